This is an optimization exercise on Yosys and OpenROAD, whose aim is small area, not a production implementation. In this exercise RTL edits were held to simulation tests only and were not proved equivalent to the original. Runs are listed by start time; runs that overlapped did not see each other's results, and the first one shown may already differ from the original design. Some runs may be left out. An edit can pass the tests and still lose a function that they never use. No driver is modelled on the clock port, so clocking that relies on it looks cheaper here than on a real chip.

==> flow/design.v <==
module debounce #(parameter DURATION = 1000000)(
input clk,
input rst_bar,
input a,
output qbar,
output term);
reg a_delay;
reg a_nedg;
reg qbar_temp;
reg term_temp;
integer count;
always @(posedge clk) begin  
if (!rst_bar || a == 1'b0) begin 
	a_delay <= 1'b0;	 
end
else if (a == 1'b1) begin	 
	a_delay <= 1'b1;	 
end
end
always @(a,a_delay) begin  
if ({a,a_delay} == 2'b01) begin 
	a_nedg = 1'b1;		 
end
else begin
	a_nedg = 1'b0;		 
end
end
always @(posedge clk) begin	 
if (!rst_bar) begin		 
	count <= 0;		 
end
else if (a_nedg == 1'b1) begin	 
	count <= 1;		 
end				 
else if (count >= 1 && count < DURATION) begin 
	count <= count + 1;
end
else if (count == DURATION) begin 
	count <= 0;
end
end
always @(posedge clk) begin  
if (!rst_bar) begin		 
	qbar_temp <= 1'b1;	 
	term_temp <= 1'b0;	 
end
else if (count == 0) begin	 
	term_temp <= 1'b0;	 
	if (a == 1'b1)		 
		qbar_temp <= 1'b1; 
end				 
else if ((count >= 1 && count < 500000) || (count > 500000 && count < DURATION)) begin 
	qbar_temp <= 1'b0;					 
	term_temp <= 1'b0;
end
else if (count == 500000 && a == 1'b0) begin 
	term_temp <= 1'b1;	 
end
end
assign qbar = qbar_temp;
assign term = term_temp;
endmodule 
module key_encoder(
input [3:0] row_in,
input [3:0] col_in,
output kp_bar,
output [3:0] key_code);
reg [3:0] key_code_temp;
reg kp_bar_temp;
integer i, j;
always @(row_in,col_in) begin
kp_bar_temp = 1'b1;		 
key_code_temp = 4'b0000;	 
for (i=0;i<4;i=i+1)begin 	     
	if (row_in[i] == 1'b0) begin 
		for(j=0;j<4;j=j+1) begin  
			if (col_in == 4'b1111) begin 
				kp_bar_temp = 1'b1; 
			end
			else if (col_in[j] == 1'b0) begin 
				key_code_temp = (i * 4) + j; 
				kp_bar_temp = 1'b0;	    
			end
		end
	end
end
end
assign key_code = key_code_temp;
assign kp_bar = kp_bar_temp;
endmodule
module row_buffer(
input [3:0] row_in,
output [3:0] row_driver);
integer i;
reg [3:0] row_driver_temp;
always @(row_in) begin
for (i=0;i<4;i=i+1) begin	 
	if (row_in[i] == 1'b1) begin 
		row_driver_temp[i] <= 1'b1; 
	end
	else begin		 
		row_driver_temp[i] <= 1'b0;
	end
end
end
assign row_driver = row_driver_temp;
endmodule 
module row_scanner(
input rst_bar,
input clk,
input en1,
input en2,
output [3:0]qout);
reg [3:0] qout_temp;
integer STATE;
always @(posedge clk) begin	 
if(!rst_bar) begin		 
	STATE <= 0;
end
else if (en1 && en2) begin	 
if (STATE < 3) begin		 
	STATE <= STATE + 1;
end
else begin			 
	STATE <= 0;
end
end
end
always @(*) begin		 
case (STATE) 			 
	0 : qout_temp = 4'b1110; 
	1 : qout_temp = 4'b1101; 
	2 : qout_temp = 4'b1011; 
	3 : qout_temp = 4'b0111; 
	default : qout_temp = 4'b1110; 
endcase
end
assign qout = qout_temp;
endmodule 
module scan_rate #(parameter prescaler = 8)(
input clk,
input reset_bar,
output q);
integer count;
reg qtemp;
always @(posedge clk) begin
if(!reset_bar) begin	 
	count <= prescaler - 1; 
	qtemp <= 1'b0;	 
end
else
if (count == 0) begin	 
	qtemp <= 1'b1;	
	count <= prescaler - 1; 
end
else begin	 
	qtemp <= 1'b0; 
	count <= count - 1; 
end
end
assign q = qtemp;
endmodule 
module spi_buffer(
input clk,
input rst_bar,
input [3:0] key_code,
input term,
input transfer_done,
output [7:0] d,
output busy,
output [1:0] status_ctr);
reg [3:0] d_temp [0:1];
reg read_ptr;
reg write_ptr;
reg [1:0] status_ctr_temp;
reg busy_temp;
always @(posedge clk) begin  
if (!rst_bar) begin
	read_ptr <= 1'b0;
end
else begin
	if (transfer_done) begin
		read_ptr <= ~read_ptr;
	end
end
end
always @(posedge clk) begin  
if (!rst_bar) begin
	write_ptr <= 1'b0;
end
else
	if (term && status_ctr < 2) begin
		d_temp[write_ptr] <= key_code;
		write_ptr <= ~write_ptr;
	end
end
always @(posedge clk) begin  
if (!rst_bar) begin
	busy_temp <= 1'b0;
	status_ctr_temp <= 0;
end
else begin
	if (term) begin
		if (status_ctr_temp < 2) begin
			status_ctr_temp <= status_ctr_temp + 1;
			if (status_ctr_temp == 1) begin
				if (transfer_done) begin
					busy_temp <= 1'b0;
					status_ctr_temp <= 1;
				end
				else begin
					busy_temp <= 1'b1;
				end
			end
			else begin
				busy_temp <= 1'b0;
			end
		end
	end
	else if (transfer_done) begin
		busy_temp <= 1'b0;
		if (status_ctr_temp > 0) begin
			status_ctr_temp <= status_ctr_temp - 1;
		end
	end
end
end
assign status_ctr = status_ctr_temp;
assign d = {4'b0000,d_temp[read_ptr]};
assign busy = busy_temp;
endmodule 
module spi_synchronizer(
input clk,
input rst_bar,
input ss_bar,
input sck,
output ssbar_synced_ne,
output ssbar_synced_pe,
output sck_synced,
output rst);
reg rst_temp;
reg ssbar_nedg;
reg ssbar_pedg;
reg sck_nedg;
reg ssbar_synced_ne_temp;
reg ssbar_synced_temp;
reg ssbar_synced_pe_temp;
reg sck_synced_temp;
integer count;
always @(posedge clk) begin
rst_temp <= ~rst_bar;
end
always @(posedge clk) begin
ssbar_synced_ne_temp <= 1'b0;	 
if (ssbar_nedg == 1'b1 && ss_bar == 1'b0) begin 
	ssbar_synced_ne_temp <= 1'b1;	 
	ssbar_nedg <= ss_bar;		 
end					 
else if (ssbar_nedg != ss_bar) begin 
	ssbar_nedg <= ss_bar;	 
end
end
always @(posedge clk) begin	
ssbar_synced_pe_temp <= 1'b0;	 
if (ssbar_pedg == 1'b0 && ss_bar == 1'b1) begin 
	ssbar_synced_pe_temp <= 1'b1;	 
	ssbar_pedg <= ss_bar;		 
end					 
else if (ssbar_pedg != ss_bar) begin 
	ssbar_pedg <= ss_bar;		 
end
end
always @(posedge clk) begin
sck_synced_temp <= 1'b0;	 
if (sck_nedg == 1'b1 && sck == 1'b0) begin 
	sck_synced_temp <= 1'b1; 
	sck_nedg <= sck;	 
end				 
else if (sck_nedg != sck) begin	 
	sck_nedg <= sck;	 
end
end
assign rst = rst_temp;
assign ssbar_synced_ne = ssbar_synced_ne_temp;
assign ssbar_synced_pe = ssbar_synced_pe_temp;
assign sck_synced = sck_synced_temp;
endmodule 
module spi_transfer(
input clk,
input rst,
input [7:0] key_code,
input ssbar_synced_ne,
input ssbar_synced_pe,
input sck_synced,
input [1:0] status_ctr,
output dav,
output transfer_done,
output miso);
reg dav_temp;
reg miso_temp;
reg transfer_done_temp;
integer count;
reg [1:0] STATE;
always @(posedge clk) begin
if (rst) begin			 
	miso_temp <= 1'b0;	 
	count <= 8;
end
else begin	 
if (ssbar_synced_pe) begin 
	miso_temp <= 1'b0; 
	count <= 8;	
end		 
else if (ssbar_synced_ne || sck_synced) begin 
	if (count > 0) begin	 
		miso_temp <= key_code[count-1]; 
		count <= count - 1;	     
	end
	else begin	 
		miso_temp <= 1'b0; 
	end		 
end
end
end
always @(posedge clk) begin
if (rst) begin
	transfer_done_temp <= 1'b0;
end
else begin
	if (count == 0 && sck_synced == 1'b1) begin
		transfer_done_temp <= 1'b1;
	end
	else begin
		transfer_done_temp <= 1'b0;
	end
end
end
always @(posedge clk) begin
if (rst) begin	 
	dav_temp <= 1'b0; 
	STATE <= 2'b00;
end
else begin 
case (STATE)
	2'b00 : begin 
		if (status_ctr > 0) begin 
			dav_temp <= 1'b1; 
			STATE <= 2'b01;
		end
		else begin 
			dav_temp <= 1'b0;
		end
	end
	2'b01 : begin 
		if (ssbar_synced_ne) begin 
			dav_temp <= 1'b0;
		end 
		else if (ssbar_synced_pe) begin 
			STATE <= 2'b00;  
		end		 
	end
endcase
end
end
assign miso = miso_temp;
assign dav = dav_temp;
assign transfer_done = transfer_done_temp;
endmodule 
module spi_interface(
input clk,
input rst_bar,
input ss_bar,
input sck,
input [3:0] key_code,
input term,
output miso,
output dav,
output busy
 );
wire [7:0] d;
wire [1:0] status_ctr;
wire transfer_done;
wire rst;
wire ssbar_synced_ne;
wire ssbar_synced_pe;
wire sck_synced;
spi_buffer buffer(
.clk(clk),
.rst_bar(rst_bar),
.term(term),
.transfer_done(transfer_done),
.key_code(key_code),
.busy(busy),
.d(d),
.status_ctr(status_ctr));
spi_synchronizer synchronizer(
.clk(clk),
.rst_bar(rst_bar),
.ss_bar(ss_bar),
.sck(sck),
.ssbar_synced_ne(ssbar_synced_ne),
.ssbar_synced_pe(ssbar_synced_pe),
.sck_synced(sck_synced),
.rst(rst));
spi_transfer transfer(
.clk(clk),
.rst(rst),
.key_code(d),
.ssbar_synced_pe(ssbar_synced_pe),
.ssbar_synced_ne(ssbar_synced_ne),
.sck_synced(sck_synced),
.status_ctr(status_ctr),
.dav(dav),
.transfer_done(transfer_done),
.miso(miso));
endmodule
module keysafe(
input clk,
input rst_bar,
input [3:0] col_in,
input sck,
input ss_bar,
output [3:0] row_out,
output dav,
output busy,
output miso);
wire [3:0] qout_row_scanner_out;
wire [3:0] key_code_key_encoder_out;
wire kp_bar_key_encoder_out;
wire qbar_debounce_out;
wire term_debounce_out;
wire q_scan_rate_out;
key_encoder key_encoder(
.col_in(col_in),
.row_in(qout_row_scanner_out),
.key_code(key_code_key_encoder_out),
.kp_bar(kp_bar_key_encoder_out));
debounce #(.DURATION(1000000)) debounce(
.a(kp_bar_key_encoder_out),
.clk(clk),
.rst_bar(rst_bar),
.qbar(qbar_debounce_out),
.term(term_debounce_out));
scan_rate #(.prescaler(8)) scan_rate(
.clk(clk),
.reset_bar(rst_bar),
.q(q_scan_rate_out));
row_scanner row_scanner(
.clk(clk),
.rst_bar(rst_bar),
.en1(qbar_debounce_out),
.en2(q_scan_rate_out),
.qout(qout_row_scanner_out));
row_buffer row_buffer(
.row_in(qout_row_scanner_out),
.row_driver(row_out));
spi_interface spi(
.clk(clk),
.rst_bar(rst_bar),
.ss_bar(ss_bar),
.sck(sck),
.key_code(key_code_key_encoder_out),
.term(term_debounce_out),
.dav(dav),
.busy(busy),
.miso(miso)
 );
endmodule 
==> flow/run.sh <==
#!/bin/bash
# synth_recipe.tcl (not shown) runs the flow's synth.tcl, then flattens the netlist and writes it again
# the make line also repeats each setting of config.mk as NAME=value (left out here)
make -C /OpenROAD-flow-scripts/flow DESIGN_CONFIG=/design/flow/config.mk WORK_HOME=/design/flow/orfs CLKGATE_MAP_FILE= SYNTH_SCRIPT=/design/flow/synth_recipe.tcl finish
==> flow/config.mk <==
export PLATFORM = sky130hd
export DESIGN_NAME = keysafe
export DESIGN_NICKNAME = keysafe
export VERILOG_FILES = /design/flow/design.v
export SDC_FILE = /design/flow/constraint.sdc
export NUM_CORES = 4
export LEC_CHECK = 0
export CAP_MARGIN = 20
export CORE_MARGIN = 2
export CORE_UTILIZATION = 40
export SLEW_MARGIN = 20
==> flow/constraint.sdc <==
create_clock -name core_clock -period 20.0 [get_ports {clk}]
set_input_delay 4.0000 -clock core_clock [delete_from_list [all_inputs] [get_ports {clk}]]
set_output_delay 4.0000 -clock core_clock [all_outputs]
set_load 0.01 [all_outputs]
==> results of run 1 <==
synthesized netlist by cell type (5+ instances only):
cell,count,area (sq um)
nand2_1,35,131
inv_1,26,97.6
o31ai_1,21,158
dfxtp_1,146,2920
nor2_1,95,357
nand3_1,41,205
a21oi_1,42,210
o21ai_0,15,75.1
or4_1,34,255
nor3_1,20,100
or2_1,5,31.3
nor4_1,23,144
and3_1,23,144
nand4_1,28,175
o211ai_1,6,45.0
o41ai_1,6,52.6
or2_2,5,31.3
and4_1,5,43.8
xnor2_1,15,131
nand2b_1,6,37.5
a311oi_1,7,61.3
or3_1,38,238
xor2_1,41,359
clkbuf_1,32,120
edfxtp_1,11,330
a31oi_1,10,62.6
o21ai_1,6,30.0
ha_1,15,188
nand3b_1,5,37.5
final timing paths:
path	endpoint	slack (ns)	cells past startpoint
worst max-delay path	row_out[1]	13.34	5
worst min-delay path	scan_rate.count[13]	0.47	2
worst max register to register	scan_rate.count[3]	16.95	6
worst min register to register	scan_rate.count[13]	0.47	2
per-stage QoR:
step	area (sq um)	setup slack (ns)	cells	hold slack (ns)
after floorplan	7440	14.59	827	0.437
after detailed placement	7820	13.82	1041	0.458
after global routing	8410	13.09	1073	0.478
after CTS	8410	13.35	1073	0.466
after global placement	7800	13.81	1041	0.447
final	8410	13.34	1073	0.466
sequential cells by signal, summed over array words and instances, names as in the netlist, 2 cells and up, named ones only:
name and count:
scan_rate.count 32, spi.buffer.status_ctr_temp 2, debounce.count 32, row_scanner.STATE 32, spi.buffer.d_temp 8, spi.transfer.count 32
cells by family (layout without fill, tap and decap cells):
logic type               Yosys count  count (layout)  share of synthesized area, %
AO/OA/AOI/OAI                    147             147                          13.9
XOR/XNOR                          56              56                          6.59
adder cells (fa/ha/maj)           15              15                          2.52
buffers and inverters             62              79                          3.28
flip-flops                       157             157                          43.7
multiplexers                       6               6                          1.14
AND/OR/NAND/NOR                  384             384                          28.9
cells in the final DEF, fill, tap and decap left out, types with 15 or more instances in the layout:
cell type	n
nor3_1	20
a21oi_1	42
nor2_1	95
or4_1	34
xor2_1	41
inv_1	26
dfxtp_1	146
o21ai_0	15
o31ai_1	20
nand3_1	41
clkbuf_16	17
or3_1	38
nand4_1	28
nor4_1	21
xnor2_1	15
nand2_1	35
ha_1	15
and3_1	23
layer usage:
metal | part of all wire [%] | wire length, microns
met4 | 1.0 | 158
met1 | 50 | 7760
met3 | 3.0 | 458
met2 | 46 | 7100
met5 | 0 | 0
final cells by class:
type / instances / area share, %
flip-flops and latches: 157 / 38.7
repair buffers: 21 / 2.29
inverters: 26 / 1.16
multi-input cells: 608 / 47.5
well taps: 229 / 3.41
clock inverters: 14 / 1.89
clock buffers: 18 / 5.10
critical path, delay by kind of cell, from the launching register on:
family | cells | cell delay [ns]
DFF | 1 | 0.36
buffers and inverters | 1 | 0.49
and+or+nand+nor | 4 | 1.40
==> flow_metrics.tcl, run 1 <==
set metrics [dict create \
    multi_input_comb_area_sq_mm 0.00399 \
    worstPathRequired_ns 16.00 \
    report.final.setup_viol 0 \
    cp_cell_sequence "nor4_1 -> nand4_1 -> nor3_1 -> nand3_1 -> clkdlybuf4s50_1" \
    use_met2_pct 26.2 \
    regToRegStartpoint "scan_rate.count[14]" \
    regArea_sq_mm 0.00325 \
    start_util_pct 41.1 \
    ant_nets 0 \
    outcome "timing/DRC/antenna clean" \
    syn_inst 827 \
    crit_start "row_scanner.STATE[3]" \
    finClkSkew_ns 0.0111 \
    critical_path_class "reg -> out" \
    fin_crit_ns 6.66 \
    first_global_vias 5594 \
    crit_path_end_kind "output port" \
    hold_start "scan_rate.count[13]" \
    layout.nets 854 \
    pin_count 15 \
    gp_congestion 0.805 \
    slowest_delay_ns 0.49 \
    cts_resized 0 \
    tightest_slew_ns 0.854 \
    synth.net_count 850 \
    hpwl_mm 10.5 \
    yosysSeqAreaShare_pct 43.7 \
    htreeDepth 4 \
    drtIter0Drc 366 \
    worstSkewPairLatency_ns 0.43 \
    syn_area_per_cell_sq_um 9.00 \
    start_kind "flop" \
    max_freq_mhz 150 \
    clock-root-buffer "clkbuf_16" \
    tns_ns 0 \
    clk_pin_slew_ns 0.06 \
    die_width_microns 140 \
    post_cts_buffers 0 \
    holdBufCountCts 0 \
    synth_warnings 8 \
    rsz0062_at_grt "no" \
    area_growth_pct 13.0 \
    period_share_pct 33.3 \
    grtUsageMet1_pct 21.2 \
    drive_gt1_share_pct 7.58 \
    cts_sinks 157 \
    ys_ff_latch 157 \
    finish.utilization_pct 46.5 \
    port_buffers 14 \
    clockBufferDepth 2 \
    fillers 1705 \
    synth_cell_type_count 67 \
    worst_path_max_delay_cell "clkdlybuf4s50_1" \
    cts_made_buffers 17 \
    core.rowCount 49 \
    synth_edf_count 11 \
    cts_tree "done" \
    drc 0 \
    dieArea_sq_mm 0.0197 \
    grt_antenna_before_repair 0 \
    worst-path-max-fanout 6 \
    hold_path.class "reg -> reg" \
    busiest_layer "met2" \
    routed_wl_mm 15.5 \
    synth_area_sq_mm 0.00744 \
    drt_first_pass_iters 5 \
    vias 6108 \
    yosys_most_used_dff "dfxtp_1" \
    gr-usage-met3_pct 4.03 \
    hold_viol 0 \
    grt_max_degree 32 \
    timing.max_cap.violations 0 \
    grt-ovfl-total 0 \
    drt-vias-per-instance 5.69 \
    slew_headroom_pct 42.6 \
    grt_pass1_wl_mm 26.4 \
    die_height_microns 140 \
    worstPathArrival_ns 2.67 \
    maxSlewViolCount 0 \
    wl_per_cell_microns 14.4 \
    async_reset_ff_share_pct 0 \
    track_usage_pct 16.1 \
    core_sq_mm 0.0181 \
    num_antenna_cells 0 \
]
Power of run 1 is not shown: the default activity estimate is doubtful for this run.
==> inputs of run 2 (changes only) <==
==> flow/design.v (replaced) <==
module keysafe(
input clk,
input rst_bar,
input [3:0] col_in,
input sck,
input ss_bar,
output [3:0] row_out,
output dav,
output busy,
output miso);
reg [1:0] row;
reg [2:0] pre;       
reg rst_d;           
assign row_out = ~(4'b0001 << row);
wire a = &col_in;
wire [1:0] col = {~col_in[3] | ~col_in[2], ~col_in[3] | (col_in[2] & ~col_in[1])};
wire [3:0] code = {a ? 2'b00 : row, col};
reg a_d;
reg [18:0] x;
reg [0:0] ph;
reg term;
reg qbar;
wire a_nedg = ~a & a_d;
wire idle = (x == 19'd0);
wire at_e = (x == 19'd342406);
wire fb = x[18] ^ x[0] ^ x[1] ^ x[4];
always @(posedge clk) begin
	a_d <= rst_bar & a;
	term <= rst_bar & at_e & (ph == 1'd0) & ~a;
	qbar <= ~rst_bar | (idle & (a | qbar));
	if (a_nedg)
		ph <= 1'd0;
	else if (at_e)
		ph <= ph + 1'd1;
	if (!rst_bar)
		x <= 19'd0;
	else if (a_nedg)
		x <= 19'd1;
	else if (at_e)
		x <= (ph == 1'd1) ? 19'd0 : 19'd1;
	else
		x <= {x[17:0], fb};
end
wire step_row = qbar & (pre == 3'd0) & ~rst_d;
always @(posedge clk) begin
	rst_d <= ~rst_bar;
	if (!rst_bar) begin
		pre <= 3'd0;
		row <= 2'd0;
	end else begin
		pre <= pre + 3'd1;
		if (step_row)
			row <= row + 2'd1;
	end
end
reg [3:0] d0, d1;
reg rp, wp;
reg [1:0] cnt;       
wire td;             
wire wr = term & ~cnt[1];
assign busy = cnt[1];
always @(posedge clk) begin
	if (wr & ~wp) d0 <= code;
	if (wr & wp) d1 <= code;
	if (!rst_bar) begin
		rp <= 1'b0;
		wp <= 1'b0;
		cnt <= 2'd0;
	end else begin
		if (td) rp <= ~rp;
		if (wr) wp <= ~wp;
		if (term) begin
			if (!cnt[1]) cnt <= (cnt[0] & td) ? 2'd1 : cnt + 2'd1;
		end else if (td && cnt != 2'd0)
			cnt <= cnt - 2'd1;
	end
end
localparam IDLE = 4'h8, DAV = 4'h9, DONE = 4'hf;
reg [3:0] s;
reg ss1, sk1, sk2;
reg miso_r;
wire sck_ne = sk2 & ~sk1;
wire [3:0] rd = rp ? d1 : d0;
assign dav = (s == DAV);
assign td = (s == DONE);
assign miso = miso_r;
always @(posedge clk) begin
	ss1 <= ss_bar;
	sk1 <= sck;
	sk2 <= sk1;
	if (rst_d) begin
		miso_r <= 1'b0;
		s <= IDLE;
	end else begin
		if (sck_ne)
			miso_r <= (s[3:2] == 2'b00) & (s[1:0] != 2'b00) & rd[s[1:0] - 2'd1] |
			          (s == 4'd4) & rd[3];
		case (s)
		IDLE: if (cnt != 2'd0) s <= DAV;
		DAV: if (!ss1) s <= 4'd7;
		default: if (ss1) s <= IDLE;
			else if (sck_ne) s <= s - 4'd1;
			else if (s == DONE) s <= 4'd0;
		endcase
	end
end
endmodule
==> run 2 against run 1 <==
Die area decreased by 71%. Core utilization grew 0.18 points. Critical path depth down 2. Sequential cell count down 108. Clock-buffer cell count shrank 12. Highest routed layer unchanged. Non-clock buffer count is 7 lower. Worst hold slack worse by 0.095 ns.
==> flow_metrics.tcl, run 2 <==
set metrics [dict create \
    outcome "timing/DRC/antenna clean" \
    synth_edf_count 8 \
    regToRegStartpoint "s[0]" \
    clk_pin_slew_ns 0.09 \
    cts_tree "done" \
    die_width_microns 76.1 \
    synth_top_area_share_pct 39.5 \
    worstSkewPairLatency_ns 0.30 \
    timing.max_cap.violations 0 \
    ys_ff_latch 49 \
    track_usage_pct 12.9 \
    worst_path_max_delay_cell "clkdlybuf4s50_1" \
    min_to "sk2" \
    final_cell_mix "dfxtp_1 (41), and2_1 (23), nor2_1 (15)" \
    report.final.setup_viol 0 \
    cts_resized 0 \
    ant_nets 0 \
    crit_path_end_kind "output port" \
    final_common_cell "dfxtp_1" \
    drc 0 \
    area_growth_pct 14.0 \
    largest_register "x" \
    max_freq_mhz 166 \
    crit_family "simple AND/OR/NAND/NOR gates" \
    synth_most_common_cell "dfxtp_1" \
    r2r_cells 6 \
    hold_viol 0 \
    drtIter0Drc 50 \
    tightest_slew_ns 0.553 \
    die_height_microns 76.1 \
    clockBufferDepth 2 \
    vias 1398 \
    gp_congestion 0.802 \
    cts_made_buffers 5 \
    finClkSkew_ns 0.00391 \
    yosysSeqAreaShare_pct 51.1 \
    regArea_sq_mm 0.00106 \
    start_util_pct 41.0 \
    whs_path_depth 0 \
    worstPathRequired_ns 16.00 \
    finish.utilization_pct 46.7 \
    pin_count 15 \
    period_share_pct 30.0 \
    clock-root-buffer "clkbuf_8" \
    drive_gt1_share_pct 6.42 \
    synth_warnings 1 \
    cts_sinks 49 \
    largest_reg_flops 19 \
    synth_top_cell_by_area "dfxtp_1" \
    cp_cell_sequence "nor2b_1 -> and2_1 -> clkdlybuf4s50_1" \
    syn_area_per_cell_sq_um 10.3 \
    drt-vias-per-instance 4.85 \
    synth_common_cells "dfxtp_1 (41), and2_1 (23), nor2_1 (15)" \
    drt_first_pass_iters 4 \
    hpwl_mm 2.49 \
    multi_input_comb_area_sq_um 912 \
    slowest_delay_ns 0.53 \
    r2r_setup_slack_ns 17.84 \
    core.rowCount 26 \
    grt_max_degree 19 \
    synth_cell_type_count 44 \
    cp.buffers_inverters 1 \
    tns_ns 0 \
    yosys_most_used_dff "dfxtp_1" \
    async_reset_ff_share_pct 0 \
    worstPathArrival_ns 2.01 \
    dieArea_sq_mm 0.00579 \
    slew_headroom_pct 62.6 \
    hold_start "sk1" \
    rsz0062_at_grt "no" \
    synth.net_count 220 \
    start_kind "flop" \
    r2r-end "s[0]" \
    fin_crit_ns 6.01 \
    maxSlewViolCount 0 \
    worst-path-max-fanout 9 \
    holdBufCountCts 0 \
    core_sq_mm 0.00507 \
    grt-ovfl-total 0 \
    wl_per_cell_microns 12.0 \
    post_cts_buffers 0 \
    place_ws_ns 14.35 \
    routed_wl_mm 3.46 \
    layout.nets 235 \
    first_global_vias 1347 \
    timing.final.ws_setup_ns 13.99 \
    num_antenna_cells 0 \
    port_buffers 14 \
    hold_path.class "reg -> reg" \
    synth_area_sq_mm 0.00208 \
    htreeDepth 2 \
    synth.area.top_cells "dfxtp_1 (39%), edfxtp_1 (12%), and2_1 (6.9%)" \
    holdWs_ns 0.372 \
    syn_inst 202 \
    critical_path_class "reg -> out" \
    grt_antenna_before_repair 0 \
    fillers 500 \
    grt_pass1_wl_mm 6.07 \
]
==> run 2: final cells by class <==
type / instances / area share [%]
clock buffers: 6 / 3.96
flip-flops and latches: 49 / 44.8
repair buffers: 14 / 5.92
well taps: 70 / 3.70
multi-input cells: 132 / 38.5
clock inverters: 2 / 0.740
inverters: 15 / 2.38
==> run 2: layer usage <==
layer  GRT usage (%)  vias up  wire length, microns
met5               0        -                     0
met2            20.7       12                  1580
li1                -      733                     -
met3            3.08        4                    93
met1            16.5      649                  1730
met4            6.18        0                    46
==> run 2: worst max path at each step <==
stage / to / from / depth (start not counted)
after floorplan: dav / s[0] / 2
after global placement: dav / s[3] / 3
after detailed placement: dav / s[3] / 3
after CTS: dav / s[3] / 3
after global routing: dav / s[3] / 3
final: dav / s[3] / 3
==> run 2: metrics by stage <==
stage,cell area (sq um),std cells
3_3_place_gp,2260,280
3_5_place_dp,2260,280
5_1_grt,2370,288
4_1_cts,2370,288
2_1_floorplan,2080,202
6_report,2370,288
==> run 2: logic make-up (layout without fill, tap and decap cells) <==
kind of cell | count (synthesis) | after routing | synth area share, %
multiplexers | 5 | 5 | 3.01
XOR/XNOR | 7 | 7 | 2.95
AND/OR/NAND/NOR | 78 | 78 | 20.8
AO/OA/AOI/OAI | 32 | 32 | 11.1
flip-flops | 49 | 49 | 51.1
adder cells (fa/ha/maj) | 10 | 10 | 6.02
buffers and inverters | 21 | 37 | 5.06
Power of run 2 is not shown: the default activity estimate is doubtful for this run.
==> inputs of run 3 (changes only) <==
==> flow/design.v (replaced) <==
module keysafe(
input clk,
input rst_bar,
input [3:0] col_in,
input sck,
input ss_bar,
output [3:0] row_out,
output dav,
output busy,
output miso);
reg [1:0] row;
reg [2:0] pre;       
reg rst_d;           
assign row_out = {~(row[1] & row[0]), ~(row[1] & ~row[0]), ~(~row[1] & row[0]), ~(~row[1] & ~row[0])};
wire a = &col_in;
wire [1:0] col = {~col_in[3] | ~col_in[2], ~col_in[3] | (col_in[2] & ~col_in[1])};
wire [3:0] code = {row[1] & ~a, row[0] & ~a, col};
localparam [18:0] POL = 19'd174762;
localparam [18:0] S1 = 19'd32768;
reg a_d;
reg [18:0] y;
reg ph;
reg term;
reg qbar;
wire [18:0] x = y ^ POL;
wire a_nedg = ~a & a_d;
wire zlow = ~|(x & 19'd522231);
wire idle = zlow & ~(x[3] | x[11]);
wire at_e = zlow & x[3] & x[11];
wire fb = x[18] ^ x[2] ^ x[9] ^ x[11];
wire clr = ~rst_bar | (at_e & ph & ~a_nedg);
wire load = a_nedg | (at_e & ~ph);
wire [18:0] x_next = clr ? 19'd0 : load ? S1 : {x[17:0], fb};
always @(posedge clk) begin
	a_d <= rst_bar & a;
	term <= rst_bar & at_e & ~ph & ~a;
	qbar <= ~rst_bar | (idle & (a | qbar));
	ph <= ~a_nedg & (ph | at_e);
	y <= x_next ^ POL;
end
wire step_row = qbar & ~(pre[2] | pre[1] | pre[0]) & ~rst_d;
always @(posedge clk) begin
	rst_d <= ~rst_bar;
	pre[0] <= rst_bar & ~pre[0];
	pre[1] <= rst_bar & (pre[1] ^ pre[0]);
	pre[2] <= rst_bar & (pre[2] ^ (pre[1] & pre[0]));
	row[0] <= rst_bar & (row[0] ^ step_row);
	row[1] <= rst_bar & (row[1] ^ (row[0] & step_row));
end
reg [3:0] d0, d1;
reg rp, wp;
reg c_b, c_o;
wire td;
wire wr = term & ~c_b;
assign busy = c_b;
always @(posedge clk) begin
	if (wr & ~wp) d0 <= code;
	if (wr & wp) d1 <= code;
	rp <= rst_bar & (rp ^ td);
	wp <= rst_bar & (wp ^ wr);
	c_b <= rst_bar & ((c_b & (term | ~td)) | (c_o & term & ~td));
	c_o <= rst_bar & ((~c_b & ~c_o & term) | (c_o & ~(term ^ td)) | (c_b & ~term & td));
end
reg [3:0] s;
reg ss1, sk1, sk2;
reg miso_r;
wire sck_ne = sk2 & ~sk1;
wire [3:0] rd = rp ? d1 : d0;
wire xfer = ~s[3];
wire s_idle = s[3] & ~s[1] & s[0];
wire s_dav = s[3] & ~s[0];
wire s_done = s[3] & s[1];
assign dav = s_dav;
assign td = s_done;
assign miso = miso_r;
wire dec = (s_idle & (c_b | c_o)) | (s_dav & ~ss1) | (xfer & sck_ne);
wire [3:0] s_dec = {s[3] ^ ~(s[2] | s[1] | s[0]), s[2] ^ ~(s[1] | s[0]), s[1] ^ ~s[0], ~s[0]};
wire bit_sel = ~s[3] & ~s[2] & (s[1] | s[0]) & rd[{s[1], s[0]} - 2'd1] | (s == 4'd4) & rd[3];
always @(posedge clk) begin
	ss1 <= ss_bar;
	sk1 <= sck;
	sk2 <= sk1;
	if (rst_d) begin
		miso_r <= 1'b0;
		s <= 4'd9;
	end else begin
		if (sck_ne) miso_r <= bit_sel;
		if (xfer & ss1) s <= 4'd9;
		else if (s_done) s <= 4'd0;
		else if (dec) s <= s_dec;
	end
end
endmodule
==> run 3 against run 2 <==
Global-route usage up 0.98 points. Core utilization rose by 1.9 points. Die area down 11%. Register-to-register slack better by 0.36 ns. Largest cell class unchanged. Critical path type unchanged.
==> flow_metrics.tcl, run 3 <==
set metrics [dict create \
    cts_tree "done" \
    hold_path.class "reg -> reg" \
    grt_pass1_wl_mm 5.43 \
    final_cell_mix "dfxtp_1 (41), nor2_1 (21), clkdlybuf4s50_1 (14)" \
    synth_warnings 1 \
    yosys_most_used_dff "dfxtp_1" \
    grt-ovfl-total 0 \
    drive_gt1_share_pct 9.19 \
    htreeDepth 2 \
    synth_top_area_share_pct 44.7 \
    drtIter0Drc 49 \
    synth_edf_count 8 \
    ys_ff_latch 49 \
    regToRegStartpoint "s[0]" \
    r2r_cells 6 \
    drt_first_pass_iters 4 \
    die_height_microns 71.8 \
    tightest_slew_ns 0.568 \
    crit_path_end_kind "output port" \
    gp_congestion 0.921 \
    routed_wl_mm 3.16 \
    worst-path-max-fanout 6 \
    grt_antenna_before_repair 0 \
    cts_made_buffers 5 \
    clk_pin_slew_ns 0.08 \
    slew_headroom_pct 62.0 \
    synth.net_count 179 \
    report.final.setup_viol 0 \
    layout.nets 198 \
    syn_inst 165 \
    drc 0 \
    worstPathArrival_ns 1.46 \
    finClkSkew_ns 0.00415 \
    worstPathRequired_ns 16.00 \
    core.rowCount 24 \
    r2r-end "miso_r" \
    clock-root-buffer "clkbuf_8" \
    clockBufferDepth 2 \
    num_antenna_cells 0 \
    syn_area_per_cell_sq_um 11.1 \
    final_common_cell "dfxtp_1" \
    synth_top_cell_by_area "dfxtp_1" \
    cts_sinks 49 \
    whs_path_depth 0 \
    largest_register "y" \
    async_reset_ff_share_pct 0 \
    holdBufCountCts 0 \
    rsz0062_at_grt "no" \
    fin_crit_ns 5.46 \
    max_freq_mhz 183 \
    synth_cell_type_count 37 \
    hold_viol 0 \
    area_growth_pct 15.9 \
    critical_path_class "reg -> out" \
    synth_area_sq_mm 0.00184 \
    start_kind "flop" \
    hpwl_mm 2.38 \
    die_width_microns 71.8 \
    r2r_setup_slack_ns 18.20 \
    grt_max_degree 16 \
    track_usage_pct 13.9 \
    period_share_pct 27.3 \
    synth.area.top_cells "dfxtp_1 (45%), edfxtp_1 (13%), nor2_1 (4.3%)" \
    wl_per_cell_microns 13.3 \
    port_buffers 14 \
    synth_most_common_cell "dfxtp_1" \
    timing.max_cap.violations 0 \
    pin_count 15 \
    maxSlewViolCount 0 \
    tns_ns 0 \
    post_cts_buffers 0 \
    first_global_vias 1186 \
    largest_reg_flops 19 \
    synth_common_cells "dfxtp_1 (41), nor2_1 (21), inv_1 (10), nand3_1 (10)" \
    worstSkewPairLatency_ns 0.30 \
    drt-vias-per-instance 5.07 \
    cts_resized 0 \
    outcome "timing/DRC/antenna clean" \
    hold_start "sk1" \
    min_to "sk2" \
    ant_nets 0 \
    dieArea_sq_mm 0.00515 \
    core_sq_mm 0.00438 \
    vias 1201 \
    start_util_pct 41.9 \
    yosysSeqAreaShare_pct 57.7 \
]
## run 3: cell families (layout without fill, tap and decap cells)
logic type	after synthesis	after routing	synth area share, %
AOI/OAI and AO/OA	19	19	7.49
muxes	6	6	5.17
buffers and inverters	13	33	2.72
adders and majority gates	6	6	4.08
and+or+nand+nor	65	65	19.5
DFF	49	49	57.7
xor gates and xnor gates	7	7	3.34
## run 3: how the worst max path moves through the flow
stage,startpoint,to,cells past startpoint
finish,s[3],dav,3
global route,s[3],dav,3
CTS,s[3],dav,3
detailed placement,col_in[3],y[10],5
global placement,col_in[2],y[0],5
floorplan,col_in[2],y[0],5
## run 3: final cells by class
cell class	instances	area [sq um]
timing repair buffer	14	140
sequential	49	1060
fill	392	2250
tap	52	65.1
inverter	11	41.3
clock buffer	6	82.6
clock inverter	2	13.8
multi-input combinational	103	727
## run 3: routing by layer
layer	wire [microns]	track usage [%]
met3	109	5.49
met5	0	0
met1	1380	15.4
met4	38	5.03
met2	1630	24.2
## run 3: metrics by stage
stage	instances	hold WS (ns)	area [sq um]	worst slack, ns	util (%)
3_3_place_gp	229	0.366	2030	14.46	46.4
3_5_place_dp	229	0.377	2030	14.39	46.4
4_1_cts	237	0.382	2130	14.53	48.6
2_1_floorplan	165	0.359	1840	15.20	-
6_report	237	0.381	2130	14.54	48.6
5_1_grt	237	0.393	2130	14.44	48.6
## run 3: worst max-delay path, stage by stage, from the launching register on
cell and delay, ns:
dfxtp_1 0.45, inv_1 0.09, nor2_1 0.09, clkdlybuf4s50_1 0.53
Power of run 3 is not shown: the default activity estimate is doubtful for this run.
==> inputs of run 4 (changes only) <==
--- a/flow/config.mk
+++ b/flow/config.mk
@@ -9,3 +9,6 @@
 export CORE_MARGIN = 2
 export CORE_UTILIZATION = 40
+export CTS_BUF_LIST = sky130_fd_sc_hd__clkbuf_8
+export CTS_CLUSTER_DIAMETER = 100
+export CTS_CLUSTER_SIZE = 50
 export SLEW_MARGIN = 20
==> run 4 against run 3 <==
Fmax did not move. Worst hold slack did not move. Core utilization did not move. Critical path type unchanged.
==> flow_metrics.tcl, run 4 <==
set metrics [dict create \
    outcome "timing/DRC/antenna clean" \
    post_cts_buffers 0 \
    finClkSkew_ns 0.00415 \
    cts_tree "done" \
    r2r_cells 6 \
    synth_top_area_share_pct 44.7 \
    first_global_vias 1186 \
    clk_pin_slew_ns 0.08 \
    layout.nets 198 \
    crit_path_end_kind "output port" \
    worstPathRequired_ns 16.00 \
    grt-ovfl-total 0 \
    multi_input_comb_area_sq_um 727 \
    wl_per_cell_microns 13.3 \
    crit_start "s[3]" \
    grt_antenna_before_repair 0 \
    maxSlewViolCount 0 \
    period_share_pct 27.3 \
    drtIter0Drc 49 \
    slowest_delay_ns 0.53 \
    critical_path_class "reg -> out" \
    worst_path_max_delay_cell "clkdlybuf4s50_1" \
    fillers 392 \
    regToRegStartpoint "s[0]" \
    clockBufferDepth 2 \
    timing.max_cap.violations 0 \
    largest_reg_flops 19 \
    tightest_slew_ns 0.568 \
    tns_ns 0 \
    worstPathArrival_ns 1.46 \
    core.rowCount 24 \
    cts_made_buffers 5 \
    core_sq_mm 0.00438 \
    synth_warnings 1 \
    synth.area.top_cells "dfxtp_1 (45%), edfxtp_1 (13%), nor2_1 (4.3%)" \
    report.final.setup_viol 0 \
    worstSkewPairLatency_ns 0.30 \
    vias 1201 \
    holdBufCountCts 0 \
    rsz0062_at_grt "no" \
    start_util_pct 41.9 \
    ys_ff_latch 49 \
    synth_area_sq_mm 0.00184 \
    slew_headroom_pct 62.0 \
    routed_wl_mm 3.16 \
    drive_gt1_share_pct 9.19 \
    yosysSeqAreaShare_pct 57.7 \
    cts_resized 0 \
    synth_cell_type_count 37 \
    final_common_cell "dfxtp_1" \
    max_freq_mhz 183 \
    cts_sinks 49 \
    synth_edf_count 8 \
    async_reset_ff_share_pct 0 \
    synth_most_common_cell "dfxtp_1" \
    track_usage_pct 13.9 \
    port_buffers 14 \
    dieArea_sq_mm 0.00515 \
    place_ws_ns 14.39 \
    drc 0 \
    gp_congestion 0.921 \
    die_height_microns 71.8 \
    synth.net_count 179 \
    finish.utilization_pct 48.6 \
    clock-root-buffer "clkbuf_8" \
    r2r_setup_slack_ns 18.20 \
    syn_area_per_cell_sq_um 11.1 \
    pin_count 15 \
    cp_cell_sequence "inv_1 -> nor2_1 -> clkdlybuf4s50_1" \
    synth_top_cell_by_area "dfxtp_1" \
    worst-path-max-fanout 6 \
    timing.final.ws_setup_ns 14.54 \
    drt_first_pass_iters 4 \
    area_growth_pct 15.9 \
    num_antenna_cells 0 \
    regArea_sq_mm 0.00106 \
    start_kind "flop" \
    yosys_most_used_dff "dfxtp_1" \
    drt-vias-per-instance 5.07 \
    setup.worst_path.end "dav" \
    syn_inst 165 \
    fin_crit_ns 5.46 \
    grt_pass1_wl_mm 5.43 \
    grt_max_degree 16 \
    synth_common_cells "dfxtp_1 (41), nor2_1 (21), inv_1 (10), nand3_1 (10)" \
    hold_path.class "reg -> reg" \
    r2r-end "miso_r" \
    die_width_microns 71.8 \
    largest_register "y" \
    final_cell_mix "dfxtp_1 (41), nor2_1 (21), clkdlybuf4s50_1 (14)" \
    hold_viol 0 \
    htreeDepth 2 \
    hold_start "sk1" \
    hpwl_mm 2.38 \
    ant_nets 0 \
]
==> run 4: cell counts in the layout (fill, tap and decap cells not counted) <==
No cell type changed its count.
==> run 4: cell type report <==
type,count,area share (%)
Clock buffer,6,3.88
Clock inverter,2,0.646
Inverter,11,1.94
Multi-Input combinational cell,103,34.1
Sequential cell,49,49.8
Tap cell,52,3.05
Timing Repair Buffer,14,6.58
==> run 4: worst min-delay path by stage <==
stage	slack [ns]	depth (start not counted)	end
after floorplan	0.36	0	sk2
after global routing	0.39	0	sk2
after detailed placement	0.38	0	sk2
after CTS	0.38	0	sk2
after global placement	0.37	0	sk2
final	0.38	0	sk2
==> run 4: kinds of logic (layout without fill, tap and decap cells) <==
logic type | after synthesis | count (layout) | synth area share (%)
and+or+nand+nor | 65 | 65 | 19.5
buffers and inverters | 13 | 33 | 2.72
muxes | 6 | 6 | 5.17
xor gates and xnor gates | 7 | 7 | 3.34
DFF | 49 | 49 | 57.7
adders and majority gates | 6 | 6 | 4.08
AOI/OAI and AO/OA | 19 | 19 | 7.49
==> run 4: worst max-delay path: cells and delay by family, from the launching register on <==
family	cells	cell delay [ns]
buf+inv	2	0.62
flops	1	0.45
simple gates	1	0.09
==> run 4: per-layer routing <==
metal	share of wire [%]	up-vias	GRT usage, %	wire length (microns)
li1	-	616	-	-
met1	44	570	15.4	1380
met2	52	10	24.2	1630
met3	3.5	5	5.49	109
met4	1.2	0	5.03	38
met5	0	-	0	0
==> run 4: through the flow <==
step,cells,area (sq um),hold WS (ns)
2_1_floorplan,165,1840,0.359
3_3_place_gp,229,2030,0.366
3_5_place_dp,229,2030,0.377
4_1_cts,237,2130,0.382
5_1_grt,237,2130,0.393
6_report,237,2130,0.381
Power of run 4 is not shown: the default activity estimate is doubtful for this run.
==> inputs of run 5 (changes only) <==
==> flow/flow/run.sh (new file) <==
#!/bin/bash
# Standard ORFS layout (standard.sh, standard synthesis unchanged), with
# the smallest buffer on the ports and a clock tree with fewer, larger clusters.
set -euo pipefail
export BUFFER_PORTS_ARGS="-buffer_cell sky130_fd_sc_hd__buf_1"
export CTS_ARGS="-sink_clustering_enable -repair_clock_nets -buf_list sky130_fd_sc_hd__clkbuf_8 -sink_clustering_size 50 -sink_clustering_max_diameter 200 -dont_use_dummy_load"
bash standard.sh > standard_flow.log 2>&1
==> flow/standard.sh (new file) <==
#!/bin/bash
# synth_recipe.tcl (not shown) runs the flow's synth.tcl, then flattens the netlist and writes it again
# the make line also repeats each setting of config.mk as NAME=value (left out here)
make -C /OpenROAD-flow-scripts/flow DESIGN_CONFIG=/design/flow/config.mk WORK_HOME=/design/flow/orfs CLKGATE_MAP_FILE= SYNTH_SCRIPT=/design/flow/synth_recipe.tcl "${@:-finish}"
--- a/flow/config.mk
+++ b/flow/config.mk
@@ -9,6 +9,3 @@
 export CORE_MARGIN = 2
 export CORE_UTILIZATION = 40
-export CTS_BUF_LIST = sky130_fd_sc_hd__clkbuf_8
-export CTS_CLUSTER_DIAMETER = 100
-export CTS_CLUSTER_SIZE = 50
 export SLEW_MARGIN = 20
removed: flow/run.sh
==> run 5 against run 4 <==
Synthesized area stayed put. Critical path depth fell by 1. Setup slack better by 0.36 ns. Sequential share of layout area up 2.8 points. Worst hold slack lost 0.0020 ns. First-iteration DRC count fell by 24%. Fmax rose by 7.0%. Highest routed layer unchanged. Critical path type unchanged. Critical endpoint is now row_out[0]. Still clean.
==> flow_metrics.tcl, run 5 <==
set metrics [dict create \
    synth_most_common_cell "dfxtp_1" \
    outcome "timing/DRC/antenna clean" \
    hold_viol 0 \
    worstSetupPathDepth 2 \
    async_reset_ff_share_pct 0 \
    worst_path_max_delay_cell "dfxtp_1" \
    largest_reg_flops 19 \
    htreeDepth 2 \
    die_width_microns 71.8 \
    grt_pass1_wl_mm 5.49 \
    grt-ovfl-total 0 \
    cts_tree "done" \
    synth_top_cell_by_area "dfxtp_1" \
    drt-vias-per-instance 5.24 \
    worstSkewPairLatency_ns 0.29 \
    syn_inst 165 \
    fin_crit_ns 5.10 \
    start_util_pct 41.9 \
    final_cell_mix "dfxtp_1 (41), nor2_1 (21), buf_1 (14)" \
    min_to "sk2" \
    ant_nets 0 \
    finClkSkew_ns 0.0145 \
    synth_top_area_share_pct 44.7 \
    worst-path-max-fanout 6 \
    cts_resized 0 \
    synth_warnings 1 \
    slowest_delay_ns 0.37 \
    whs_path_depth 0 \
    post_cts_buffers 0 \
    crit_path_end_kind "output port" \
    largest_register "y" \
    clk_pin_slew_ns 0.08 \
    holdBufCountCts 0 \
    multi_input_comb_area_sq_um 727 \
    synth_common_cells "dfxtp_1 (41), nor2_1 (21), inv_1 (10), nand3_1 (10)" \
    synth_area_sq_mm 0.00184 \
    r2r-end "miso_r" \
    first_global_vias 1286 \
    hold_path.class "reg -> reg" \
    max_freq_mhz 196 \
    synth.area.top_cells "dfxtp_1 (45%), edfxtp_1 (13%), nor2_1 (4.3%)" \
    gp_congestion 0.889 \
    ys_ff_latch 49 \
    tns_ns 0 \
    port_buffers 14 \
    area_growth_pct 9.67 \
    critical_path_class "reg -> out" \
    r2r_setup_slack_ns 18.24 \
    yosys_most_used_dff "dfxtp_1" \
    fillers 420 \
    grt_antenna_before_repair 0 \
    hold_start "sk1" \
    core_sq_mm 0.00438 \
    vias 1227 \
    routed_wl_mm 3.17 \
    rsz0062_at_grt "no" \
    report.final.setup_viol 0 \
    drtIter0Drc 37 \
    die_height_microns 71.8 \
    track_usage_pct 14.0 \
    regToRegStartpoint "s[0]" \
    crit_family "flip-flops" \
    clockBufferDepth 2 \
    drc 0 \
    drive_gt1_share_pct 7.69 \
    yosysSeqAreaShare_pct 57.7 \
    tightest_slew_ns 0.660 \
    grt_max_degree 16 \
    slew_headroom_pct 56.0 \
    cts_made_buffers 5 \
    hpwl_mm 2.40 \
    timing.max_cap.violations 0 \
    cts_sinks 49 \
    dieArea_sq_mm 0.00515 \
    start_kind "flop" \
    pin_count 15 \
    synth_edf_count 8 \
    r2r_cells 6 \
    final_common_cell "dfxtp_1" \
    period_share_pct 25.5 \
    num_antenna_cells 0 \
    synth.net_count 179 \
    layout.nets 198 \
    syn_area_per_cell_sq_um 11.1 \
    drt_first_pass_iters 4 \
    regArea_sq_mm 0.00106 \
    maxSlewViolCount 0 \
    clock-root-buffer "clkbuf_8" \
    core.rowCount 24 \
    synth_cell_type_count 37 \
    worstPathRequired_ns 16.00 \
    cp.buffers_inverters 1 \
    wl_per_cell_microns 13.6 \
    worstPathArrival_ns 1.10 \
    cp_cell_sequence "or2_2 -> buf_1" \
]
==> run 5: cell counts after synthesis <==
No cell type changed its count.
==> run 5: cells by family after synthesis <==
| kind of cell | after synthesis | synth area share [%] |
|---|---|---|
| buffers and inverters | 13 | 2.72 |
| xor gates and xnor gates | 7 | 3.34 |
| and+or+nand+nor | 65 | 19.5 |
| muxes | 6 | 5.17 |
| AOI/OAI and AO/OA | 19 | 7.49 |
| DFF | 49 | 57.7 |
| adders and majority gates | 6 | 4.08 |
==> run 5: how the worst max path moves through the flow <==
| stage | slack [ns] | start | endpoint |
|---|---|---|---|
| 2_1_floorplan | 15.20 | col_in[2] | y[0] |
| 3_3_place_gp | 14.78 | col_in[2] | y[4] |
| 3_5_place_dp | 14.73 | col_in[2] | y[0] |
| 4_1_cts | 14.87 | row[0] | row_out[0] |
| 5_1_grt | 14.83 | row[0] | row_out[0] |
| 6_report | 14.90 | row[0] | row_out[0] |
==> run 5: metrics by stage <==
| stage | std cells | worst slack (ns) | hold slack (ns) | util [%] | area (sq um) |
|---|---|---|---|---|---|
| floorplan | 165 | 15.20 | 0.359 | - | 1840 |
| global placement | 229 | 14.78 | 0.365 | 44.4 | 1950 |
| detailed placement | 229 | 14.73 | 0.370 | 44.4 | 1950 |
| CTS | 234 | 14.87 | 0.382 | 46.0 | 2020 |
| global route | 234 | 14.83 | 0.387 | 46.0 | 2020 |
| finish | 234 | 14.90 | 0.379 | 46.0 | 2020 |
==> run 5: final cells by class <==
type / instances / area share, %
timing repair buffer: 14 / 2.61
multi-input combinational: 103 / 36.1
inverter: 11 / 2.05
sequential: 49 / 52.6
tap: 52 / 3.23
clock buffer: 5 / 3.41
==> run 5: worst register-to-register path, stage by stage, from the launching register on <==
cell	delay (ns)
dfxtp_1	0.44
inv_1	0.11
ha_1	0.35
mux4_1	0.28
mux2_2	0.27
nand3_1	0.12
a31oi_1	0.09
==> run 5: layer usage <==
metal | vias up | GRT usage, % | wire length, microns
met4 | 0 | 8.81 | 142
li1 | 608 | - | -
met1 | 575 | 14.3 | 1300
met2 | 30 | 24.6 | 1610
met5 | - | 0 | 0
met3 | 14 | 4.64 | 113
Power of run 5 is not shown: the default activity estimate is doubtful for this run.
==> inputs of run 6 (changes only) <==
==> flow/flow/run.sh (replaced) <==
#!/bin/bash
# Standard ORFS layout (standard.sh, standard synthesis unchanged), with
# the smallest buffer on the ports, a clock tree with fewer, larger clusters and
# every combinational cell at the smallest drive of its family before floorplan.
set -euo pipefail
export BUFFER_PORTS_ARGS="-buffer_cell sky130_fd_sc_hd__buf_1"
export CTS_ARGS="-sink_clustering_enable -repair_clock_nets -buf_list sky130_fd_sc_hd__clkbuf_8 -sink_clustering_size 50 -sink_clustering_max_diameter 200 -dont_use_dummy_load"
export PRE_FLOORPLAN_TCL="$PWD/flow/downsize.tcl"
bash standard.sh > standard_flow.log 2>&1
==> flow/flow/downsize.tcl (new file) <==
# Give every combinational cell the smallest drive strength of its family
# (same function, same pins); the 20 ns clock leaves ample slack.
proc my_downsize {} {
  set db [ord::get_db]
  set dont_use {}
  if {[info exists ::env(DONT_USE_CELLS)]} { set dont_use $::env(DONT_USE_CELLS) }
  set fam [dict create]
  foreach lib [$db getLibs] {
    foreach m [$lib getMasters] {
      set n [$m getName]
      if {[lsearch -exact $dont_use $n] >= 0} continue
      if {![regexp {^(sky130_fd_sc_hd__[a-z0-9]+)_([0-9]+)$} $n -> base drv]} continue
      dict lappend fam $base $m
    }
  }
  set cnt 0
  foreach inst [[ord::get_db_block] getInsts] {
    set m [$inst getMaster]
    set n [$m getName]
    if {![regexp {^(sky130_fd_sc_hd__[a-z0-9]+)_([0-9]+)$} $n -> base drv]} continue
    if {[regexp {df|dl|sdf|edf|tap|fill|decap|clkbuf|clkinv|conb|diode} $base]} continue
    if {![dict exists $fam $base]} continue
    set best $m
    foreach c [dict get $fam $base] {
      if {[$c getWidth] < [$best getWidth]} { set best $c }
    }
    if {$best ne $m} {
      $inst swapMaster $best
      incr cnt
    }
  }
  puts "my_downsize: swapped $cnt instances"
}
my_downsize
==> run 6 against run 5 <==
Still clean on timing, DRC and antenna. First-iteration DRC count grew 130%. Fmax is 0.14% higher. Via count is 0.57% lower. Cell area is 2.1% lower. Sequential cell count unchanged. Register-to-register slack worse by 0.03 ns. Clock-buffer cell count is the same. Cell count rose by 0.43%.
==> flow_metrics.tcl, run 6 <==
set metrics [dict create \
    min_to "sk2" \
    hold_path.class "reg -> reg" \
    cts_resized 0 \
    tightest_slew_ns 0.613 \
    r2r_cells 6 \
    cp.buffers_inverters 1 \
    post_cts_buffers 0 \
    whs_path_depth 0 \
    cp_cell_sequence "or2_2 -> buf_1" \
    max_freq_mhz 196 \
    clk_pin_slew_ns 0.08 \
    outcome "timing/DRC/antenna clean" \
    layout.nets 199 \
    largest_register "y" \
    wl_per_cell_microns 14.0 \
    first_global_vias 1272 \
    track_usage_pct 14.8 \
    final_common_cell "dfxtp_1" \
    port_buffers 14 \
    hold_viol 0 \
    grt_antenna_before_repair 0 \
    clock-root-buffer "clkbuf_8" \
    slowest_delay_ns 0.37 \
    cts_tree "done" \
    fillers 403 \
    start_util_pct 41.3 \
    worst_path_max_delay_cell "dfxtp_1" \
    hold_start "sk1" \
    synth_warnings 1 \
    crit_family "flip-flops" \
    multi_input_comb_area_sq_um 677 \
    regArea_sq_mm 0.00106 \
    worstPathArrival_ns 1.09 \
    core_sq_mm 0.00432 \
    final_cell_mix "dfxtp_1 (41), nor2_1 (21), buf_1 (14)" \
    start_kind "flop" \
    r2r_setup_slack_ns 18.21 \
    routed_wl_mm 3.30 \
    syn_inst 165 \
    slew_headroom_pct 59.0 \
    placed_cells 230 \
    core.rowCount 24 \
    die_width_microns 70.8 \
    dieArea_sq_mm 0.00502 \
    hpwl_mm 2.53 \
    drt_first_pass_iters 4 \
    pin_count 15 \
    clockBufferDepth 2 \
    cts_sinks 49 \
    timing.max_cap.violations 0 \
    drive_gt1_share_pct 7.10 \
    ant_nets 0 \
    tns_ns 0 \
    num_antenna_cells 0 \
    r2r-end "miso_r" \
    maxSlewViolCount 0 \
    largest_reg_flops 19 \
    crit_start "row[0]" \
    worstSkewPairLatency_ns 0.29 \
    gp_congestion 0.879 \
    vias 1220 \
    drc 0 \
    drt-vias-per-instance 5.19 \
    htreeDepth 2 \
    regToRegStartpoint "s[0]" \
    grt_max_degree 16 \
    instances_no_fill 235 \
    report.final.setup_viol 0 \
    critical_path_class "reg -> out" \
    finClkSkew_ns 0.0134 \
    worst-path-max-fanout 6 \
    synth.net_count 179 \
    drtIter0Drc 84 \
    period_share_pct 25.5 \
    cts_made_buffers 5 \
    fin_crit_ns 5.09 \
    grt-ovfl-total 0 \
    crit_path_end_kind "output port" \
    worstPathRequired_ns 16.00 \
    holdBufCountCts 0 \
    grt_pass1_wl_mm 5.87 \
    rsz0062_at_grt "no" \
    die_height_microns 70.8 \
]
==> run 6: layout make-up <==
class	count	share of cell area, %
clock buffer	5	3.49
inverter	11	2.09
multi-input combinational	103	34.3
sequential	49	53.8
tap	52	3.30
timing repair buffer	15	3.04
==> run 6: metal layers <==
metal  vias to the layer above  GRT usage (%)  wire [microns]
li1                        610              -               -
met1                       586           16.3            1350
met2                        16           26.9            1790
met3                         8           5.13             111
met4                         0           4.40              55
met5                         -              0               0
==> run 6: how the worst max path moves through the flow <==
stage                  to  cells after the start
3_3_place_gp         y[0]                      6
3_5_place_dp         y[8]                      6
5_1_grt               dav                      3
2_1_floorplan        y[0]                      5
4_1_cts        row_out[0]                      2
6_report       row_out[0]                      2
==> run 6: metrics by stage <==
step / util, % / area, sq um / setup WS, ns / hold WS [ns]
2_1_floorplan: - / 1790 / 14.79 / 0.347
3_3_place_gp: 44.0 / 1900 / 14.77 / 0.357
3_5_place_dp: 44.0 / 1900 / 14.73 / 0.360
4_1_cts: 45.6 / 1970 / 14.89 / 0.370
5_1_grt: 45.6 / 1970 / 14.81 / 0.387
6_report: 45.6 / 1970 / 14.91 / 0.368
Power of run 6 is not shown: the default activity estimate is doubtful for this run.
==> inputs of run 7 (changes only) <==
--- a/flow/design.v
+++ b/flow/design.v
@@ -59,6 +59,6 @@
 	rp <= rst_bar & (rp ^ td);
 	wp <= rst_bar & (wp ^ wr);
-	c_b <= rst_bar & ((c_b & (term | ~td)) | (c_o & term & ~td));
-	c_o <= rst_bar & ((~c_b & ~c_o & term) | (c_o & ~(term ^ td)) | (c_b & ~term & td));
+	c_b <= rst_bar & ((c_b & ~td) | (c_o & term & ~td) | (c_b & term));
+	c_o <= rst_bar & ((c_o & ~td) | term | c_b);
 end
 reg [3:0] s;
@@ -66,15 +66,14 @@
 reg miso_r;
 wire sck_ne = sk2 & ~sk1;
+wire nz = c_o;
 wire [3:0] rd = rp ? d1 : d0;
-wire xfer = ~s[3];
-wire s_idle = s[3] & ~s[1] & s[0];
-wire s_dav = s[3] & ~s[0];
-wire s_done = s[3] & s[1];
-assign dav = s_dav;
-assign td = s_done;
+wire [3:0] f;
+assign f[0] = (s[0] & ~ss1 & ~sck_ne) | (~s[0] & sck_ne) | (~s[1] & s[3] & sck_ne);
+assign f[1] = (~s[2] & ss1) | (s[3] & sck_ne) | (s[1] & ~s[2] & ~sck_ne) | (s[0] & s[1] & ~s[2]) | (s[1] & ss1 & ~nz);
+assign f[2] = (ss1) | (s[0] & ~s[1] & s[3] & sck_ne);
+assign f[3] = (s[3] & ~sck_ne) | (ss1) | (~s[0] & ~s[1] & sck_ne) | (s[0] & s[3]);
+assign dav = (~s[1] & s[2]);
+assign td = (s[0] & s[2]);
 assign miso = miso_r;
-wire dec = (s_idle & (c_b | c_o)) | (s_dav & ~ss1) | (xfer & sck_ne);
-wire [3:0] s_dec = {s[3] ^ ~(s[2] | s[1] | s[0]), s[2] ^ ~(s[1] | s[0]), s[1] ^ ~s[0], ~s[0]};
-wire bit_sel = ~s[3] & ~s[2] & (s[1] | s[0]) & rd[{s[1], s[0]} - 2'd1] | (s == 4'd4) & rd[3];
 always @(posedge clk) begin
 	ss1 <= ss_bar;
@@ -83,10 +82,8 @@
 	if (rst_d) begin
 		miso_r <= 1'b0;
-		s <= 4'd9;
+		s <= 4'd14;
 	end else begin
-		if (sck_ne) miso_r <= bit_sel;
-		if (xfer & ss1) s <= 4'd9;
-		else if (s_done) s <= 4'd0;
-		else if (dec) s <= s_dec;
+		if (sck_ne) miso_r <= ~s[3] & ~s[2] & rd[s[1:0]];
+		s <= f;
 	end
 end
==> flow/flow/run.sh (replaced) <==
#!/bin/bash
# Standard ORFS layout (standard.sh) with these changes:
# - after the standard synthesis (unchanged), its gates between the flip-flops
#   are re-mapped for area by ABC (flow/remap.sh); flip-flops stay as they are,
# - the smallest buffer on the ports,
# - every combinational cell at the smallest drive of its family (before floorplan),
# - a flat clock tree: the clock port drives 3 or more clock buffers (the fewest
#   whose estimated clock slew is within 105 ps), one per equal-size k-means
#   cluster of flip-flops (before CTS, which then skips the clock nets).
set -euo pipefail
export BUFFER_PORTS_ARGS="-buffer_cell sky130_fd_sc_hd__buf_1"
export PRE_FLOORPLAN_TCL="$PWD/flow/downsize.tcl"
export PRE_CTS_TCL="$PWD/flow/clock.tcl"
export CTS_ARGS="-sink_clustering_enable -repair_clock_nets -dont_use_dummy_load"
bash standard.sh synth > standard_synth.log 2>&1
RES=orfs/results/$FLOW_PLATFORM/keysafe/base
cp $RES/1_2_yosys.v standard_1_2_yosys.v
bash flow/remap.sh standard_1_2_yosys.v remapped.v > remap.log 2>&1
sleep 1
cp remapped.v $RES/1_2_yosys.v
bash standard.sh > standard_flow.log 2>&1
==> flow/flow/clkbuf.tcl (new file) <==
# Clock distribution for a small design: the clock port drives a few clock
# buffers directly, each feeding one cluster of nearby flip-flops (k-means with
# equal-size clusters on the placed positions).  my_clock_auto tries 3, 4,
# ... buffers and keeps the first whose worst flip-flop clock slew, estimated
# from the placement, is within the target.  CTS then skips these nets.
proc my_clk_slew {} {
  set w 0.0
  foreach p [get_pins -hierarchical */CLK] {
    foreach pr {slew_max_rise slew_max_fall} {
      set s [get_property $p $pr]
      if {$s > $w} { set w $s }
    }
  }
  return $w
}

proc my_clock_tree {nbuf bufname} {
  set block [ord::get_db_block]
  set db [ord::get_db]
  set clk [[$block findBTerm clk] getNet]
  set master [$db findMaster $bufname]
  set sinks {}
  foreach it [$clk getITerms] {
    set bb [[$it getInst] getBBox]
    lappend sinks [list $it [expr {([$bb xMin]+[$bb xMax])/2.0}] [expr {([$bb yMin]+[$bb yMax])/2.0}]]
  }
  set n [llength $sinks]
  set cap [expr {($n + $nbuf - 1) / $nbuf}]
  set sorted [lsort -real -index 1 $sinks]
  set cent {}
  for {set k 0} {$k < $nbuf} {incr k} {
    set s [lindex $sorted [expr {int(($k + 0.5) * $n / $nbuf)}]]
    lappend cent [list [lindex $s 1] [lindex $s 2]]
  }
  for {set iter 0} {$iter < 40} {incr iter} {
    # capacity-limited assignment: closest (sink, cluster) pairs first
    set pairs {}
    set i 0
    foreach s $sinks {
      for {set k 0} {$k < $nbuf} {incr k} {
        lassign [lindex $cent $k] cx cy
        lappend pairs [list [expr {abs([lindex $s 1]-$cx) + abs([lindex $s 2]-$cy)}] $i $k]
      }
      incr i
    }
    set assign [lrepeat $n -1]
    set sc [lrepeat $nbuf 0]
    foreach pr [lsort -real -index 0 $pairs] {
      lassign $pr d i k
      if {[lindex $assign $i] >= 0 || [lindex $sc $k] >= $cap} continue
      lset assign $i $k
      lset sc $k [expr {[lindex $sc $k] + 1}]
    }
    set sx [lrepeat $nbuf 0.0]; set sy [lrepeat $nbuf 0.0]
    foreach s $sinks a $assign {
      lset sx $a [expr {[lindex $sx $a] + [lindex $s 1]}]
      lset sy $a [expr {[lindex $sy $a] + [lindex $s 2]}]
    }
    set cent {}
    for {set k 0} {$k < $nbuf} {incr k} {
      lappend cent [list [expr {[lindex $sx $k]/max(1,[lindex $sc $k])}] [expr {[lindex $sy $k]/max(1,[lindex $sc $k])}]]
    }
  }
  set bufs {}
  for {set k 0} {$k < $nbuf} {incr k} {
    set buf [odb::dbInst_create $block $master "clkbuf_bench_$k"]
    set net [odb::dbNet_create $block "clk_bench_$k"]
    $net setSigType CLOCK
    lassign [lindex $cent $k] cx cy
    $buf setLocation [expr {int($cx)}] [expr {int($cy)}]
    $buf setPlacementStatus PLACED
    [$buf findITerm A] connect $clk
    [$buf findITerm X] connect $net
    set nets($k) $net
    lappend bufs $buf
  }
  foreach s $sinks a $assign {
    set it [lindex $s 0]
    $it disconnect
    $it connect $nets($a)
  }
  puts "my_clock_tree: $n sinks, $nbuf buffers $bufname, sizes $sc"
  return $bufs
}

# Undo my_clock_tree: sinks back on the clock port's net.
proc my_clock_undo {bufs} {
  set block [ord::get_db_block]
  set clk [[$block findBTerm clk] getNet]
  foreach buf $bufs {
    set net [[$buf findITerm X] getNet]
    foreach it [$net getITerms] {
      if {[$it getInst] eq $buf} continue
      $it disconnect
      $it connect $clk
    }
    odb::dbInst_destroy $buf
    odb::dbNet_destroy $net
  }
}

proc my_clock_auto {bufname target maxbuf} {
  set_propagated_clock [all_clocks]
  for {set nb 3} {$nb <= $maxbuf} {incr nb} {
    set bufs [my_clock_tree $nb $bufname]
    estimate_parasitics -placement
    set w [my_clk_slew]
    puts "my_clock_auto: $nb buffers, worst clock slew [format %.4f $w] ns (target $target)"
    if {$w <= $target || $nb == $maxbuf} break
    my_clock_undo $bufs
  }
  set skip {}
  foreach b $bufs { lappend skip [[[$b findITerm X] getNet] getName] }
  lappend skip [[[[ord::get_db_block] findBTerm clk] getNet] getName]
  set_cts_config -skip_nets $skip
}
==> flow/flow/clock.tcl (new file) <==
source [file join [file dirname [info script]] clkbuf.tcl]
my_clock_auto sky130_fd_sc_hd__clkbuf_8 0.105 6
==> flow/flow/mkmodels.py (new file) <==
#!/usr/bin/env python3
"""Write Verilog models (assign statements) of the combinational cells of a
liberty file, so that Yosys can re-map a mapped netlist's logic."""
import re, sys
lib = open(sys.argv[1]).read()
out = open(sys.argv[2], 'w')
for chunk in re.split(r'\n\s*cell \(', lib)[1:]:
    name = chunk.split('"')[1]
    if re.search(r'\b(ff|latch|statetable)\s*\(', chunk): continue
    pins = []
    for m in re.finditer(r'\bpin \("(\w+)"\)\s*\{', chunk):
        body = chunk[m.end():m.end() + 4000]
        d = re.search(r'direction\s*:\s*"?(\w+)"?', body)
        f = re.search(r'\bfunction\s*:\s*"([^"]*)"', body[:body.find('timing') if 'timing' in body else 4000])
        pins.append((m.group(1), d.group(1) if d else None, f.group(1) if f else None))
    outs = [p for p in pins if p[1] == 'output']
    ins = [p for p in pins if p[1] == 'input']
    if not outs or any(p[2] is None for p in outs): continue
    ports = ", ".join(p[0] for p in ins + outs)
    out.write(f"module {name}({ports});\n")
    for p in ins: out.write(f"  input {p[0]};\n")
    for p in outs:
        fn = p[2].replace('!', '~')
        fn = re.sub(r'\)\s*\(', ')&(', fn)
        out.write(f"  output {p[0]};\n  assign {p[0]} = {fn};\n")
    out.write("endmodule\n")
==> flow/flow/remap.sh (new file) <==
#!/bin/bash
# remap.sh IN.v OUT.v -- re-map the combinational logic of the standard
# synthesis netlist for area. Every flip-flop instance is kept as it is (same
# name, same cell); only the gates between them are re-optimised by ABC.
# Several ABC scripts are run and the smallest result is kept.
set -euo pipefail
IN=$1; OUT=$2
F=$(dirname $(readlink -f $0))
LIB=$FLOW_HOME/platforms/sky130hd/lib/sky130_fd_sc_hd__tt_025C_1v80.lib
YOSYS=${YOSYS_EXE:-$FLOW_HOME/../tools/install/yosys/bin/yosys}
python3 $F/mkmodels.py $LIB remap_models.v
DU=""
for c in $(grep -A40 "DONT_USE_CELLS +=" $FLOW_HOME/platforms/sky130hd/config.mk | grep -oE "sky130_fd_sc_hd__\w+"); do DU="$DU -dont_use $c"; done
best=""; bestA=""
for scr in $F/remap*.abc; do
  k=$(basename $scr .abc)
  cat > $k.ys <<EOY
read_liberty -lib $LIB
read_verilog -overwrite remap_models.v
read_verilog $IN
hierarchy -top $FLOW_TOP
flatten
delete t:\$scopeinfo
techmap
opt -purge
abc -liberty $LIB $DU -script $scr
opt_clean -purge
hilomap -singleton -hicell sky130_fd_sc_hd__conb_1 HI -locell sky130_fd_sc_hd__conb_1 LO
rename -enumerate -pattern _r%_
write_verilog -noattr -noexpr -nohex -nodec $k.v
stat -liberty $LIB
EOY
  if $YOSYS -l ${k}_yosys.log $k.ys > /dev/null 2>&1; then
    A=$(grep "Chip area" ${k}_yosys.log | tail -1 | awk '{print $NF}')
    echo "$k: $A"
    if [ -z "$bestA" ] || python3 -c "import sys; sys.exit(0 if $A < $bestA else 1)"; then best=$k; bestA=$A; fi
  fi
done
echo "kept $best ($bestA)"
cp $best.v $OUT
==> flow/flow/remap1.abc (new file) <==
strash
&get -n
&st
&dch
&nf -R 1000
&put
==> flow/flow/remap2.abc (new file) <==
strash
&get -n
&st
&dch -f
&nf -p -R 1000
&put
==> flow/flow/remap3.abc (new file) <==
strash
balance
rewrite
refactor
balance
rewrite
rewrite -z
balance
refactor -z
rewrite -z
balance
&get -n
&st
&dch -f
&nf -R 1000
&put
==> flow/flow/remap4.abc (new file) <==
strash
dch -f
amap
--- a/flow/config.mk
+++ b/flow/config.mk
@@ -7,5 +7,5 @@
 export LEC_CHECK = 0
 export CAP_MARGIN = 20
-export CORE_MARGIN = 2
-export CORE_UTILIZATION = 40
+export CORE_AREA = 2.3 2.72 63.7 62.56
+export DIE_AREA = 0 0 66 66
 export SLEW_MARGIN = 20
==> run 7 against run 6 <==
Sequential cell count is the same. Die area decreased by 13%. Global-route usage shrank 1.1 points. Cell count down 6.8%. Sequential share of layout area is 5.7 points higher. Critical path type is now in -> reg. Largest cell class unchanged.
==> flow_metrics.tcl, run 7 <==
set metrics [dict create \
    track_usage_pct 13.7 \
    post_cts_buffers 0 \
    worstSkewPairLatency_ns 0.16 \
    grt_pass1_wl_mm 4.77 \
    drt_first_pass_iters 4 \
    hold_viol 0 \
    tns_ns 0 \
    largest_register "y" \
    start_kind "input port" \
    drtIter0Drc 68 \
    slowest_delay_ns 0.57 \
    die_height_microns 66 \
    holdWs_ns 0.361 \
    syn_area_per_cell_sq_um 10.6 \
    maxSlewViolCount 0 \
    rsz0062_at_grt "no" \
    finish.utilization_pct 48.7 \
    tightest_slew_ns 0.609 \
    holdBufCountCts 0 \
    clk_pin_slew_ns 0.09 \
    cts_resized 0 \
    worst-path-max-fanout 10 \
    area_growth_pct 9.44 \
    fillers 342 \
    worstPathArrival_ns 5.70 \
    max_freq_mhz 178 \
    drive_gt1_share_pct 2.92 \
    final_common_cell "dfxtp_1" \
    grt-ovfl-total 0 \
    vias 1098 \
    hpwl_mm 2.07 \
    cp.buffers_inverters 2 \
    largest_reg_flops 19 \
    routed_wl_mm 2.74 \
    timing.max_cap.violations 0 \
    ant_nets 0 \
    start_util_pct 44.5 \
    layout.nets 181 \
    pin_count 15 \
    finClkSkew_ns 0.00894 \
    synth.net_count 162 \
    slew_headroom_pct 59.4 \
    grt_antenna_before_repair 0 \
    final_cell_mix "dfxtp_1 (41), nor2_1 (26), nand2_1 (18)" \
    hold_path.class "reg -> reg" \
    syn_inst 154 \
    worst_path_max_delay_cell "a21oi_1" \
    drt-vias-per-instance 5.01 \
    fin_crit_ns 5.61 \
    drc 0 \
    crit_path_end_kind "flop" \
    dieArea_sq_mm 0.00436 \
    report.final.setup_viol 0 \
    port_buffers 14 \
    die_width_microns 66 \
    synth_warnings 1 \
    critical_path_class "in -> reg" \
    wl_per_cell_microns 12.5 \
    crit_family "buffers and inverters" \
    period_share_pct 28.1 \
    core.rowCount 22 \
    synth_area_sq_mm 0.00163 \
    outcome "timing/DRC/antenna clean" \
    grt_max_degree 18 \
    first_global_vias 1038 \
    num_antenna_cells 0 \
    core_sq_mm 0.00366 \
    gp_congestion 0.821 \
    cp_cell_sequence "buf_1 -> clkinv_1 -> a21oi_1 -> nand2b_1 -> nor2_1" \
    worstPathRequired_ns 20.08 \
]
-- run 7: layout make-up --
type,instances,area [sq um],share of cell area [%]
plain buffers,3,41.3,2.31
multi-input cells,101,554,31.1
repair buffers,14,52.6,2.95
inverters,4,15.0,0.842
well taps,48,60.1,3.37
flip-flops and latches,49,1060,59.5
-- run 7: worst paths after layout --
path	from	slack, ns	end	depth (start not counted)
worst max-delay path	rst_bar	14.39	y[12]	5
worst min-delay path	sk1	0.36	sk2	0
worst max register to register	y[16]	18.23	y[12]	5
worst min register to register	sk1	0.36	sk2	0
-- run 7: per-layer routing --
metal  part of all wire (%)  up-vias  global-route usage (%)
met5                      0        -                       0
met3                    1.9        4                    1.02
met4                    1.3        0                    1.53
met1                     48      518                    18.9
met2                     49        6                    24.2
li1                       -      570                       -
-- run 7: metrics by stage --
| step | worst slack [ns] | std cells | instance area, sq um |
|---|---|---|---|
| floorplan | 14.89 | 154 | 1630 |
| finish | 14.39 | 219 | 1780 |
| detailed placement | 14.20 | 216 | 1740 |
| global route | 14.13 | 219 | 1780 |
| CTS | 14.36 | 219 | 1780 |
| global placement | 14.39 | 216 | 1740 |
Power of run 7 is not shown: the default activity estimate is doubtful for this run.
==> inputs of run 8 (changes only) <==
--- a/flow/flow/run.sh
+++ b/flow/flow/run.sh
@@ -2,5 +2,6 @@
 # Standard ORFS layout (standard.sh) with these changes:
 # - after the standard synthesis (unchanged), its gates between the flip-flops
-#   are re-mapped for area by ABC (flow/remap.sh); flip-flops stay as they are,
+#   are re-mapped for area by ABC (flow/remap.sh: several scripts over a few
+#   rounds, smallest result kept); flip-flops stay as they are,
 # - the smallest buffer on the ports,
 # - every combinational cell at the smallest drive of its family (before floorplan),
==> flow/flow/clock.tcl (replaced) <==
source [file join [file dirname [info script]] clkbuf.tcl]
my_clock_auto sky130_fd_sc_hd__clkbuf_8 0.105 4
==> flow/flow/remap.sh (replaced) <==
#!/bin/bash
# remap.sh IN.v OUT.v -- re-map the combinational logic of the standard
# synthesis netlist for area. Every flip-flop instance is kept as it is (same
# name, same cell); only the gates between them are re-optimised by ABC.
# Each round runs every ABC script in flow/remap_*.abc on the best netlist so
# far (the first round on the standard netlist); the smallest result is kept.
set -euo pipefail
IN=$1; OUT=$2
ROUNDS=${REMAP_ROUNDS:-4}
F=$(dirname $(readlink -f $0))
LIB=$FLOW_HOME/platforms/sky130hd/lib/sky130_fd_sc_hd__tt_025C_1v80.lib
YOSYS=${YOSYS_EXE:-$FLOW_HOME/../tools/install/yosys/bin/yosys}
python3 $F/mkmodels.py $LIB remap_models.v
DU=""
for c in $(grep -A40 "DONT_USE_CELLS +=" $FLOW_HOME/platforms/sky130hd/config.mk | grep -oE "sky130_fd_sc_hd__\w+"); do DU="$DU -dont_use $c"; done
mkdir -p remap
cur=$IN; best=""; bestA=""
for r in $(seq 1 $ROUNDS); do
  rbest=""; rbestA=""
  for scr in $F/remap_*.abc; do
    k=r${r}_$(basename $scr .abc)
    cat > remap/$k.ys <<EOY
read_liberty -lib $LIB
read_verilog -overwrite remap_models.v
read_verilog $cur
hierarchy -top $FLOW_TOP
flatten
delete t:\$scopeinfo
techmap
opt -purge
abc -liberty $LIB $DU -script $scr
opt_clean -purge
hilomap -singleton -hicell sky130_fd_sc_hd__conb_1 HI -locell sky130_fd_sc_hd__conb_1 LO
rename -enumerate -pattern _r%_
write_verilog -noattr -noexpr -nohex -nodec remap/$k.v
stat -liberty $LIB
EOY
    if $YOSYS -l remap/${k}_yosys.log remap/$k.ys > /dev/null 2>&1; then
      A=$(grep "Chip area" remap/${k}_yosys.log | tail -1 | awk '{print $NF}')
      echo "$k: $A"
      if [ -z "$rbestA" ] || python3 -c "import sys; sys.exit(0 if $A < $rbestA else 1)"; then rbest=remap/$k.v; rbestA=$A; fi
    fi
  done
  echo "round $r best: $rbest ($rbestA)"
  if [ -z "$bestA" ] || python3 -c "import sys; sys.exit(0 if $rbestA < $bestA else 1)"; then best=$rbest; bestA=$rbestA; fi
  cur=$rbest
done
echo "kept $best ($bestA)"
cp $best $OUT
==> flow/flow/remap_a5.abc (new file) <==
strash
balance
rewrite
refactor
balance
rewrite
rewrite -z
balance
refactor -z
rewrite -z
balance
&get -n
&st
&dch -f
&nf -R 1000
&put
==> flow/flow/remap_a6.abc (new file) <==
strash
dc2
&get -n
&st
&dch -f
&nf -a -R 1000
&put
==> flow/flow/remap_a7.abc (new file) <==
strash
balance
rewrite
refactor
balance
rewrite
rewrite -z
balance
refactor -z
rewrite -z
balance
strash
balance
rewrite
refactor
balance
rewrite
rewrite -z
balance
refactor -z
rewrite -z
balance
&get -n
&st
&dch -f
&nf -R 1000
&put
==> flow/flow/remap_area1.abc (new file) <==
strash
dch
map -a
topo
dnsize
==> flow/flow/remap_area2.abc (new file) <==
strash
&get -n
&st
&dch
&nf -R 1000
&put
==> flow/flow/remap_b1.abc (new file) <==
strash
&get -n
&st
&dch -f
&nf -R 1000
&put
strash
&get -n
&st
&dch -f
&nf -R 1000
&put
==> flow/flow/remap_b2.abc (new file) <==
strash
&get -n
&st
&if -K 6 -a
&mfs
&st
&dch -f
&nf -R 1000
&put
==> flow/flow/remap_b3.abc (new file) <==
strash
&get -n
&st
&dch -f
&nf -p -R 1000
&put
removed: flow/flow/remap1.abc
removed: flow/flow/remap2.abc
removed: flow/flow/remap3.abc
removed: flow/flow/remap4.abc
==> run 8 against run 7 <==
Via count down 0.73%. Cell area down 0.56%. Still clean on timing, DRC and antenna. Critical path depth stayed put.
==> flow_metrics.tcl, run 8 <==
set metrics [dict create \
    start_util_pct 44.3 \
    r2r_cells 6 \
    largest_reg_flops 19 \
    r2r-end "y[0]" \
    regToRegStartpoint "y[16]" \
    grt_pass1_wl_mm 4.60 \
    hold_path.class "reg -> reg" \
    holdBufCountCts 0 \
    num_antenna_cells 0 \
    pin_count 15 \
    drive_gt1_share_pct 2.94 \
    report.final.setup_viol 0 \
    first_global_vias 1060 \
    worstPathArrival_ns 5.70 \
    routed_wl_mm 2.64 \
    tightest_slew_ns 0.637 \
    hold_start "sk1" \
    period_share_pct 28.0 \
    ant_nets 0 \
    largest_register "y" \
    critical_path_class "in -> reg" \
    grt-ovfl-total 0 \
    synth_warnings 1 \
    hpwl_mm 2.04 \
    port_buffers 14 \
    synth_area_sq_mm 0.00162 \
    tns_ns 0 \
    vias 1090 \
    cp_cell_sequence "buf_1 -> clkinv_1 -> a21oi_1 -> nand2_1 -> nor2_1" \
    cts_resized 0 \
    hold_viol 0 \
    drt_first_pass_iters 4 \
    whs_path_depth 0 \
    die_width_microns 66 \
    crit_path_end_kind "flop" \
    post_cts_buffers 0 \
    track_usage_pct 13.2 \
    min_to "sk2" \
    slowest_delay_ns 0.57 \
    grt_max_degree 18 \
    outcome "timing/DRC/antenna clean" \
    final_cell_mix "dfxtp_1 (41), nor2_1 (24), nand2_1 (19)" \
    start_kind "input port" \
    layout.nets 180 \
    final_common_cell "dfxtp_1" \
    drt-vias-per-instance 5.00 \
    worstPathRequired_ns 20.09 \
    slew_headroom_pct 57.6 \
    rsz0062_at_grt "no" \
    core_sq_mm 0.00366 \
    finClkSkew_ns 0.0126 \
    worst_path_max_delay_cell "a21oi_1" \
    dpl_cell_area_sq_mm 0.00173 \
    core.rowCount 22 \
    finish.utilization_pct 48.5 \
    final_area_sq_mm 0.00177 \
    area_growth_pct 9.50 \
    drc 0 \
    max_freq_mhz 178 \
    wl_per_cell_microns 12.1 \
    gp_congestion 0.758 \
    timing.max_cap.violations 0 \
    clk_pin_slew_ns 0.09 \
    r2r_setup_slack_ns 17.98 \
    grt_antenna_before_repair 0 \
    drtIter0Drc 33 \
    die_height_microns 66 \
    maxSlewViolCount 0 \
    syn_area_per_cell_sq_um 10.6 \
    synth.net_count 161 \
    syn_inst 153 \
    worst-path-max-fanout 10 \
    worstSkewPairLatency_ns 0.15 \
    dieArea_sq_mm 0.00436 \
    fin_crit_ns 5.61 \
]
==> run 8: per-stage QoR <==
| stage | setup WS (ns) | cells | hold WS [ns] |
|---|---|---|---|
| 5_1_grt | 14.23 | 218 | 0.370 |
| 6_report | 14.39 | 218 | 0.358 |
| 2_1_floorplan | 14.90 | 153 | 0.331 |
| 4_1_cts | 14.41 | 218 | 0.363 |
| 3_5_place_dp | 14.23 | 215 | 0.348 |
| 3_3_place_gp | 14.38 | 215 | 0.341 |
==> run 8: routing by layer <==
layer | part of all wire, % | wire length (microns) | track usage (%) | vias up
li1 | - | - | - | 553
met1 | 44 | 1170 | 16.0 | 523
met2 | 51 | 1350 | 25.8 | 10
met3 | 3.4 | 89 | 1.36 | 4
met4 | 1.1 | 29 | 1.28 | 0
met5 | 0 | 0 | 0 | -
==> run 8: cell type report <==
type | count | area (sq um)
fillers | 368 | 1890
flip-flops and latches | 49 | 1060
multi-input cells | 101 | 548
well taps | 48 | 60.1
repair buffers | 14 | 52.6
plain buffers | 3 | 41.3
inverters | 3 | 11.3
==> run 8: worst max-delay path, delay by kind of cell <==
family,cells,cell delay (ns)
AO/OA/AOI/OAI,1,0.57
buffers and inverters,2,0.56
AND/OR/NAND/NOR,2,0.56
==> run 8: how the worst max path moves through the flow <==
stage,from,to,slack [ns]
2_1_floorplan,col_in[1],y[0],14.90
3_3_place_gp,rst_bar,y[0],14.38
3_5_place_dp,rst_bar,y[0],14.23
4_1_cts,rst_bar,y[12],14.41
5_1_grt,rst_bar,y[12],14.23
6_report,rst_bar,y[12],14.39
Power of run 8 is not shown: the default activity estimate is doubtful for this run.
==> inputs of run 9 (changes only) <==
==> flow/flow/ffmodels.v (new file) <==
module sky130_fd_sc_hd__dfxtp_1(CLK, D, Q);
  input CLK, D; output reg Q;
  always @(posedge CLK) Q <= D;
endmodule
module sky130_fd_sc_hd__edfxtp_1(CLK, D, DE, Q);
  input CLK, D, DE; output reg Q;
  always @(posedge CLK) if (DE) Q <= D;
endmodule
--- a/flow/flow/remap.sh
+++ b/flow/flow/remap.sh
@@ -4,5 +4,6 @@
 # name, same cell); only the gates between them are re-optimised by ABC.
 # Each round runs every ABC script in flow/remap_*.abc on the best netlist so
-# far (the first round on the standard netlist); the smallest result is kept.
+# far (the first round on the standard netlist); the smallest result that
+# Yosys proves equivalent to the standard netlist is kept.
 set -euo pipefail
 IN=$1; OUT=$2
@@ -15,4 +16,24 @@
 for c in $(grep -A40 "DONT_USE_CELLS +=" $FLOW_HOME/platforms/sky130hd/config.mk | grep -oE "sky130_fd_sc_hd__\w+"); do DU="$DU -dont_use $c"; done
 mkdir -p remap
+# equivalence of a candidate with the standard netlist (flip-flops paired by name)
+eqchk() {
+  cat > remap/eq_$2.ys <<EOY
+read_verilog remap_models.v
+read_verilog $F/ffmodels.v
+read_verilog $IN
+rename $FLOW_TOP gold
+read_verilog $1
+rename $FLOW_TOP gate
+proc
+flatten gold gate
+opt_clean
+equiv_make gold gate eq
+hierarchy -top eq
+equiv_simple -seq 1
+equiv_induct
+equiv_status -assert
+EOY
+  $YOSYS -l remap/eq_$2.log remap/eq_$2.ys > /dev/null 2>&1
+}
 cur=$IN; best=""; bestA=""
 for r in $(seq 1 $ROUNDS); do
@@ -38,12 +59,15 @@
     if $YOSYS -l remap/${k}_yosys.log remap/$k.ys > /dev/null 2>&1; then
       A=$(grep "Chip area" remap/${k}_yosys.log | tail -1 | awk '{print $NF}')
+      if ! eqchk remap/$k.v $k; then echo "$k: $A, not proved equivalent, dropped"; continue; fi
       echo "$k: $A"
       if [ -z "$rbestA" ] || python3 -c "import sys; sys.exit(0 if $A < $rbestA else 1)"; then rbest=remap/$k.v; rbestA=$A; fi
     fi
   done
+  [ -z "$rbest" ] && break
   echo "round $r best: $rbest ($rbestA)"
   if [ -z "$bestA" ] || python3 -c "import sys; sys.exit(0 if $rbestA < $bestA else 1)"; then best=$rbest; bestA=$rbestA; fi
   cur=$rbest
 done
+if [ -z "$best" ]; then echo "no candidate proved equivalent: keeping the standard netlist"; cp $IN $OUT; exit 0; fi
 echo "kept $best ($bestA)"
 cp $best $OUT
==> flow/flow/remap_c2.abc (new file) <==
strash
&get -n
&st
&dc2
&dch -f
&nf -R 1000
&put
==> run 9 against run 8 <==
Clock skew decreased by 0.0061 ns. Core utilization did not move. Worst hold slack gained 0.0092 ns.
==> flow_metrics.tcl, run 9 <==
set metrics [dict create \
    outcome "timing/DRC/antenna clean" \
    grt_antenna_before_repair 0 \
    worstPathRequired_ns 20.09 \
    ant_nets 0 \
    grt-ovfl-total 0 \
    drc 0 \
    crit_path_end_kind "flop" \
    clk_pin_slew_ns 0.10 \
    grt_max_degree 18 \
    worstSkewPairLatency_ns 0.16 \
    critical_path_class "in -> reg" \
    post_cts_buffers 0 \
    first_global_vias 965 \
    wl_per_cell_microns 12.1 \
    fillers 354 \
    pin_count 15 \
    largest_reg_flops 19 \
    cts_resized 0 \
    drt-vias-per-instance 4.91 \
    grt_pass1_wl_mm 4.35 \
    vias 1066 \
    tightest_slew_ns 0.620 \
    layout.nets 179 \
    start_kind "input port" \
    dieArea_sq_mm 0.00436 \
    regArea_sq_mm 0.00106 \
    fin_crit_ns 5.57 \
    synth_warnings 1 \
    die_height_microns 66 \
    die_width_microns 66 \
    core.rowCount 22 \
    finClkSkew_ns 0.00647 \
    worst-path-max-fanout 10 \
    largest_register "y" \
    gp_congestion 0.732 \
    num_antenna_cells 0 \
    rsz0062_at_grt "no" \
    drt_first_pass_iters 4 \
    syn_inst 152 \
    max_freq_mhz 179 \
    track_usage_pct 12.5 \
    timing.max_cap.violations 0 \
    start_util_pct 44.3 \
    drive_gt1_share_pct 2.96 \
    final_cell_mix "dfxtp_1 (41), nand2_1 (23), nor2_1 (19)" \
    maxSlewViolCount 0 \
    holdBufCountCts 0 \
    multi_input_comb_area_sq_um 541 \
    core_sq_mm 0.00366 \
    hold_viol 0 \
    tns_ns 0 \
    hold_path.class "reg -> reg" \
    worstPathArrival_ns 5.66 \
    final_common_cell "dfxtp_1" \
    hpwl_mm 1.98 \
    slew_headroom_pct 58.7 \
    report.final.setup_viol 0 \
    synth.net_count 160 \
    r2r_setup_slack_ns 17.85 \
    routed_wl_mm 2.62 \
    port_buffers 14 \
    period_share_pct 27.9 \
    drtIter0Drc 26 \
]
==> run 9: changes by cell type in the layout (fill, tap and decap cells not counted), moves of 2 or more <==
cell and delta:
clkinv_1 +2, nor2_1 -5, o21ai_0 -2, xnor2_1 -2, nand2_1 +4, xor2_1 +2
==> run 9: worst max-delay path, stage by stage <==
cell and delay (ns):
buf_1 0.29, clkinv_1 0.27, a21oi_1 0.55, nand2_1 0.36, nor2_1 0.17
==> run 9: cell type report <==
| cell class | instances | area share (%) |
|---|---|---|
| Multi-Input combinational cell | 98 | 30.5 |
| Sequential cell | 49 | 59.8 |
| Inverter | 5 | 1.06 |
| Tap cell | 48 | 3.39 |
| Timing Repair Buffer | 14 | 2.96 |
| Buffer | 3 | 2.33 |
==> run 9: routing by layer <==
metal / GRT usage (%) / vias up / routed length [microns] / share of wire (%)
li1: - / 556 / - / -
met1: 16.2 / 489 / 1160 / 44
met2: 23.1 / 16 / 1320 / 50
met3: 0.852 / 5 / 97 / 3.7
met4: 2.04 / 0 / 45 / 1.7
met5: 0 / - / 0 / 0
==> run 9: through the flow <==
stage / hold slack (ns) / instances / worst slack, ns / instance area, sq um / util (%)
after CTS: 0.363 / 217 / 14.44 / 1770 / 48.5
after global placement: 0.339 / 214 / 14.37 / 1730 / 47.3
after global routing: 0.372 / 217 / 14.12 / 1770 / 48.5
after detailed placement: 0.346 / 214 / 14.27 / 1730 / 47.3
final: 0.367 / 217 / 14.43 / 1770 / 48.5
after floorplan: 0.331 / 152 / 14.90 / 1620 / -
==> run 9: final timing paths <==
path         endpoint     from  depth (start not counted)
min               sk2      sk1                          0
max reg2reg     y[12]     y[4]                          5
max             y[12]  rst_bar                          5
min reg2reg       sk2      sk1                          0
Power of run 9 is not shown: the default activity estimate is doubtful for this run.

[separate check: timing with driven ports]
In the flow no input, the clock included, has a driving cell. The finished layouts below were timed again as built, in two steps. Step 1 (the two cells are an assumption about what drives the block):
set clk [get_ports {clk}]
set_driving_cell -lib_cell sky130_fd_sc_hd__clkbuf_16 $clk
set_driving_cell -lib_cell sky130_fd_sc_hd__buf_2 [delete_from_list [all_inputs] $clk]
Step 2 adds t to the input delays and takes it off the output delays; t is the mean of the earliest and latest rising clock arrival at the registers after step 1. Input paths then give back, and output paths get back, about the clock's delay inside the block. Three values: ideal ports, drivers, drivers and shift; two values: the first two.
run | t, ns | slack for setup (ns) | worst data-port slew with drivers (ns) | pins driven straight from the clock port
run 1 | 0.461 | 13.335 / 13.293 / 13.754 | 0.04 | 1
run 2 | 0.323 | 13.992 / 13.964 / 14.287 | 0.03 | 1
run 3 | 0.322 | 14.543 / 14.517 / 14.374 | 0.03 | 1
run 4 | 0.322 | 14.543 / 14.517 / 14.374 | 0.03 | 1
run 5 | 0.316 | 14.901 / 14.871 / 14.747 | 0.03 | 1
run 6 | 0.312 | 14.907 / 14.883 / 14.752 | 0.04 | 1
run 7 | 0.196 | 14.385 / 14.406 / 14.211 | 0.03 | 3
run 8 | 0.195 | 14.390 / 14.412 / 14.218 | 0.03 | 3
run 9 | 0.196 | 14.427 / 14.448 / 14.252 | 0.03 | 3
After both steps setup and hold are still met in every run listed. For run 9, which loses most, drivers alone change the setup slack by +0.021 ns; drivers and shift together by -0.175 ns.
